From an optimization exercise on the open Yosys and OpenROAD flow, aimed at a short achievable clock period and few clock cycles; shortcuts taken in it are not production practice.
Function was checked by simulation only, so behaviour that the tests miss may differ from the original.
Order is by start time. A run may have started before the one above it ended, and the first run may already hold edits.
The series may have gaps, and a smaller design here may also do less where the tests do not look.
Power figures rest on the tool's default switching activity, not on a simulated workload.

## design.v

```verilog
`timescale 1ns / 1ps
module ALU (
    input signed [31:0] A, B,
    output [31:0] ALU_o,
    input [3:0] ALUSel
    );
    wire signed [31:0] ADD, SUB, SLL, SLT, SLTU, XOR, SRL, SRA, OR, AND;
    assign ADD  = A + B;
    assign SUB  = A - B;
    assign SLL  = A << B;
    assign SLT  = A < B;
    assign SLTU = A < B;
    assign XOR  = A ^ B;
    assign SRL  = A >> B;
    assign SRA  = A >>> B;
    assign OR   = A | B;
    assign AND  = A & B;
    assign ALU_o =
        (ALUSel == 4'b0000) ? ADD  :
        (ALUSel == 4'b1000) ? SUB  :
        (ALUSel == 4'b0001) ? SLL  :
        (ALUSel == 4'b0010) ? SLT  :
        (ALUSel == 4'b0011) ? SLTU :
        (ALUSel == 4'b0100) ? XOR  :
        (ALUSel == 4'b0101) ? SRL  :
        (ALUSel == 4'b1101) ? SRA  :
        (ALUSel == 4'b0110) ? OR   :
        (ALUSel == 4'b0111) ? AND  : 0;
endmodule
`timescale 1ns / 1ps
module BranchComp (
    output BrEq, BrLT,
    input [31:0] RD1, RD2,
    input BrUn
    );
    wire s_BrLT;
    assign s_BrLT = (RD1[31] > RD2[31]) ? 1 :
                    (RD1[30:0] < RD2[30:0]) ? 1 : 0;
    assign BrEq = (RD1 == RD2);
    assign BrLT = BrUn ? (RD1 < RD2) : s_BrLT;
endmodule
`timescale 1ns / 1ps
module ImmGen(
    input [2:0] ImmSel, 
    input [24:0] inst_Imm,  
    output [31:0] Imm
    );
    wire [31:0] I, B, U, J, S;
    assign I = {{20{inst_Imm[24]}}, inst_Imm[24-:12]};
    assign B = {{19{inst_Imm[24]}}, inst_Imm[24], inst_Imm[0], inst_Imm[23-:6], inst_Imm[4:1], 1'b0};
    assign U = {inst_Imm[24-:20], 12'b0};
    assign J = {{11{inst_Imm[24]}}, inst_Imm[24], inst_Imm[12-:8], inst_Imm[13], inst_Imm[23-:10], 1'b0};
    assign S = {{20{inst_Imm[24]}}, inst_Imm[24-:7], inst_Imm[4:0]};
    assign Imm = (ImmSel == 0) ? I :
                 (ImmSel == 1) ? B :
                 (ImmSel == 2) ? U :
                 (ImmSel == 3) ? J :
                 (ImmSel == 4) ? S : 0;
endmodule
`timescale 1ns / 1ps
module register_file (
    output [31:0] RD1, RD2,
    input [4:0] RR1, RR2, WR,
    input [31:0] WD,
    input RegWrite, clk, reset_p
    );
    reg [31:0] Register_file [0:31];
    assign RD1 = Register_file[RR1];
    assign RD2 = Register_file[RR2];
    always @(posedge clk) begin
        if (reset_p) begin  
            Register_file [0]  <= 0;
            Register_file [1]  <= 0;
            Register_file [2]  <= 0;
            Register_file [3]  <= 0;
            Register_file [4]  <= 0;
            Register_file [5]  <= 0;
            Register_file [6]  <= 0;
            Register_file [7]  <= 0;
            Register_file [8]  <= 0;
            Register_file [9]  <= 0;
            Register_file [10] <= 0;
            Register_file [11] <= 0;
            Register_file [12] <= 0;
            Register_file [13] <= 0;
            Register_file [14] <= 0;
            Register_file [15] <= 0;
            Register_file [16] <= 0;
            Register_file [17] <= 0;
            Register_file [18] <= 0;
            Register_file [19] <= 0;
            Register_file [20] <= 0;
            Register_file [21] <= 0;
            Register_file [22] <= 0;
            Register_file [23] <= 0;
            Register_file [24] <= 0;
            Register_file [25] <= 0;
            Register_file [26] <= 0;
            Register_file [27] <= 0;
            Register_file [28] <= 0;
            Register_file [29] <= 0;
            Register_file [30] <= 0;
            Register_file [31] <= 0;
        end
        else if (RegWrite) begin
            if (WR) Register_file[WR] <= WD;  
        end
    end
endmodule
`timescale 1ns / 1ps
module control_unit (
    input [31:0] instruction,
    input BrEq, BrLT,
    output [3:0] ALUSel,
    output [2:0] ImmSel,  
    output [2:0] WordSizeSel,  
    output [1:0] WBSel, 
    output [1:0] PCSel,
    output BSel, MemRW, BrUn,
    output RegEn
    );
    wire I_cond, B_cond, U_cond, J_cond, S_cond, R_cond;
    wire [8:0] inst_opcode = {instruction[30], instruction[14:12], instruction[6:2]};
    assign I_cond = {inst_opcode[4:3], inst_opcode[1:0]} == 4'b0000;
    assign B_cond = inst_opcode[4:0] == 5'b11000;
    assign U_cond = {inst_opcode[4], inst_opcode[2:0]} == 4'b0101;
    assign J_cond = inst_opcode[4:0] == 5'b11011;
    assign S_cond = inst_opcode[4:0] == 5'b01000;
    assign R_cond = inst_opcode[4:0] == 5'b01100;
    assign ALUSel = inst_opcode[8:5];
    assign ImmSel = (I_cond == 1) ? 0 :
                    (B_cond == 1) ? 1 :
                    (U_cond == 1) ? 2 :
                    (J_cond == 1) ? 3 :
                    (S_cond == 1) ? 4 : 5;
    assign BSel = R_cond;
    assign MemRW = S_cond;
    assign RegEn = ~(S_cond | B_cond);  
    assign WBSel = J_cond ? 2 : ((inst_opcode[4:0] == 5'b00000) ? 0 : 1);
    assign WordSizeSel = inst_opcode[7:5];
    assign BrUn = inst_opcode[6];
    assign PCSel = (inst_opcode[4:0] == 5'b11001) ? 2 :
                   (((B_cond & BrEq & (inst_opcode[7:5] == 3'b000))  |
                     (B_cond & ~BrEq & (inst_opcode[7:5] == 3'b001)) |
                     (B_cond & BrLT & (inst_opcode[7:5] == 3'b100))  |
                     (B_cond & ~BrLT & (inst_opcode[7:5] == 3'b101)) |
                     (B_cond & BrLT & (inst_opcode[7:5] == 3'b110))  |
                     (B_cond & ~BrLT & (inst_opcode[7:5] == 3'b111)) | J_cond) ? 1 : 0);
endmodule
`timescale 1ns / 1ps
module riscV32I (
    input clk, reset_p,
    output [6:0] imem_addr,
    input [31:0] imem_data,
    output [31:0] dmem_addr,
    output [31:0] dmem_wdata,
    output dmem_we,
    input [31:0] dmem_rdata
    );
    reg [6:0] PC;
    wire [6:0] PC_NEXT;
    wire [31:0] instruction;
    wire [31:0] DataA, DataB, ALU_o, ALU_B, Imm, DMEM;
    wire [31:0] WB, WB_Byte, WB_Half, WB_cut;  
    wire [3:0] ALUSel;
    wire [2:0] ImmSel, WordSizeSel;
    wire [1:0] WBSel, PCSel;
    wire RegEn, BSel, MemRW, BrEq, BrLT, BrUn;
    assign imem_addr = PC;
    assign instruction = imem_data;
    register_file REGFILE (.RD1(DataA), .RD2(DataB), .WD(WB_cut),
        .RR1(instruction[19:15]), .RR2(instruction[24:20]), .WR(instruction[11:7]),
        .RegWrite(RegEn), .clk(clk), .reset_p(reset_p));
    ALU ALU_2 (.A(DataA), .B(ALU_B), .ALU_o(ALU_o), .ALUSel(ALUSel));
    control_unit CNTR (.instruction(instruction), .BrEq(BrEq), .BrLT(BrLT),
        .ALUSel(ALUSel), .ImmSel(ImmSel), .WordSizeSel(WordSizeSel),
        .BSel(BSel), .MemRW(MemRW), .WBSel(WBSel), .BrUn(BrUn), .PCSel(PCSel),
        .RegEn(RegEn));
    ImmGen immgen (.ImmSel(ImmSel), .inst_Imm(instruction[31:7]), .Imm(Imm));
    assign dmem_addr = ALU_o;
    assign dmem_wdata = DataB;
    assign dmem_we = MemRW;
    assign DMEM = dmem_rdata;
    BranchComp BrComp (.BrEq(BrEq), .BrLT(BrLT), .RD1(DataA), .RD2(DataB), .BrUn(BrUn));
    assign PC_NEXT = (PCSel == 2) ? ALU_o :
                     (PCSel == 1) ? Imm : (PC + 1);
    assign ALU_B = BSel ? DataB : Imm;
    assign WB = (WBSel == 2) ? (PC + 1) : ((WBSel == 1) ? ALU_o : DMEM);
    assign WB_Byte = WordSizeSel[2] ? {24'b0, WB[7:0]} : {{24{WB[7]}}, WB[7:0]};  
    assign WB_Half = WordSizeSel[2] ? {16'b0, WB[15:0]} : {{16{WB[15]}}, WB[15:0]};
    assign WB_cut = (WordSizeSel[1:0] == 0) ? WB_Byte :
                    (WordSizeSel[1:0] == 1) ? WB_Half : WB;
    always @(posedge clk, posedge reset_p) begin
        if (reset_p) PC <= 0;
        else PC <= PC_NEXT;
    end
endmodule
```

## run.sh

```bash
#!/bin/bash
# synth_recipe.tcl (not shown) runs the flow's synth.tcl, then flattens the netlist and writes it again
# the make line also repeats each setting of config.mk as NAME=value (left out here)
make -C /OpenROAD-flow-scripts/flow DESIGN_CONFIG=/design/flow/config.mk WORK_HOME=/design/flow/orfs CLKGATE_MAP_FILE= SYNTH_SCRIPT=/design/flow/synth_recipe.tcl finish
```

## constraint.sdc

```tcl
create_clock -name core_clock -period 11.0 [get_ports {clk}]
set_input_delay 2.2000 -clock core_clock [delete_from_list [all_inputs] [get_ports {clk}]]
set_output_delay 2.2000 -clock core_clock [all_outputs]
set_load 0.01 [all_outputs]
```

## config.mk

```make
export PLATFORM = sky130hd
export DESIGN_NAME = riscV32I
export DESIGN_NICKNAME = riscV32I
export VERILOG_FILES = /design/flow/design.v
export SDC_FILE = /design/flow/constraint.sdc
export NUM_CORES = 4
export LEC_CHECK = 0
export CAP_MARGIN = 20
export CORE_MARGIN = 2
export CORE_UTILIZATION = 40
export SLEW_MARGIN = 20
```

==> run notes, run 1 <==
worst setup path class input pin to output pin; Multi-input gate area around 0.032 mm²; CTS tree built; detailed-route via count around 60000; Reg2Reg Depth 27; Avg Inst Size Synth 10.51 µm²; Setup crit end dmem_addr[6]; Hold Vio Cnt, Final 0; Total Wirelength about 350000 µm; share of cells above drive strength 1 between 10% and 20%; worst vdd ir between 0.1 and 0.15 mV; Final Net Count slightly below 7000; GRT met3 Usage a little under an eighth; Netlist cell types 106; area delta synth->final 16.68%; Hold WC Path Type flop to flop; maximum clock rate 92.17 MHz; via density per instance 6.779; outcome finished clean; Sink Count 1031; CTS root buffer clkbuf_16; antenna violations before repair 20; Synth top cells by count nor2_1, edfxtp_1, mux2i_1; YS warnings 2; Synth Register Bits 1031; vias in the first global route slightly below 60000; Pre-antenna DRT Iters 9; M2 GR Usage 60.07%; clk latency of the worst-skew pair between 0.7 and 0.8 ns; Mapped Cells between 6000 and 7000; initial drt markers approximately 10000; fin crit share a little over nine tenths; number of max-cap violations 0; maximum number of pins on one net before global-route repair 67; RR Endpoint REGFILE.Register_file[28][24]$_SDFFCE_PN0P_; synthesized area 0.06620 mm²; grt total ovfl 0; All-Layer GR Usage around 41%; CTS Hold Buffers Added 0; crit path from imem_data[17]; Reg area 0.03092 mm²; die span in x a little over 400 µm; Crit. End Element output pin; number of buffers created by CTS around 110; arrival time at the worst endpoint just under 9 ns; final antenna-violating net count 0; PortBufs between 100 and 150; Top FF cell, synth edfxtp_1; asr flop ratio synth 0.6790%; Tmin final approximately 11 ns; Synth top area share between 40% and 50%; post-synthesis sequential area ratio about 47%; initial core utilization approximately 40%; clock-pin slew on the worst setup and hold paths 0.06 ns; final setup fails 0; dpl hpwl between 200000 and 250000 µm; Yosys top cell by area edfxtp_1; max_slew headroom 21.57%; first-pass GRT wire length 473500 µm; fillcell total ~15000; Lkg Pwr roughly 29 nW; Tot Pwr approximately 11 mW; reg-to-reg slack, setup 3.91 ns; Worst Tran Pin Value roughly 1.2 ns; core box area roughly 0.16 mm²; Fin Hold WS slightly above 0.7 ns; Max clock buf depth 3; routed len/inst between 30 and 40 µm; crit start category input pin; DRC 0; most instantiated library cell after synthesis nor2_1; gpl congestion about 1.0; die height 410.8 µm; grt peak-use layer met2; Cell Rows approximately 150; Critical Path Fanout Max ~60; IO Pins 138; Post-synth EDFFs between 1000 and 1500; top cells by area, synth edfxtp_1, mux2i_1, nor2_1, mux4_2, a22oi_1; met1 Use GR 49.47%; total die area roughly 0.17 mm²; RSZ-0062 raised after global routing no; pwr dens between 100 and 150 mW/mm²; Placed Cells a little under 9000; CP required 8.80 ns; Reg-to-Reg Start REGFILE.Register_file[23][9]$_SDFFCE_PN0P_; Final Instance Count excl. Fillers 8971; H-tree levels 3; Fin Clk Skew 0.06239 ns; max-slew violation count 0
## routing by layer
| layer | up-vias | routed length, µm | part of all wire [%] |
|---|---|---|---|
| met4 | 10 | 35190 | 10 |
| met2 | 5018 | 149000 | 42 |
| met3 | 1351 | 45390 | 13 |
| li1 | 24420 | - | - |
| met1 | 30010 | 122900 | 35 |
| met5 | - | 76 | 0.022 |
## logic make-up after synthesis
kind of cell / after synthesis / synth area share [%]
and+or+nand+nor: 2040 / 13.63
AOI/OAI and AO/OA: 1387 / 14.35
DFF: 1031 / 46.72
muxes: 930 / 17.05
buffers and inverters: 736 / 5.177
adders and majority gates: 131 / 2.499
xor gates and xnor gates: 43 / 0.5689
other: 1 / 0.005665
## per-stage QoR
stage	worst slack [ns]	area, µm²	TNS [ns]	utilization (%)
floorplan	0.8310	66310	0	-
global placement	-0.06719	73610	-0.1283	44.71
detailed placement	0.01505	73610	0	44.72
CTS	0.1089	77060	0	46.81
global route	0.03680	77210	0	46.91
finish	0.1506	77240	0	46.92
## repair_timing
action,CTS,global route
resized for setup,1,15
pin swaps,0,1
setup endpoints to repair,1,6
buffers inserted,0,7
gates cloned,0,0
## worst min-delay path by stage
stage,cells after the start,endpoint,start
after floorplan,2,PC[0]$_DFF_PP0_,PC[0]$_DFF_PP0_
after global placement,2,PC[0]$_DFF_PP0_,PC[0]$_DFF_PP0_
after detailed placement,2,PC[0]$_DFF_PP0_,PC[0]$_DFF_PP0_
after CTS,2,PC[0]$_DFF_PP0_,PC[0]$_DFF_PP0_
after global routing,2,PC[0]$_DFF_PP0_,PC[0]$_DFF_PP0_
final,2,PC[0]$_DFF_PP0_,PC[0]$_DFF_PP0_
## sequential cells by signal, summed over array words and instances (netlist names)
register and count:
REGFILE.Register_file 1024, PC 7
## placed cells by master, fill, tap and decap left out, types with 23 or more instances in the layout
master | synthesis | final
xnor2_1 | 35 | 35
nor2b_1 | 67 | 57
a21oi_1 | 329 | 325
inv_1 | 132 | 131
clkbuf_16 | 0 | 107
a31oi_1 | 28 | 28
clkinv_1 | 2 | 29
nor2_1 | 1132 | 1124
nand3_1 | 168 | 167
nor3_1 | 70 | 65
clkdlybuf4s50_1 | 0 | 122
ha_1 | 129 | 129
mux2i_1 | 769 | 769
o31ai_1 | 23 | 23
a21o_1 | 36 | 36
and3_1 | 55 | 54
a22o_1 | 33 | 33
nand2b_1 | 30 | 30
buf_12 | 1 | 32
mux4_2 | 158 | 158
nand2_1 | 321 | 258
o22ai_1 | 151 | 151
a22oi_1 | 319 | 319
o211ai_1 | 35 | 35
o21ai_0 | 148 | 145
nor4_1 | 31 | 27
a221oi_1 | 35 | 34
conb_1 | 1 | 32
nand4_1 | 40 | 40
a211oi_1 | 28 | 27
nand2_2 | 1 | 64
buf_4 | 47 | 679
edfxtp_1 | 1024 | 1024
## area by class of cell
cell class,instances,share of cell area (%)
inverter,137,0.6658
clock inverter,70,0.9169
timing repair buffer,846,9.178
multi-input combinational,4563,42.07
tap,2189,3.546
antenna,10,0.03240
clock buffer,125,3.554
sequential,1031,40.04
## worst max-delay path, stage by stage
cell	delay [ns]
buf_8	0.36
buf_12	0.45
buf_4	0.57
mux2i_1	0.30
o22ai_1	0.11
nor4_1	0.29
and3_1	0.50
inv_1	0.42
a21oi_1	0.50
nor2_1	0.22
a2111oi_0	0.57
buf_4	0.20
o21a_1	0.14
o21ai_0	0.11
a311oi_1	0.72
o21ai_0	0.16
buf_4	0.20
clkdlybuf4s50_1	0.47
## power breakdown
part	switching [mW]	internal [mW]	leakage, nW
logic	2.01	1.03	17.2
clock network	1.66	2.01	1.66
registers	0.0946	4.48	10.6
total	3.76	7.52	29.5
Testbench counts, summed over its fixed seeds: cycles 80,554.
==> inputs of run 2 (changes only) <==
--- a/design.v
+++ b/design.v
@@ -64,46 +64,16 @@
     input [31:0] WD,
     input RegWrite, clk, reset_p
     );
-    reg [31:0] Register_file [0:31];
-    assign RD1 = Register_file[RR1];
-    assign RD2 = Register_file[RR2];
-    always @(posedge clk) begin
-        if (reset_p) begin  
-            Register_file [0]  <= 0;
-            Register_file [1]  <= 0;
-            Register_file [2]  <= 0;
-            Register_file [3]  <= 0;
-            Register_file [4]  <= 0;
-            Register_file [5]  <= 0;
-            Register_file [6]  <= 0;
-            Register_file [7]  <= 0;
-            Register_file [8]  <= 0;
-            Register_file [9]  <= 0;
-            Register_file [10] <= 0;
-            Register_file [11] <= 0;
-            Register_file [12] <= 0;
-            Register_file [13] <= 0;
-            Register_file [14] <= 0;
-            Register_file [15] <= 0;
-            Register_file [16] <= 0;
-            Register_file [17] <= 0;
-            Register_file [18] <= 0;
-            Register_file [19] <= 0;
-            Register_file [20] <= 0;
-            Register_file [21] <= 0;
-            Register_file [22] <= 0;
-            Register_file [23] <= 0;
-            Register_file [24] <= 0;
-            Register_file [25] <= 0;
-            Register_file [26] <= 0;
-            Register_file [27] <= 0;
-            Register_file [28] <= 0;
-            Register_file [29] <= 0;
-            Register_file [30] <= 0;
-            Register_file [31] <= 0;
-        end
-        else if (RegWrite) begin
-            if (WR) Register_file[WR] <= WD;  
+    reg [31:0] Register_file [1:31];
+    assign RD1 = (RR1 == 5'd0) ? 32'd0 : Register_file[RR1];
+    assign RD2 = (RR2 == 5'd0) ? 32'd0 : Register_file[RR2];
+    integer i;
+    always @(posedge clk) begin
+        if (reset_p) begin
+            for (i = 1; i < 32; i = i + 1) Register_file[i] <= 32'd0;
+        end
+        else if (RegWrite && WR != 5'd0) begin
+            Register_file[WR] <= WD;
         end
     end
 endmodule
@@ -157,41 +127,239 @@
     output dmem_we,
     input [31:0] dmem_rdata
     );
-    reg [6:0] PC;
-    wire [6:0] PC_NEXT;
-    wire [31:0] instruction;
-    wire [31:0] DataA, DataB, ALU_o, ALU_B, Imm, DMEM;
-    wire [31:0] WB, WB_Byte, WB_Half, WB_cut;  
-    wire [3:0] ALUSel;
-    wire [2:0] ImmSel, WordSizeSel;
-    wire [1:0] WBSel, PCSel;
-    wire RegEn, BSel, MemRW, BrEq, BrLT, BrUn;
-    assign imem_addr = PC;
-    assign instruction = imem_data;
-    register_file REGFILE (.RD1(DataA), .RD2(DataB), .WD(WB_cut),
-        .RR1(instruction[19:15]), .RR2(instruction[24:20]), .WR(instruction[11:7]),
-        .RegWrite(RegEn), .clk(clk), .reset_p(reset_p));
-    ALU ALU_2 (.A(DataA), .B(ALU_B), .ALU_o(ALU_o), .ALUSel(ALUSel));
-    control_unit CNTR (.instruction(instruction), .BrEq(BrEq), .BrLT(BrLT),
-        .ALUSel(ALUSel), .ImmSel(ImmSel), .WordSizeSel(WordSizeSel),
-        .BSel(BSel), .MemRW(MemRW), .WBSel(WBSel), .BrUn(BrUn), .PCSel(PCSel),
-        .RegEn(RegEn));
-    ImmGen immgen (.ImmSel(ImmSel), .inst_Imm(instruction[31:7]), .Imm(Imm));
-    assign dmem_addr = ALU_o;
-    assign dmem_wdata = DataB;
-    assign dmem_we = MemRW;
-    assign DMEM = dmem_rdata;
-    BranchComp BrComp (.BrEq(BrEq), .BrLT(BrLT), .RD1(DataA), .RD2(DataB), .BrUn(BrUn));
-    assign PC_NEXT = (PCSel == 2) ? ALU_o :
-                     (PCSel == 1) ? Imm : (PC + 1);
-    assign ALU_B = BSel ? DataB : Imm;
-    assign WB = (WBSel == 2) ? (PC + 1) : ((WBSel == 1) ? ALU_o : DMEM);
-    assign WB_Byte = WordSizeSel[2] ? {24'b0, WB[7:0]} : {{24{WB[7]}}, WB[7:0]};  
-    assign WB_Half = WordSizeSel[2] ? {16'b0, WB[15:0]} : {{16{WB[15]}}, WB[15:0]};
-    assign WB_cut = (WordSizeSel[1:0] == 0) ? WB_Byte :
-                    (WordSizeSel[1:0] == 1) ? WB_Half : WB;
-    always @(posedge clk, posedge reset_p) begin
-        if (reset_p) PC <= 0;
-        else PC <= PC_NEXT;
-    end
-endmodule
+    function [31:0] cut;
+        input [31:0] v;
+        input [2:0] f3;
+        begin
+            case (f3[1:0])
+                2'b00: cut = f3[2] ? {24'b0, v[7:0]} : {{24{v[7]}}, v[7:0]};
+                2'b01: cut = f3[2] ? {16'b0, v[15:0]} : {{16{v[15]}}, v[15:0]};
+                default: cut = v;
+            endcase
+        end
+    endfunction
+    reg [6:0]  pc;
+    reg [1:0]  bht [0:127];
+    reg        d_valid;
+    reg [31:0] d_ir;
+    reg [6:0]  d_pc;
+    reg        d_pred, d_static;
+    reg        x_valid, x_wen, x_isL, x_isS, x_isB, x_isJ, x_isJR;
+    reg [4:0]  x_rd;
+    reg [2:0]  x_f3;
+    reg        x_i30;
+    reg [31:0] x_a, x_b, x_s;
+    reg        x_fa_m, x_fa_w, x_fb_m, x_fb_w, x_fs_m, x_fs_w;
+    reg [31:0] x_link;
+    reg [6:0]  x_pc1, x_btgt, x_pc;
+    reg        x_pred, x_static;
+    reg        m_we, m_wen, m_isL;
+    reg [4:0]  m_rd;
+    reg [2:0]  m_f3;
+    reg [31:0] m_addr, m_wdata, m_res;
+    reg        w_wen;
+    reg [4:0]  w_rd;
+    reg [31:0] w_res;
+    wire       x_redirect;
+    wire [6:0] x_target;
+    wire       stall;
+    assign imem_addr = pc;
+    wire [31:0] fi = imem_data;
+    wire f_isB = fi[6:2] == 5'b11000;
+    wire f_isJ = fi[6:2] == 5'b11011;
+    wire [6:0] f_btgt = {fi[26:25], fi[11:8], 1'b0};
+    wire [6:0] f_jtgt = {fi[26:21], 1'b0};
+    wire f_never = (fi[14:13] == 2'b01);           
+    wire f_static = ~f_never & (f_btgt <= pc);     
+    wire f_flip = bht[pc][1];
+    wire f_pred = f_isB & ~f_never & (f_static ^ f_flip);
+    always @(posedge clk or posedge reset_p) begin
+        if (reset_p) pc <= 7'd0;
+        else if (x_redirect) pc <= x_target;
+        else if (stall) pc <= pc;
+        else if (f_isJ) pc <= f_jtgt;
+        else if (f_pred) pc <= f_btgt;
+        else pc <= pc + 7'd1;
+    end
+    always @(posedge clk or posedge reset_p) begin
+        if (reset_p) d_valid <= 1'b0;
+        else if (x_redirect) d_valid <= 1'b0;
+        else if (!stall) d_valid <= 1'b1;
+    end
+    always @(posedge clk) begin
+        if (!stall) begin
+            d_ir <= fi;
+            d_pc <= pc;
+            d_pred <= f_pred;
+            d_static <= f_static;
+        end
+    end
+    wire [4:0] d_op = d_ir[6:2];
+    wire [2:0] d_f3 = d_ir[14:12];
+    wire d_isB  = d_op == 5'b11000;
+    wire d_isJ  = d_op == 5'b11011;
+    wire d_isJR = d_op == 5'b11001;
+    wire d_isS  = d_op == 5'b01000;
+    wire d_isL  = d_op == 5'b00000;
+    wire d_isR  = d_op == 5'b01100;
+    wire d_isI  = (d_op[4:3] == 2'b00) && (d_op[1:0] == 2'b00);
+    wire d_isU  = ~d_op[4] && (d_op[2:0] == 3'b101);
+    wire [4:0] d_rs1 = d_ir[19:15];
+    wire [4:0] d_rs2 = d_ir[24:20];
+    wire [4:0] d_rd  = d_ir[11:7];
+    wire d_wen = ~(d_isS | d_isB) & (d_rd != 5'd0);
+    wire [31:0] d_imm =
+        d_isI ? {{20{d_ir[31]}}, d_ir[31:20]} :
+        d_isB ? {{19{d_ir[31]}}, d_ir[31], d_ir[7], d_ir[30:25], d_ir[11:8], 1'b0} :
+        d_isU ? {d_ir[31:12], 12'b0} :
+        d_isJ ? {{11{d_ir[31]}}, d_ir[31], d_ir[19:12], d_ir[20], d_ir[30:21], 1'b0} :
+        d_isS ? {{20{d_ir[31]}}, d_ir[31:25], d_ir[11:7]} : 32'd0;
+    wire [31:0] rf1, rf2;
+    register_file REGFILE (.RD1(rf1), .RD2(rf2), .RR1(d_rs1), .RR2(d_rs2), .WR(w_rd),
+        .WD(w_res), .RegWrite(w_wen), .clk(clk), .reset_p(reset_p));
+    wire [31:0] d_v1 = (w_wen && w_rd == d_rs1) ? w_res : rf1;
+    wire [31:0] d_v2 = (w_wen && w_rd == d_rs2) ? w_res : rf2;
+    wire d_use1 = ~d_isJ;
+    wire d_use2 = d_isR | d_isS | d_isB;
+    assign stall = d_valid & x_valid & x_isL & x_wen &
+                   ((d_use1 & (x_rd == d_rs1)) | (d_use2 & (x_rd == d_rs2)));
+    wire d_hit1_x = x_valid & x_wen & (x_rd == d_rs1);
+    wire d_hit1_m = m_wen & (m_rd == d_rs1);
+    wire d_hit2_x = x_valid & x_wen & (x_rd == d_rs2);
+    wire d_hit2_m = m_wen & (m_rd == d_rs2);
+    wire [7:0] d_link8 = {1'b0, d_pc} + 8'd1;
+    wire d_go = d_valid & ~stall & ~x_redirect;
+    always @(posedge clk or posedge reset_p) begin
+        if (reset_p) begin
+            x_valid <= 1'b0;
+            x_wen <= 1'b0;
+            x_isL <= 1'b0; x_isS <= 1'b0; x_isB <= 1'b0; x_isJ <= 1'b0; x_isJR <= 1'b0;
+        end else begin
+            x_valid <= d_go;
+            x_wen <= d_go & d_wen;
+            x_isL <= d_go & d_isL;
+            x_isS <= d_go & d_isS;
+            x_isB <= d_go & d_isB;
+            x_isJ <= d_go & d_isJ;
+            x_isJR <= d_go & d_isJR;
+        end
+    end
+    always @(posedge clk) begin
+        x_rd <= d_rd;
+        x_f3 <= d_f3;
+        x_i30 <= d_ir[30];
+        x_a <= d_v1;
+        x_b <= d_isR ? d_v2 : d_imm;
+        x_s <= d_v2;
+        x_fa_m <= d_hit1_x;
+        x_fa_w <= d_hit1_m;
+        x_fb_m <= d_isR & d_hit2_x;
+        x_fb_w <= d_isR & d_hit2_m;
+        x_fs_m <= d_hit2_x;
+        x_fs_w <= d_hit2_m;
+        x_link <= cut({24'b0, d_link8}, d_f3);
+        x_pc1 <= d_pc + 7'd1;
+        x_btgt <= d_imm[6:0];
+        x_pc <= d_pc;
+        x_pred <= d_pred;
+        x_static <= d_static;
+    end
+    wire [31:0] xa = x_fa_m ? m_res : x_fa_w ? w_res : x_a;
+    wire [31:0] xb = x_fb_m ? m_res : x_fb_w ? w_res : x_b;
+    wire [31:0] xs = x_fs_m ? m_res : x_fs_w ? w_res : x_s;
+    wire [3:0] x_sel = {x_i30, x_f3};
+    wire [31:0] alu_full;
+    ALU ALU_2 (.A(xa), .B(xb), .ALU_o(alu_full), .ALUSel(x_sel));
+    wire [7:0]  add8 = xa[7:0] + xb[7:0];
+    wire [7:0]  sub8 = xa[7:0] - xb[7:0];
+    wire [15:0] sll16 = (|xb[31:4]) ? 16'd0 : (xa[15:0] << xb[3:0]);
+    wire [31:0] srl32 = xa >> xb[4:0];
+    wire signed [31:0] xa_s = xa;
+    wire signed [31:0] xb_s = xb;
+    wire [31:0] sra32 = xa_s >>> xb[4:0];
+    wire        big = |xb[31:5];
+    wire [15:0] srl16 = big ? 16'd0 : srl32[15:0];
+    wire [15:0] sra16 = big ? {16{xa[31]}} : sra32[15:0];
+    wire        slt = xa_s < xb_s;
+    reg  [31:0] x_alu;
+    always @* begin
+        case (x_sel)
+            4'b0000: x_alu = {{24{add8[7]}}, add8};
+            4'b1000: x_alu = {{24{sub8[7]}}, sub8};
+            4'b0001: x_alu = {{16{sll16[15]}}, sll16};
+            4'b0010, 4'b0011: x_alu = {31'd0, slt};
+            4'b0100: x_alu = {24'd0, xa[7:0] ^ xb[7:0]};
+            4'b0101: x_alu = {16'd0, srl16};
+            4'b1101: x_alu = {16'd0, sra16};
+            4'b0110: x_alu = xa | xb;
+            4'b0111: x_alu = xa & xb;
+            default: x_alu = 32'd0;
+        endcase
+    end
+    wire [31:0] x_res = x_isJ ? x_link : x_alu;
+    wire br_eq = xa == xs;
+    wire br_ltu = xa < xs;
+    wire br_lts = (xa[31] & ~xs[31]) | (xa[30:0] < xs[30:0]);
+    wire br_lt = x_f3[1] ? br_ltu : br_lts;
+    reg  taken;
+    always @* begin
+        case (x_f3)
+            3'b000: taken = br_eq;
+            3'b001: taken = ~br_eq;
+            3'b100, 3'b110: taken = br_lt;
+            3'b101, 3'b111: taken = ~br_lt;
+            default: taken = 1'b0;
+        endcase
+    end
+    reg [6:0] jr_tgt;
+    always @* begin
+        case (x_sel)
+            4'b0000, 4'b1000, 4'b0001, 4'b0100, 4'b0101, 4'b1101, 4'b0110: jr_tgt = xa[6:0];
+            4'b0010, 4'b0011: jr_tgt = {6'd0, xa[31]};
+            default: jr_tgt = 7'd0;
+        endcase
+    end
+    assign x_redirect = x_isJR | (x_isB & (taken ^ x_pred));
+    assign x_target = x_isJR ? jr_tgt : (taken ? x_btgt : x_pc1);
+    integer k;
+    always @(posedge clk) begin
+        if (reset_p) begin
+            for (k = 0; k < 128; k = k + 1) bht[k] <= 2'd0;
+        end else if (x_isB && x_f3[2:1] != 2'b01) begin
+            if (taken ^ x_static) begin
+                if (bht[x_pc] != 2'd3) bht[x_pc] <= bht[x_pc] + 2'd1;
+            end else begin
+                if (bht[x_pc] != 2'd0) bht[x_pc] <= bht[x_pc] - 2'd1;
+            end
+        end
+    end
+    always @(posedge clk or posedge reset_p) begin
+        if (reset_p) begin
+            m_we <= 1'b0;
+            m_wen <= 1'b0;
+            m_isL <= 1'b0;
+        end else begin
+            m_we <= x_isS;
+            m_wen <= x_wen;
+            m_isL <= x_isL;
+        end
+    end
+    always @(posedge clk) begin
+        m_rd <= x_rd;
+        m_f3 <= x_f3;
+        m_addr <= alu_full;
+        m_wdata <= xs;
+        m_res <= x_res;
+    end
+    assign dmem_addr = m_addr;
+    assign dmem_wdata = m_wdata;
+    assign dmem_we = m_we;
+    always @(posedge clk or posedge reset_p) begin
+        if (reset_p) w_wen <= 1'b0;
+        else w_wen <= m_wen;
+    end
+    always @(posedge clk) begin
+        w_rd <= m_rd;
+        w_res <= m_isL ? cut(dmem_rdata, m_f3) : m_res;
+    end
+endmodule
==> run 2 against run 1 <==
Compared with the run above: clock power up 58%; clock skew fell by 0.019 ns; synthesized cell count increased by 17%; power is 68% higher; sequential power increased by 63%; hold slack lost 0.38 ns; critical path type is now flop to flop; largest cell class is now flip-flops and latches.
==> run notes, run 2 <==
number of max-cap violations 0 (unchanged); Reg-to-Reg Start w_res[29]$_DFF_P_; Tot Pwr 18.94 mW (+68%); Placed Cells 10040 (+15%); Clk pwr share 30.6% (-1.9 points); post-synthesis mux area share 21.90% (+4.8 points); Fin Clk Skew 0.04367 ns (-0.01872 ns); total die area 0.2317 mm² (+37%); maximum clock rate 128.0 MHz (+39%); arrival time at the worst endpoint 8.39 ns (-0.26 ns); detailed-route via count 65440 (+7.6%); HP Start d_static$_DFFE_PN_; Final Net Count 7410 (+7.7%); vias in the first global route 64670 (+11%); Netlist cell types 100 (-5.7%); CTS tree built; fin util 44.67% (-2.2 points); Sink Count 1625 (+58%); synthesized area 0.09116 mm² (+38%); Pre-antenna DRT Iters 12 (+3); worst vdd ir 0.3805 mV (+160%); top cells by area, synth edfxtp_1, mux4_2, and2_1, dfxtp_1, mux2i_1; Reg area 0.04588 mm² (+48%); post-synthesis sequential area ratio 50.27% (+3.6 points); final instance area 0.1014 mm² (+31%); fin crit share 71.05% (-28 points); pwr dens 186.7 mW/mm² (+28%); final antenna-violating net count 0 (unchanged); core box area 0.2271 mm² (+38%); Synth Area in Simple Gates 13.35% (-0.28 points); first-pass GRT wire length 482400 µm (+1.9%); initial drt markers 8667 (-12%); via density per instance 6.314 (-6.9%); Cell Area, Placed 0.09589 mm² (+30%); die height 481.4 µm (+17%); Avg Inst Size Synth 12.40 µm² (+18%); Mapped Cells 7350 (+17%); share of cells above drive strength 1 18.78% (+0.89 points); Hold Vio Cnt, Final 0 (unchanged); post-CTS setup buffer count 0 (unchanged); commonest cells after routing, fill and taps aside edfxtp_1, and2_1, mux4_2; max-slew violation count 0 (unchanged); Largest register FFs 1024 (unchanged); CP required 11.57 ns (+2.77 ns); total internal power 12.01 mW (+60%); Post-synth EDFFs 1319 (+29%); All-Layer GR Usage 29.18% (-11 points); crit path from w_res[29]$_DFF_P_; Yosys top cell by area edfxtp_1; cts repair resizes 0 (-1); clk latency of the worst-skew pair 0.87 ns (+0.09 ns); Total Wirelength 341800 µm (-3.0%); asr flop ratio synth 1.169% (+0.49 points); xor and xnor fraction of the mapped netlist area 0.4900% (-0.079 points); final setup fails 0 (unchanged); PortBufs 135 (unchanged); Crit. End Element flop; Tmin final 7.815 ns (-3.034 ns); H-tree levels 4 (+1); most instantiated library cell after synthesis edfxtp_1; fillcell total 20250 (+33%); antenna violations before repair 22 (+10%); IO Pins 138 (unchanged); DRC 0 (unchanged); largest family of logic cells by synthesized area multiplexers; number of buffers created by CTS 174 (+64%); maximum number of pins on one net before global-route repair 110 (+64%); RSZ-0062 raised after global routing no; Worst Tran Pin Value 1.178 ns (+0.01384 ns); worst setup path class flop to flop; Multi-input gate area 0.04264 mm² (+31%); CTS root buffer clkbuf_16; die span in x 481.4 µm (+17%); dpl hpwl 222000 µm (-5.2%); Synth Register Bits 1625 (+58%); Max clock buf depth 3 (unchanged); Lkg Pwr 36.49 nW (+24%); Critical Path Fanout Max 68 (+15%); Top FF cell, synth edfxtp_1; most common cell after layout, fill and taps aside edfxtp_1; initial core utilization 40.15% (-0.067 points); gpl congestion 0.9962 (-4.5%); area delta synth->final 11.28%; crit start category flop; Hold WC Path Type flop to flop; YS warnings 2 (unchanged); clock-pin slew on the worst setup and hold paths 0.06 ns (about the same); sequential power share 39.4% (-1.2 points); compound-cell area share of the yosys netlist 8.353% (-6.0 points); CTS Hold Buffers Added 0 (unchanged); max_slew headroom 20.47% (-1.1 points); Final Instance Count excl. Fillers 10360 (+16%); switching portion of total power 36.59% (+3.2 points); Synth top cells by count edfxtp_1, and2_1, mux4_2; share of power burned in combinational logic 30.0% (+3.0 points); routed len/inst 32.98 µm (-16%); Top Registers REGFILE.Register_file (1024), bht (256); Synth Area in Adders 1.924% (-0.57 points); grt total ovfl 0 (unchanged); outcome finished clean; Cell Rows 175 (+17%); Post-Route Setup TNS 0 ns (unchanged); Synth top area share 43.45% (-3.0 points); Top reg by flops REGFILE.Register_file; Net Sw Power 6.929 mW (+84%)
[run 2: cell types whose count changed after synthesis, moves of 291 or more]
cell	delta
edfxtp_1	+295
mux4_2	+545
nor2_1	-589
mux2i_1	-459
and2_1	+989
a22oi_1	-291
[run 2: final timing paths]
path                                             endpoint  slack (ns)  cells after the start
worst max-delay path            bht[113][1]$_SDFFCE_PN0P_        3.18                     15
worst min-delay path                     x_static$_DFF_P_        0.35                      0
worst max register to register  bht[113][1]$_SDFFCE_PN0P_        3.18                     15
worst min register to register           x_static$_DFF_P_        0.35                      0
max in group asynchronous               pc[0]$_DFFE_PP0P_        8.72                      2
min in group asynchronous                 w_wen$_DFF_PP0_        1.93                      2
[run 2: per-stage QoR]
step | setup slack, ns | hold WS, ns
final | 3.185 | 0.3495
after floorplan | 5.417 | 0.3233
after global routing | 3.121 | 0.3621
after global placement | 2.933 | 0.3267
after detailed placement | 3.293 | 0.3432
after CTS | 3.292 | 0.3554
[run 2: layout make-up]
type | instances | share of cell area (%)
sequential | 1625 | 45.23
tap | 3009 | 3.712
timing repair buffer | 348 | 2.990
multi-input combinational | 4897 | 42.04
inverter | 159 | 0.5933
antenna | 8 | 0.01974
clock buffer | 231 | 4.646
clock inverter | 87 | 0.7722
[run 2: critical path: stages (launching register included)]
cell       delay, ns
dfxtp_1         0.31
buf_4           0.39
mux2i_1         0.16
o21ai_1         0.78
ha_1            0.41
nand4_1         0.35
inv_1           0.10
a221oi_2        0.79
o2111ai_1       0.33
o211a_1         0.30
a211oi_2        0.85
xnor2_1         0.50
mux2i_4         0.64
buf_4           0.77
buf_4           0.62
nor2_1          0.10
[run 2: cell families after synthesis]
| family | Yosys count |
|---|---|
| other | 1 |
| adders and majority gates | 139 |
| xor gates and xnor gates | 51 |
| DFF | 1625 |
| muxes | 1103 |
| buffers and inverters | 859 |
| and+or+nand+nor | 2378 |
| AOI/OAI and AO/OA | 1194 |
[run 2: power by group through the flow]
| stage | combinational, mW | sequential, mW | clock [mW] |
|---|---|---|---|
| final | 5.68 | 7.47 | 5.79 |
| after floorplan | 3.52 | 7.37 | 0 |
| after global placement | 5.49 | 7.56 | 0 |
| after detailed placement | 5.50 | 7.58 | 0 |
| after global routing | 5.91 | 7.51 | 6.08 |
| after CTS | 5.52 | 7.46 | 5.85 |
[run 2: layer usage]
metal  vias up  GRT usage (%)  wire [µm]
met2      3897          46.46     159200
li1      27290              -          -
met1     33450          37.77     128400
met5         -              0         66
met4        10          14.87      19560
met3       784          6.016      34630
Testbench counts for the RTL of run 2, summed over its fixed seeds: cycles 86,617.
==> inputs of run 3 (changes only) <==
--- a/config.mk
+++ b/config.mk
@@ -5,7 +5,9 @@
 export SDC_FILE = /design/flow/constraint.sdc
 export NUM_CORES = 4
 export LEC_CHECK = 0
+export ABC_CLOCK_PERIOD_IN_PS = 2500
 export CAP_MARGIN = 20
 export CORE_MARGIN = 2
 export CORE_UTILIZATION = 40
+export SETUP_SLACK_MARGIN = 5
 export SLEW_MARGIN = 20
==> run 3 against run 2 <==
Compared with the run above: via count hardly changed; first-iteration DRC count is 4.1% higher; global-route usage grew 0.063 points; core utilization up 0.10 points; register-to-register slack better by 1.8 ns; combinational power increased by 4.0%; sequential share of layout area is 0.10 points lower; hold slack improved by 0.0029 ns; clock power barely moved; power up 1.3%; setup slack better by 1.8 ns; critical endpoint is now m_addr[14]$_DFF_P_.
==> run notes, run 3 <==
clk latency of the worst-skew pair 0.87 ns (about the same); arrival time at the worst endpoint 6.73 ns (-1.66 ns); first-pass GRT wire length 483400 µm (+0.22%); Post-Route Setup TNS 0 ns (unchanged); Critical Path Fanout Max 32 (-53%); gpl congestion 0.9962 (unchanged); routed len/inst 33.08 µm (+0.30%); Final Net Count 7417 (+0.094%); max_slew headroom 15.26% (-5.2 points); CTS root buffer clkbuf_16; Multi-input gate area 0.04276 mm² (+0.28%); grt total ovfl 0 (unchanged); dpl hpwl 222000 µm (unchanged); Top reg by flops REGFILE.Register_file; CP required 11.74 ns (+0.17 ns); Avg Inst Size Synth 12.40 µm² (unchanged); largest family of logic cells by synthesized area multiplexers; worst setup path class flop to flop; xor and xnor fraction of the mapped netlist area 0.4900% (unchanged); GRT met3 Usage 5.868% (-0.15 points); initial drt markers 9026 (+4.1%); fin crit share 54.42% (-17 points); die span in x 481.4 µm (unchanged); pwr dens 188.6 mW/mm² (+1.0%); commonest cells after routing, fill and taps aside edfxtp_1, and2_1, mux4_2; post-synthesis mux area share 21.90% (unchanged); CTS tree built; via density per instance 6.311 (about the same); Total Wirelength 343100 µm (+0.36%); Synth Area in Simple Gates 13.35% (unchanged); H-tree levels 4 (unchanged); met1 Use GR 37.97% (+0.20 points); crit start category flop; Post-synth EDFFs 1319 (unchanged); Cell Rows 175 (unchanged); max-slew violation count 0 (unchanged); Synth Area in Adders 1.924% (unchanged); Mapped Cells 7350 (unchanged); clock-pin slew on the worst setup and hold paths 0.06 ns (about the same); Synth top area share 43.45% (unchanged); YS warnings 2 (unchanged); initial core utilization 40.15% (unchanged); post-synthesis sequential area ratio 50.27% (unchanged); Hold WC Path Type flop to flop; antenna violations before repair 19 (-14%); Synth Register Bits 1625 (unchanged); number of buffers created by CTS 174 (unchanged); Netlist cell types 100 (unchanged); final antenna-violating net count 0 (unchanged); Yosys top cell by area edfxtp_1; Tmin final 5.986 ns (-1.829 ns); most instantiated library cell after synthesis edfxtp_1; most common cell after layout, fill and taps aside edfxtp_1; Crit. End Element flop; worst vdd ir 0.3893 mV (+2.3%); top cells by area, synth edfxtp_1, mux4_2, and2_1, dfxtp_1, mux2i_1; Max clock buf depth 3 (unchanged); Top FF cell, synth edfxtp_1; final setup fails 0 (unchanged); Sink Count 1625 (unchanged); IO Pins 138 (unchanged); total die area 0.2317 mm² (unchanged); maximum clock rate 167.1 MHz (+31%); Worst Tran Pin Value 1.255 ns (+0.07708 ns); Lkg Pwr 36.56 nW (+0.21%); number of max-cap violations 0 (unchanged); RSZ-0062 raised after global routing no; Top Registers REGFILE.Register_file (1024), bht (256); DRC 0 (unchanged); maximum number of pins on one net before global-route repair 110 (unchanged); PortBufs 135 (unchanged); CTS Hold Buffers Added 0 (unchanged); Hold Vio Cnt, Final 0 (unchanged); All-Layer GR Usage 29.24% (+0.063 points); fillcell total 20230 (-0.094%); share of cells above drive strength 1 19.00% (+0.21 points); detailed-route via count 65460 (+0.031%); Largest register FFs 1024 (unchanged); Pre-antenna DRT Iters 6 (-6); outcome finished clean; compound-cell area share of the yosys netlist 8.353% (unchanged); Fin Clk Skew 0.04239 ns (-0.001276 ns); vias in the first global route 64680 (+0.0093%); fin util 44.78% (+0.10 points); Synth top cells by count edfxtp_1, and2_1, mux4_2; area delta synth->final 11.53%; synthesized area 0.09116 mm² (unchanged); core box area 0.2271 mm² (unchanged); grt peak-use layer met2; M2 GR Usage 46.62% (+0.16 points); Reg area 0.04588 mm² (about the same); asr flop ratio synth 1.169% (unchanged); die height 481.4 µm (unchanged)
## run 3: cell counts after synthesis
No cell type changed its count.
## run 3: worst paths after layout
path	start	to	slack (ns)	depth (start not counted)
min reg2reg	d_static$_DFFE_PN_	x_static$_DFF_P_	0.35	0
max reg2reg	x_fb_w$_DFF_P_	m_addr[14]$_DFF_P_	5.01	9
max	x_fb_w$_DFF_P_	m_addr[14]$_DFF_P_	5.01	9
min	d_static$_DFFE_PN_	x_static$_DFF_P_	0.35	0
max in group asynchronous	reset_p	pc[0]$_DFFE_PP0P_	8.69	2
min in group asynchronous	reset_p	w_wen$_DFF_PP0_	1.95	2
## run 3: per-stage QoR
step / setup slack [ns] / cell area (µm²) / hold WS, ns / total power [mW] / cells
final: 5.014 / 101700 / 0.3524 / 19.17 / 10370
after global routing: 5.044 / 101700 / 0.3621 / 19.72 / 10370
after CTS: 5.016 / 101500 / 0.3554 / 19.01 / 10360
after detailed placement: 3.293 / 95890 / 0.3432 / 13.08 / 10040
after global placement: 2.933 / 95870 / 0.3267 / 13.04 / 10040
after floorplan: 5.417 / 91280 / 0.3233 / 10.90 / 7381
## run 3: power by group
group	total, mW	internal (mW)	switching (mW)	leakage [nW]
sequential	7.47	7.06	0.402	16.3
clock	5.80	3.21	2.58	2.67
combinational	5.91	1.83	4.08	17.6
total	19.2	12.1	7.07	36.6
## run 3: worst max-delay path, stage by stage, from the launching register on
cell	delay, ns
dfxtp_1	0.31
buf_4	0.44
mux2_2	0.39
mux2i_1	0.44
nand4_1	0.29
nor3_2	0.98
nand3_1	1.08
o31ai_1	1.23
o211ai_1	0.36
a32oi_1	0.33
## run 3: area by class of cell
cell class                 count  area share [%]
sequential                  1625           45.13
antenna                        8         0.01969
timing repair buffer         353           3.088
clock inverter                87          0.7704
inverter                     159          0.5956
multi-input combinational   4899           42.06
tap                         3009           3.703
clock buffer                 231           4.636
## run 3: kinds of logic after synthesis
family          after synthesis
compound gates             1194
simple gates               2378
fa+ha+maj                   139
other cells                   1
buf+inv                     859
xor+xnor                     51
flops                      1625
mux                        1103
## run 3: repair_timing
| action | 4_1_cts | 5_1_grt |
|---|---|---|
| buffers inserted | 3 | 2 |
| pin swaps | 2 | 2 |
| endpoints found under the setup margin | 512 | 299 |
| resized for setup | 20 | 14 |
| cloned | 2 | 1 |
## run 3: metal layers
metal,vias up,share of wire (%)
met4,8,5.9
met1,33410,38
met2,3932,46
met3,829,10
met5,-,0.015
li1,27280,-
==> inputs of run 4 (changes only) <==
--- a/design.v
+++ b/design.v
@@ -140,10 +140,8 @@
     endfunction
     reg [6:0]  pc;
     reg [1:0]  bht [0:127];
-    reg        d_valid;
-    reg [31:0] d_ir;
-    reg [6:0]  d_pc;
-    reg        d_pred, d_static;
+    reg        u_valid, u_inc;
+    reg [6:0]  u_pc;
     reg        x_valid, x_wen, x_isL, x_isS, x_isB, x_isJ, x_isJR;
     reg [4:0]  x_rd;
     reg [2:0]  x_f3;
@@ -162,107 +160,91 @@
     reg [31:0] w_res;
     wire       x_redirect;
     wire [6:0] x_target;
-    wire       stall;
     assign imem_addr = pc;
     wire [31:0] fi = imem_data;
-    wire f_isB = fi[6:2] == 5'b11000;
-    wire f_isJ = fi[6:2] == 5'b11011;
+    wire [4:0] f_op = fi[6:2];
+    wire [2:0] f_f3 = fi[14:12];
+    wire f_isB  = f_op == 5'b11000;
+    wire f_isJ  = f_op == 5'b11011;
+    wire f_isJR = f_op == 5'b11001;
+    wire f_isS  = f_op == 5'b01000;
+    wire f_isL  = f_op == 5'b00000;
+    wire f_isR  = f_op == 5'b01100;
+    wire f_isI  = (f_op[4:3] == 2'b00) && (f_op[1:0] == 2'b00);
+    wire f_isU  = ~f_op[4] && (f_op[2:0] == 3'b101);
+    wire [4:0] f_rs1 = fi[19:15];
+    wire [4:0] f_rs2 = fi[24:20];
+    wire [4:0] f_rd  = fi[11:7];
+    wire f_wen = ~(f_isS | f_isB) & (f_rd != 5'd0);
+    wire [31:0] f_imm =
+        f_isI ? {{20{fi[31]}}, fi[31:20]} :
+        f_isB ? {{19{fi[31]}}, fi[31], fi[7], fi[30:25], fi[11:8], 1'b0} :
+        f_isU ? {fi[31:12], 12'b0} :
+        f_isJ ? {{11{fi[31]}}, fi[31], fi[19:12], fi[20], fi[30:21], 1'b0} :
+        f_isS ? {{20{fi[31]}}, fi[31:25], fi[11:7]} : 32'd0;
     wire [6:0] f_btgt = {fi[26:25], fi[11:8], 1'b0};
     wire [6:0] f_jtgt = {fi[26:21], 1'b0};
     wire f_never = (fi[14:13] == 2'b01);           
     wire f_static = ~f_never & (f_btgt <= pc);     
     wire f_flip = bht[pc][1];
     wire f_pred = f_isB & ~f_never & (f_static ^ f_flip);
+    wire [31:0] rf1, rf2;
+    register_file REGFILE (.RD1(rf1), .RD2(rf2), .RR1(f_rs1), .RR2(f_rs2), .WR(w_rd),
+        .WD(w_res), .RegWrite(w_wen), .clk(clk), .reset_p(reset_p));
+    wire [31:0] f_v1 = (w_wen && w_rd == f_rs1) ? w_res : rf1;
+    wire [31:0] f_v2 = (w_wen && w_rd == f_rs2) ? w_res : rf2;
+    wire f_use1 = ~f_isJ;
+    wire f_use2 = f_isR | f_isS | f_isB;
+    wire stall = x_isL & x_wen &
+                 ((f_use1 & (x_rd == f_rs1)) | (f_use2 & (x_rd == f_rs2)));
+    wire f_hit1_x = x_wen & (x_rd == f_rs1);
+    wire f_hit1_m = m_wen & (m_rd == f_rs1);
+    wire f_hit2_x = x_wen & (x_rd == f_rs2);
+    wire f_hit2_m = m_wen & (m_rd == f_rs2);
+    wire [7:0] f_link8 = {1'b0, pc} + 8'd1;
+    wire f_go = ~stall & ~x_redirect;
     always @(posedge clk or posedge reset_p) begin
         if (reset_p) pc <= 7'd0;
         else if (x_redirect) pc <= x_target;
         else if (stall) pc <= pc;
         else if (f_isJ) pc <= f_jtgt;
         else if (f_pred) pc <= f_btgt;
-        else pc <= pc + 7'd1;
+        else pc <= f_link8[6:0];
     end
     always @(posedge clk or posedge reset_p) begin
-        if (reset_p) d_valid <= 1'b0;
-        else if (x_redirect) d_valid <= 1'b0;
-        else if (!stall) d_valid <= 1'b1;
-    end
-    always @(posedge clk) begin
-        if (!stall) begin
-            d_ir <= fi;
-            d_pc <= pc;
-            d_pred <= f_pred;
-            d_static <= f_static;
-        end
-    end
-    wire [4:0] d_op = d_ir[6:2];
-    wire [2:0] d_f3 = d_ir[14:12];
-    wire d_isB  = d_op == 5'b11000;
-    wire d_isJ  = d_op == 5'b11011;
-    wire d_isJR = d_op == 5'b11001;
-    wire d_isS  = d_op == 5'b01000;
-    wire d_isL  = d_op == 5'b00000;
-    wire d_isR  = d_op == 5'b01100;
-    wire d_isI  = (d_op[4:3] == 2'b00) && (d_op[1:0] == 2'b00);
-    wire d_isU  = ~d_op[4] && (d_op[2:0] == 3'b101);
-    wire [4:0] d_rs1 = d_ir[19:15];
-    wire [4:0] d_rs2 = d_ir[24:20];
-    wire [4:0] d_rd  = d_ir[11:7];
-    wire d_wen = ~(d_isS | d_isB) & (d_rd != 5'd0);
-    wire [31:0] d_imm =
-        d_isI ? {{20{d_ir[31]}}, d_ir[31:20]} :
-        d_isB ? {{19{d_ir[31]}}, d_ir[31], d_ir[7], d_ir[30:25], d_ir[11:8], 1'b0} :
-        d_isU ? {d_ir[31:12], 12'b0} :
-        d_isJ ? {{11{d_ir[31]}}, d_ir[31], d_ir[19:12], d_ir[20], d_ir[30:21], 1'b0} :
-        d_isS ? {{20{d_ir[31]}}, d_ir[31:25], d_ir[11:7]} : 32'd0;
-    wire [31:0] rf1, rf2;
-    register_file REGFILE (.RD1(rf1), .RD2(rf2), .RR1(d_rs1), .RR2(d_rs2), .WR(w_rd),
-        .WD(w_res), .RegWrite(w_wen), .clk(clk), .reset_p(reset_p));
-    wire [31:0] d_v1 = (w_wen && w_rd == d_rs1) ? w_res : rf1;
-    wire [31:0] d_v2 = (w_wen && w_rd == d_rs2) ? w_res : rf2;
-    wire d_use1 = ~d_isJ;
-    wire d_use2 = d_isR | d_isS | d_isB;
-    assign stall = d_valid & x_valid & x_isL & x_wen &
-                   ((d_use1 & (x_rd == d_rs1)) | (d_use2 & (x_rd == d_rs2)));
-    wire d_hit1_x = x_valid & x_wen & (x_rd == d_rs1);
-    wire d_hit1_m = m_wen & (m_rd == d_rs1);
-    wire d_hit2_x = x_valid & x_wen & (x_rd == d_rs2);
-    wire d_hit2_m = m_wen & (m_rd == d_rs2);
-    wire [7:0] d_link8 = {1'b0, d_pc} + 8'd1;
-    wire d_go = d_valid & ~stall & ~x_redirect;
-    always @(posedge clk or posedge reset_p) begin
         if (reset_p) begin
             x_valid <= 1'b0;
             x_wen <= 1'b0;
             x_isL <= 1'b0; x_isS <= 1'b0; x_isB <= 1'b0; x_isJ <= 1'b0; x_isJR <= 1'b0;
         end else begin
-            x_valid <= d_go;
-            x_wen <= d_go & d_wen;
-            x_isL <= d_go & d_isL;
-            x_isS <= d_go & d_isS;
-            x_isB <= d_go & d_isB;
-            x_isJ <= d_go & d_isJ;
-            x_isJR <= d_go & d_isJR;
+            x_valid <= f_go;
+            x_wen <= f_go & f_wen;
+            x_isL <= f_go & f_isL;
+            x_isS <= f_go & f_isS;
+            x_isB <= f_go & f_isB;
+            x_isJ <= f_go & f_isJ;
+            x_isJR <= f_go & f_isJR;
         end
     end
     always @(posedge clk) begin
-        x_rd <= d_rd;
-        x_f3 <= d_f3;
-        x_i30 <= d_ir[30];
-        x_a <= d_v1;
-        x_b <= d_isR ? d_v2 : d_imm;
-        x_s <= d_v2;
-        x_fa_m <= d_hit1_x;
-        x_fa_w <= d_hit1_m;
-        x_fb_m <= d_isR & d_hit2_x;
-        x_fb_w <= d_isR & d_hit2_m;
-        x_fs_m <= d_hit2_x;
-        x_fs_w <= d_hit2_m;
-        x_link <= cut({24'b0, d_link8}, d_f3);
-        x_pc1 <= d_pc + 7'd1;
-        x_btgt <= d_imm[6:0];
-        x_pc <= d_pc;
-        x_pred <= d_pred;
-        x_static <= d_static;
+        x_rd <= f_rd;
+        x_f3 <= f_f3;
+        x_i30 <= fi[30];
+        x_a <= f_v1;
+        x_b <= f_isR ? f_v2 : f_imm;
+        x_s <= f_v2;
+        x_fa_m <= f_hit1_x;
+        x_fa_w <= f_hit1_m;
+        x_fb_m <= f_isR & f_hit2_x;
+        x_fb_w <= f_isR & f_hit2_m;
+        x_fs_m <= f_hit2_x;
+        x_fs_w <= f_hit2_m;
+        x_link <= cut({24'b0, f_link8}, f_f3);
+        x_pc1 <= f_link8[6:0];
+        x_btgt <= f_btgt;
+        x_pc <= pc;
+        x_pred <= f_pred;
+        x_static <= f_static;
     end
     wire [31:0] xa = x_fa_m ? m_res : x_fa_w ? w_res : x_a;
     wire [31:0] xb = x_fb_m ? m_res : x_fb_w ? w_res : x_b;
@@ -270,12 +252,12 @@
     wire [3:0] x_sel = {x_i30, x_f3};
     wire [31:0] alu_full;
     ALU ALU_2 (.A(xa), .B(xb), .ALU_o(alu_full), .ALUSel(x_sel));
+    wire signed [31:0] xa_s = xa;
+    wire signed [31:0] xb_s = xb;
     wire [7:0]  add8 = xa[7:0] + xb[7:0];
     wire [7:0]  sub8 = xa[7:0] - xb[7:0];
     wire [15:0] sll16 = (|xb[31:4]) ? 16'd0 : (xa[15:0] << xb[3:0]);
     wire [31:0] srl32 = xa >> xb[4:0];
-    wire signed [31:0] xa_s = xa;
-    wire signed [31:0] xb_s = xb;
     wire [31:0] sra32 = xa_s >>> xb[4:0];
     wire        big = |xb[31:5];
     wire [15:0] srl16 = big ? 16'd0 : srl32[15:0];
@@ -321,15 +303,23 @@
     end
     assign x_redirect = x_isJR | (x_isB & (taken ^ x_pred));
     assign x_target = x_isJR ? jr_tgt : (taken ? x_btgt : x_pc1);
+    always @(posedge clk or posedge reset_p) begin
+        if (reset_p) u_valid <= 1'b0;
+        else u_valid <= x_isB & (x_f3[2:1] != 2'b01);
+    end
+    always @(posedge clk) begin
+        u_inc <= taken ^ x_static;
+        u_pc <= x_pc;
+    end
     integer k;
     always @(posedge clk) begin
         if (reset_p) begin
             for (k = 0; k < 128; k = k + 1) bht[k] <= 2'd0;
-        end else if (x_isB && x_f3[2:1] != 2'b01) begin
-            if (taken ^ x_static) begin
-                if (bht[x_pc] != 2'd3) bht[x_pc] <= bht[x_pc] + 2'd1;
+        end else if (u_valid) begin
+            if (u_inc) begin
+                if (bht[u_pc] != 2'd3) bht[u_pc] <= bht[u_pc] + 2'd1;
             end else begin
-                if (bht[x_pc] != 2'd0) bht[x_pc] <= bht[x_pc] - 2'd1;
+                if (bht[u_pc] != 2'd0) bht[u_pc] <= bht[u_pc] - 2'd1;
             end
         end
     end
==> run 4 against run 3 <==
Compared with the run above: combinational power is 12% lower; setup slack worse by 0.078 ns; synthesized cell count is 0.35% higher; core utilization is 0.071 points lower; clock power is 2% lower; wire length is 4.9% lower; count of clock-buffer cells in the layout is 12 lower; power is 6.2% lower; sequential share of layout area is 0.72 points lower; die area is 1.2% lower; via count is 1.3% lower; fmax is 1.3% lower.
==> run notes, run 4 <==
CP required 11.70 ns (-0.04 ns); H-tree levels 4 (unchanged); Mapped Cells 7376 (+0.35%); Total Wirelength 326400 µm (-4.9%); worst setup path class flop to flop; Netlist cell types 92 (-8.0%); via density per instance 6.253 (-0.92%); All-Layer GR Usage 28.05% (-1.2 points); synthesized area 0.09006 mm² (-1.2%); Top Registers REGFILE.Register_file (1024), bht (256); clock-pin slew on the worst setup and hold paths 0.06 ns (about the same); most instantiated library cell after synthesis edfxtp_1; Hold Vio Cnt, Final 0 (unchanged); pwr dens 179.4 mW/mm² (-4.9%); Fin Clk Skew 0.05367 ns (+0.01128 ns); Yosys top cell by area edfxtp_1; maximum number of pins on one net before global-route repair 99 (-10%); Cell Area, Placed 0.09463 mm² (-1.3%); fin crit share 55.13% (+0.71 points); Tmin final 6.064 ns (+0.07845 ns); Hold WC Path Type flop to flop; PortBufs 135 (unchanged); commonest cells after routing, fill and taps aside edfxtp_1, and2_1, mux4_2; antenna violations before repair 24 (+5); Avg Inst Size Synth 12.21 µm² (-1.6%); Placed Cells 10010 (-0.32%); Max clock buf depth 3 (unchanged); outcome finished clean; Largest register FFs 1024 (unchanged); fillcell total 20250 (+0.13%); arrival time at the worst endpoint 6.77 ns (+0.04 ns); maximum clock rate 164.9 MHz (-1.3%); worst vdd ir 0.3926 mV (+0.84%); CTS Hold Buffers Added 0 (unchanged); Lkg Pwr 36.01 nW (-1.5%); CTS root buffer clkbuf_16; max-slew violation count 0 (unchanged); Pre-antenna DRT Iters 6 (unchanged); grt total ovfl 0 (unchanged); YS warnings 2 (unchanged); core box area 0.2242 mm² (-1.2%); final instance area 0.1002 mm² (-1.4%); Post-synth EDFFs 1280 (-3.0%); total die area 0.2289 mm² (-1.2%); gpl congestion 1.008 (+1.2%); Final Net Count 7397 (-0.27%); IO Pins 138 (unchanged); dpl hpwl 213900 µm (-3.7%); clk latency of the worst-skew pair 0.86 ns (about the same); initial core utilization 40.16% (about the same); initial drt markers 8721 (-3.4%); Reg area 0.04451 mm² (-3.0%); Synth top cells by count edfxtp_1, and2_1, mux4_2; asr flop ratio synth 1.141% (-0.029 points); Synth Register Bits 1578 (-2.9%); die height 478.5 µm (-0.60%); share of cells above drive strength 1 19.31% (+0.31 points); PnR worst setup slack 4.936 ns (-0.07845 ns); final setup fails 0 (unchanged); post-synthesis sequential area ratio 49.41% (-0.87 points); Multi-input gate area 0.04275 mm² (about the same); final antenna-violating net count 0 (unchanged); vias in the first global route 63980 (-1.1%); Top FF cell, synth edfxtp_1; Post-Route Setup TNS 0 ns (unchanged); CTS tree built; first-pass GRT wire length 465600 µm (-3.7%); DRC 0 (unchanged); detailed-route via count 64580 (-1.3%); RSZ-0062 raised after global routing no; Sink Count 1578 (-2.9%); Final Instance Count excl. Fillers 10330 (-0.41%); Cell Rows 174 (-0.57%); area delta synth->final 11.32%; number of buffers created by CTS 175 (+0.57%); worst slack, placed 4.660 ns (+1.366 ns); Synth top area share 42.68% (-0.77 points); most common cell after layout, fill and taps aside edfxtp_1; Worst Tran Pin Value 1.311 ns (+0.05568 ns); routed len/inst 31.60 µm (-4.5%); die span in x 478.5 µm (-0.60%); max_slew headroom 11.69% (-3.6 points); Crit. End Element flop; crit start category flop; number of max-cap violations 0 (unchanged); top cells by area, synth edfxtp_1, mux4_2, and2_1, dfxtp_1, mux2i_1; Critical Path Fanout Max 47 (+47%); Top reg by flops REGFILE.Register_file
run 4: cell types whose count changed in the layout (fill, tap and decap cells not counted), moves of 27 or more:
cell	previous run	this run
mux2_2	88	124
a21oi_1	206	237
nand2_1	516	376
mux4_2	703	649
o31ai_1	15	42
nor2b_1	26	68
o22ai_1	40	67
nor3_1	56	161
o21ai_1	6	39
edfxtp_1	1319	1280
o21ai_0	390	343
nor2_1	508	407
run 4: routing by layer:
metal,routed length (µm),GRT usage (%),vias to the layer above
li1,-,-,27360
met3,31630,5.386,624
met4,12960,10.14,10
met1,129200,37.97,32930
met5,67,0,-
met2,152500,44.89,3665
run 4: path summary, 6_finish.rpt:
| path | end | from | slack, ns | depth (start not counted) |
|---|---|---|---|---|
| worst max-delay path | m_res[0]$_DFF_P_ | x_fb_w$_DFF_P_ | 4.94 | 19 |
| worst min-delay path | u_pc[2]$_DFF_P_ | x_pc[2]$_DFF_P_ | 0.33 | 0 |
| worst max register to register | m_res[0]$_DFF_P_ | x_fb_w$_DFF_P_ | 4.94 | 19 |
| worst min register to register | u_pc[2]$_DFF_P_ | x_pc[2]$_DFF_P_ | 0.33 | 0 |
| max in group asynchronous | pc[2]$_DFFE_PP0P_ | reset_p | 7.41 | 3 |
| min in group asynchronous | m_wen$_DFF_PP0_ | reset_p | 2.27 | 2 |
run 4: logic make-up (layout without fill, tap and decap cells):
| family | count (synthesis) | after routing | share of synthesized area [%] |
|---|---|---|---|
| AOI/OAI and AO/OA | 1266 | 1266 | 9.049 |
| DFF | 1578 | 1578 | 49.41 |
| buffers and inverters | 907 | 828 | 3.931 |
| adders and majority gates | 138 | 138 | 1.934 |
| and+or+nand+nor | 2349 | 2349 | 13.91 |
| muxes | 1092 | 1092 | 21.33 |
| xor gates and xnor gates | 45 | 45 | 0.4377 |
| other | 1 | 40 | 0.004164 |
run 4: stage by stage:
step / hold slack, ns / power [mW] / utilization, %
3_5_place_dp: 0.3146 / 12.22 / 42.20
4_1_cts: 0.3259 / 17.86 / 44.65
5_1_grt: 0.3354 / 18.55 / 44.70
3_3_place_gp: 0.3098 / 12.19 / 42.20
2_1_floorplan: 0.3096 / 10.35 / -
6_report: 0.3252 / 17.98 / 44.70
run 4: what timing repair did:
action,4_1_cts,5_1_grt
pin swaps,0,0
resized for setup,5,14
setup endpoints to repair,163,140
buffers inserted,1,0
run 4: final cells by class:
| cell class | count | share of cell area [%] |
|---|---|---|
| repair buffers | 359 | 3.155 |
| inverters | 157 | 0.5966 |
| diodes | 8 | 0.01997 |
| flip-flops and latches | 1578 | 44.40 |
| well taps | 2992 | 3.734 |
| clock inverters | 93 | 0.8263 |
| multi-input cells | 4922 | 42.65 |
| clock buffers | 219 | 4.613 |
run 4: report_power, final:
group          total, mW  leakage (nW)  switching (mW)  internal [mW]
Sequential          7.13          15.8           0.282           6.84
Combinational       5.20          17.6            3.46           1.74
Clock               5.66          2.65            2.51           3.15
run 4: critical path, stage by stage (launching register included):
cell,delay [ns]
dfxtp_1,0.32
buf_6,0.32
mux2i_1,0.33
o21a_2,0.16
clkbuf_8,0.41
inv_2,0.16
ha_1,0.23
inv_1,0.08
fa_1,0.20
nor2b_1,0.20
o21ai_0,0.27
a31oi_1,0.58
a311oi_1,0.28
a21oi_1,0.52
and3_1,0.27
a211oi_1,0.06
buf_4,0.16
o311ai_0,0.32
o211ai_1,0.53
a221o_1,0.49
Testbench counts for the RTL of run 4, summed over its fixed seeds: cycles 85,006.
==> inputs of run 5 (changes only) <==
==> design.v (replaced) <==
`timescale 1ns / 1ps
module ks_add #(parameter W = 32, parameter L = 5) (
    input [W-1:0] A, B,
    input CI,
    output [W-1:0] S,
    output CO
    );
    wire [W-1:0] g [0:L];
    wire [W-1:0] p [0:L];
    wire [W-1:0] hp = A ^ B;
    assign g[0] = (A & B) | {{(W-1){1'b0}}, hp[0] & CI};
    assign p[0] = hp;
    genvar l, i;
    generate
        for (l = 0; l < L; l = l + 1) begin : row
            for (i = 0; i < W; i = i + 1) begin : col
                if (i >= (1 << l)) begin : comb
                    assign g[l+1][i] = g[l][i] | (p[l][i] & g[l][i - (1 << l)]);
                    assign p[l+1][i] = p[l][i] & p[l][i - (1 << l)];
                end else begin : pass
                    assign g[l+1][i] = g[l][i];
                    assign p[l+1][i] = p[l][i];
                end
            end
        end
    endgenerate
    wire [W:0] c = {g[L], CI};
    assign S = hp ^ c[W-1:0];
    assign CO = c[W];
endmodule
`timescale 1ns / 1ps
module BranchComp (
    output BrEq, BrLT,
    input [31:0] RD1, RD2,
    input BrUn
    );
    wire s_BrLT;
    assign s_BrLT = (RD1[31] > RD2[31]) ? 1 :
                    (RD1[30:0] < RD2[30:0]) ? 1 : 0;
    assign BrEq = (RD1 == RD2);
    assign BrLT = BrUn ? (RD1 < RD2) : s_BrLT;
endmodule
`timescale 1ns / 1ps
module ImmGen(
    input [2:0] ImmSel, 
    input [24:0] inst_Imm,  
    output [31:0] Imm
    );
    wire [31:0] I, B, U, J, S;
    assign I = {{20{inst_Imm[24]}}, inst_Imm[24-:12]};
    assign B = {{19{inst_Imm[24]}}, inst_Imm[24], inst_Imm[0], inst_Imm[23-:6], inst_Imm[4:1], 1'b0};
    assign U = {inst_Imm[24-:20], 12'b0};
    assign J = {{11{inst_Imm[24]}}, inst_Imm[24], inst_Imm[12-:8], inst_Imm[13], inst_Imm[23-:10], 1'b0};
    assign S = {{20{inst_Imm[24]}}, inst_Imm[24-:7], inst_Imm[4:0]};
    assign Imm = (ImmSel == 0) ? I :
                 (ImmSel == 1) ? B :
                 (ImmSel == 2) ? U :
                 (ImmSel == 3) ? J :
                 (ImmSel == 4) ? S : 0;
endmodule
`timescale 1ns / 1ps
module register_file (
    output [31:0] RD1, RD2,
    input [4:0] RR1, RR2, WR,
    input [31:0] WD,
    input RegWrite, clk, reset_p
    );
    reg [31:0] Register_file [1:31];
    reg [31:1] valid;
    wire [31:0] q [0:31];
    assign q[0] = 32'd0;
    genvar g;
    generate
        for (g = 1; g < 32; g = g + 1) begin : rd
            assign q[g] = Register_file[g] & {32{valid[g]}};
        end
    endgenerate
    assign RD1 = q[RR1];
    assign RD2 = q[RR2];
    always @(posedge clk) begin
        if (reset_p) valid <= 31'd0;
        else if (RegWrite && WR != 5'd0) valid[WR] <= 1'b1;
    end
    always @(posedge clk) begin
        if (RegWrite && WR != 5'd0) Register_file[WR] <= WD;
    end
endmodule
`timescale 1ns / 1ps
module control_unit (
    input [31:0] instruction,
    input BrEq, BrLT,
    output [3:0] ALUSel,
    output [2:0] ImmSel,  
    output [2:0] WordSizeSel,  
    output [1:0] WBSel, 
    output [1:0] PCSel,
    output BSel, MemRW, BrUn,
    output RegEn
    );
    wire I_cond, B_cond, U_cond, J_cond, S_cond, R_cond;
    wire [8:0] inst_opcode = {instruction[30], instruction[14:12], instruction[6:2]};
    assign I_cond = {inst_opcode[4:3], inst_opcode[1:0]} == 4'b0000;
    assign B_cond = inst_opcode[4:0] == 5'b11000;
    assign U_cond = {inst_opcode[4], inst_opcode[2:0]} == 4'b0101;
    assign J_cond = inst_opcode[4:0] == 5'b11011;
    assign S_cond = inst_opcode[4:0] == 5'b01000;
    assign R_cond = inst_opcode[4:0] == 5'b01100;
    assign ALUSel = inst_opcode[8:5];
    assign ImmSel = (I_cond == 1) ? 0 :
                    (B_cond == 1) ? 1 :
                    (U_cond == 1) ? 2 :
                    (J_cond == 1) ? 3 :
                    (S_cond == 1) ? 4 : 5;
    assign BSel = R_cond;
    assign MemRW = S_cond;
    assign RegEn = ~(S_cond | B_cond);  
    assign WBSel = J_cond ? 2 : ((inst_opcode[4:0] == 5'b00000) ? 0 : 1);
    assign WordSizeSel = inst_opcode[7:5];
    assign BrUn = inst_opcode[6];
    assign PCSel = (inst_opcode[4:0] == 5'b11001) ? 2 :
                   (((B_cond & BrEq & (inst_opcode[7:5] == 3'b000))  |
                     (B_cond & ~BrEq & (inst_opcode[7:5] == 3'b001)) |
                     (B_cond & BrLT & (inst_opcode[7:5] == 3'b100))  |
                     (B_cond & ~BrLT & (inst_opcode[7:5] == 3'b101)) |
                     (B_cond & BrLT & (inst_opcode[7:5] == 3'b110))  |
                     (B_cond & ~BrLT & (inst_opcode[7:5] == 3'b111)) | J_cond) ? 1 : 0);
endmodule
`timescale 1ns / 1ps
module riscV32I (
    input clk, reset_p,
    output [6:0] imem_addr,
    input [31:0] imem_data,
    output [31:0] dmem_addr,
    output [31:0] dmem_wdata,
    output dmem_we,
    input [31:0] dmem_rdata
    );
    function [31:0] cut;
        input [31:0] v;
        input [2:0] f3;
        begin
            case (f3[1:0])
                2'b00: cut = f3[2] ? {24'b0, v[7:0]} : {{24{v[7]}}, v[7:0]};
                2'b01: cut = f3[2] ? {16'b0, v[15:0]} : {{16{v[15]}}, v[15:0]};
                default: cut = v;
            endcase
        end
    endfunction
    reg [6:0]  pc;
    reg [127:0] bht;
    reg        u_valid, u_inc;
    reg [6:0]  u_pc;
    reg        xr_valid, xr_wen, xr_isL, xr_isS, xr_isB, xr_isJ, xr_isJR, x_kill;
    wire       x_valid = xr_valid & ~x_kill;
    wire       x_wen = xr_wen & ~x_kill;
    wire       x_isL = xr_isL & ~x_kill;
    wire       x_isS = xr_isS & ~x_kill;
    wire       x_isB = xr_isB & ~x_kill;
    wire       x_isJ = xr_isJ & ~x_kill;
    wire       x_isJR = xr_isJR & ~x_kill;
    reg [4:0]  x_rd;
    reg [2:0]  x_f3;
    reg [31:0] x_a, x_b, x_s;
    reg [31:0] x_link;
    reg [6:0]  x_pc1, x_btgt, x_pc;
    reg        x_pred, x_static;
    reg        x_o_add, x_o_sub, x_o_sll, x_o_slt, x_o_xor, x_o_sr, x_o_sra, x_o_or, x_o_and;
    reg        x_c_eq, x_c_ne, x_c_lts, x_c_ges, x_c_ltu, x_c_geu;
    reg        x_jr_a, x_jr_s;
    reg        x_la, x_lb, x_ls;
    reg        m_we, m_wen, m_isL;
    reg [4:0]  m_rd;
    reg [2:0]  m_f3;
    reg [31:0] m_addr, m_wdata, m_res;
    reg        w_wen;
    reg [4:0]  w_rd;
    reg [31:0] w_res;
    wire [31:0] m_ld = cut(dmem_rdata, m_f3);
    wire       x_redirect;
    wire [6:0] x_target;
    assign imem_addr = pc;
    wire [31:0] fi = imem_data;
    wire [4:0] f_op = fi[6:2];
    wire [2:0] f_f3 = fi[14:12];
    wire f_isB  = f_op == 5'b11000;
    wire f_isJ  = f_op == 5'b11011;
    wire f_isJR = f_op == 5'b11001;
    wire f_isS  = f_op == 5'b01000;
    wire f_isL  = f_op == 5'b00000;
    wire f_isR  = f_op == 5'b01100;
    wire f_isI  = (f_op[4:3] == 2'b00) && (f_op[1:0] == 2'b00);
    wire f_isU  = ~f_op[4] && (f_op[2:0] == 3'b101);
    wire [4:0] f_rs1 = fi[19:15];
    wire [4:0] f_rs2 = fi[24:20];
    wire [4:0] f_rd  = fi[11:7];
    wire f_wen = ~(f_isS | f_isB) & (f_rd != 5'd0);
    wire [31:0] f_imm =
        f_isI ? {{20{fi[31]}}, fi[31:20]} :
        f_isB ? {{19{fi[31]}}, fi[31], fi[7], fi[30:25], fi[11:8], 1'b0} :
        f_isU ? {fi[31:12], 12'b0} :
        f_isJ ? {{11{fi[31]}}, fi[31], fi[19:12], fi[20], fi[30:21], 1'b0} :
        f_isS ? {{20{fi[31]}}, fi[31:25], fi[11:7]} : 32'd0;
    wire [6:0] f_btgt = {fi[26:25], fi[11:8], 1'b0};
    wire [6:0] f_jtgt = {fi[26:21], 1'b0};
    wire f_never = (fi[14:13] == 2'b01);           
    wire f_static = ~f_never & (f_btgt <= pc);     
    wire f_flip = bht[pc] & ~bht_rst;
    wire f_pred = f_isB & ~f_never & (f_static ^ f_flip);
    wire [31:0] rf1, rf2;
    register_file REGFILE (.RD1(rf1), .RD2(rf2), .RR1(f_rs1), .RR2(f_rs2), .WR(w_rd),
        .WD(w_res), .RegWrite(w_wen), .clk(clk), .reset_p(reset_p));
    wire [31:0] f_v1 = (w_wen && w_rd == f_rs1) ? w_res : rf1;
    wire [31:0] f_v2 = (w_wen && w_rd == f_rs2) ? w_res : rf2;
    wire [3:0] f_sel = {fi[30], f_f3};
    wire f_o_add = f_sel == 4'b0000;
    wire f_o_sub = f_sel == 4'b1000;
    wire f_o_sll = f_sel == 4'b0001;
    wire f_o_slt = (f_sel == 4'b0010) | (f_sel == 4'b0011);
    wire f_o_xor = f_sel == 4'b0100;
    wire f_o_sr  = (f_sel == 4'b0101) | (f_sel == 4'b1101);
    wire f_o_sra = f_sel == 4'b1101;
    wire f_o_or  = f_sel == 4'b0110;
    wire f_o_and = f_sel == 4'b0111;
    wire f_jr_a = f_o_add | f_o_sub | f_o_sll | f_o_xor | f_o_sr | f_o_or;
    wire f_use1 = ~f_isJ;
    wire f_use2 = f_isR | f_isS | f_isB;
    wire f_lf1 = x_isL & x_wen & f_use1 & (x_rd == f_rs1);
    wire f_lf2 = x_isL & x_wen & f_use2 & (x_rd == f_rs2);
    wire f_simple = ~(f_isL | f_isS | f_isB | f_isJR) &
                    ~(f_o_sll | f_o_slt | f_o_sr);
    wire stall = (f_lf1 & ~f_simple) | (f_lf2 & ~((f_isR & f_simple) | f_isS));
    wire f_hit1_x = x_wen & (x_rd == f_rs1);
    wire f_hit1_m = m_wen & (m_rd == f_rs1);
    wire f_hit2_x = x_wen & (x_rd == f_rs2);
    wire f_hit2_m = m_wen & (m_rd == f_rs2);
    wire [7:0] f_link8 = {1'b0, pc} + 8'd1;
    always @(posedge clk or posedge reset_p) begin
        if (reset_p) pc <= 7'd0;
        else if (x_redirect) pc <= x_target;
        else if (stall) pc <= pc;
        else if (f_isJ) pc <= f_jtgt;
        else if (f_pred) pc <= f_btgt;
        else pc <= f_link8[6:0];
    end
    always @(posedge clk or posedge reset_p) begin
        if (reset_p) begin
            xr_valid <= 1'b0;
            xr_wen <= 1'b0;
            xr_isL <= 1'b0; xr_isS <= 1'b0; xr_isB <= 1'b0; xr_isJ <= 1'b0; xr_isJR <= 1'b0;
            x_kill <= 1'b0;
        end else begin
            xr_valid <= ~stall;
            xr_wen <= ~stall & f_wen;
            xr_isL <= ~stall & f_isL;
            xr_isS <= ~stall & f_isS;
            xr_isB <= ~stall & f_isB;
            xr_isJ <= ~stall & f_isJ;
            xr_isJR <= ~stall & f_isJR;
            x_kill <= x_redirect;
        end
    end
    always @(posedge clk) begin
        x_rd <= f_rd;
        x_f3 <= f_f3;
        x_link <= cut({24'b0, f_link8}, f_f3);
        x_pc1 <= f_link8[6:0];
        x_btgt <= f_btgt;
        x_pc <= pc;
        x_pred <= f_pred;
        x_static <= f_static;
        x_o_add <= f_o_add & ~f_isJ;
        x_o_sub <= f_o_sub & ~f_isJ;
        x_o_sll <= f_o_sll & ~f_isJ;
        x_o_slt <= f_o_slt & ~f_isJ;
        x_o_xor <= f_o_xor & ~f_isJ;
        x_o_sr  <= f_o_sr & ~f_isJ;
        x_o_sra <= f_o_sra;
        x_o_or  <= f_o_or & ~f_isJ;
        x_o_and <= f_o_and & ~f_isJ;
        x_c_eq  <= f_f3 == 3'b000;
        x_c_ne  <= f_f3 == 3'b001;
        x_c_lts <= f_f3 == 3'b100;
        x_c_ges <= f_f3 == 3'b101;
        x_c_ltu <= f_f3 == 3'b110;
        x_c_geu <= f_f3 == 3'b111;
        x_jr_a <= f_jr_a;
        x_la <= f_lf1;
        x_lb <= f_lf2 & f_isR;
        x_ls <= f_lf2;
        x_jr_s <= f_o_slt;
    end
    wire [31:0] xa = x_a;
    wire [31:0] xb = x_b;
    wire [31:0] xs = x_s;
    wire [31:0] add32, sub32;
    wire add_co, sub_co, alo_ge, blo_ge;
    ks_add #(32) ADD (.A(xa), .B(xb), .CI(1'b0), .S(add32), .CO(add_co));
    ks_add #(32) SUB (.A(xa), .B(~xb), .CI(1'b1), .S(sub32), .CO(sub_co));
    wire        big = |xb[31:5];
    wire [31:0] sll32 = xa << xb[4:0];
    wire [63:0] sr_in = {{32{x_o_sra & xa[31]}}, xa};
    wire [63:0] sr64 = sr_in >> xb[4:0];
    wire [31:0] sr32 = sr64[31:0];
    wire        fill = x_o_sra & xa[31];
    wire [30:0] alo_d, blo_d;
    ks_add #(31) ALT (.A(xa[30:0]), .B(~xb[30:0]), .CI(1'b1), .S(alo_d), .CO(alo_ge));
    wire        alo_lt = ~alo_ge;
    wire        slt = (xa[31] & ~xb[31]) | (~(xa[31] ^ xb[31]) & alo_lt);
    wire [31:0] lxor = xa ^ xb;
    wire [31:0] lor = xa | xb;
    wire [31:0] land = xa & xb;
    wire [31:0] alu_full =
        ({32{x_o_add}} & add32) |
        ({32{x_o_sub}} & sub32) |
        ({32{x_o_sll & ~big}} & sll32) |
        ({32{x_o_slt}} & {31'd0, slt}) |
        ({32{x_o_xor}} & lxor) |
        ({32{x_o_sr & ~big}} & sr32) |
        ({32{x_o_sr & big}} & {32{fill}}) |
        ({32{x_o_or}} & lor) |
        ({32{x_o_and}} & land);
    wire [7:0]  add8 = add32[7:0];
    wire [7:0]  sub8 = sub32[7:0];
    wire [15:0] sll16 = (|xb[31:4]) ? 16'd0 : sll32[15:0];
    wire [15:0] sr16 = big ? {16{fill}} : sr32[15:0];
    wire [31:0] x_res =
        ({32{x_o_add}} & {{24{add8[7]}}, add8}) |
        ({32{x_o_sub}} & {{24{sub8[7]}}, sub8}) |
        ({32{x_o_sll}} & {{16{sll16[15]}}, sll16}) |
        ({32{x_o_slt}} & {31'd0, slt}) |
        ({32{x_o_xor}} & {24'd0, lxor[7:0]}) |
        ({32{x_o_sr}} & {16'd0, sr16}) |
        ({32{x_o_or}} & lor) |
        ({32{x_o_and}} & land) |
        ({32{x_isJ}} & x_link);
    wire [31:0] la = x_la ? m_ld : xa;
    wire [31:0] lb = x_lb ? m_ld : xb;
    wire [7:0]  ladd8 = la[7:0] + lb[7:0];
    wire [7:0]  lsub8 = la[7:0] - lb[7:0];
    wire [31:0] l_res =
        ({32{x_o_add}} & {{24{ladd8[7]}}, ladd8}) |
        ({32{x_o_sub}} & {{24{lsub8[7]}}, lsub8}) |
        ({32{x_o_xor}} & {24'd0, la[7:0] ^ lb[7:0]}) |
        ({32{x_o_or}} & (la | lb)) |
        ({32{x_o_and}} & (la & lb));
    wire x_luse = x_la | x_lb;
    wire br_eq = xa == xs;
    ks_add #(31) BLT (.A(xa[30:0]), .B(~xs[30:0]), .CI(1'b1), .S(blo_d), .CO(blo_ge));
    wire blo_lt = ~blo_ge;
    wire br_lts = (xa[31] & ~xs[31]) | blo_lt;
    wire br_ltu = (~xa[31] & xs[31]) | (~(xa[31] ^ xs[31]) & blo_lt);
    wire taken = (x_c_eq & br_eq) | (x_c_ne & ~br_eq) |
                 (x_c_lts & br_lts) | (x_c_ges & ~br_lts) |
                 (x_c_ltu & br_ltu) | (x_c_geu & ~br_ltu);
    wire [6:0] jr_tgt = x_jr_a ? xa[6:0] : {6'd0, x_jr_s & xa[31]};
    wire [31:0] m_wb = m_isL ? m_ld : m_res;
    wire [31:0] x_out = x_luse ? l_res : x_res;
    wire [31:0] f_fw1 = f_hit1_x ? x_out : f_hit1_m ? m_wb : f_v1;
    wire [31:0] f_fw2 = f_hit2_x ? x_out : f_hit2_m ? m_wb : f_v2;
    always @(posedge clk) begin
        x_a <= f_fw1;
        x_b <= f_isR ? f_fw2 : f_imm;
        x_s <= f_fw2;
    end
    assign x_redirect = x_isJR | (x_isB & (taken ^ x_pred));
    assign x_target = x_isJR ? jr_tgt : (taken ? x_btgt : x_pc1);
    always @(posedge clk or posedge reset_p) begin
        if (reset_p) u_valid <= 1'b0;
        else u_valid <= x_isB & (x_f3[2:1] != 2'b01);
    end
    always @(posedge clk) begin
        u_inc <= taken ^ x_static;
        u_pc <= x_pc;
    end
    reg bht_rst;
    always @(posedge clk) bht_rst <= reset_p;
    always @(posedge clk) begin
        if (bht_rst) begin
            bht <= 128'd0;
        end else if (u_valid) begin
            bht[u_pc] <= u_inc;
        end
    end
    always @(posedge clk or posedge reset_p) begin
        if (reset_p) begin
            m_we <= 1'b0;
            m_wen <= 1'b0;
            m_isL <= 1'b0;
        end else begin
            m_we <= x_isS;
            m_wen <= x_wen;
            m_isL <= x_isL;
        end
    end
    always @(posedge clk) begin
        m_rd <= x_rd;
        m_f3 <= x_f3;
        m_addr <= alu_full;
        m_wdata <= x_ls ? m_ld : xs;
        m_res <= x_out;
    end
    assign dmem_addr = m_addr;
    assign dmem_wdata = m_wdata;
    assign dmem_we = m_we;
    always @(posedge clk or posedge reset_p) begin
        if (reset_p) w_wen <= 1'b0;
        else w_wen <= m_wen;
    end
    always @(posedge clk) begin
        w_rd <= m_rd;
        w_res <= m_wb;
    end
endmodule
==> flow/run.sh (new file) <==
#!/bin/bash
set -euo pipefail
bash standard.sh SETUP_SLACK_MARGIN=7.2 finish > standard_flow.log 2>&1
==> standard.sh (new file) <==
#!/bin/bash
# synth_recipe.tcl (not shown) runs the flow's synth.tcl, then flattens the netlist and writes it again
# the make line also repeats each setting of config.mk as NAME=value (left out here)
make -C /OpenROAD-flow-scripts/flow DESIGN_CONFIG=/design/flow/config.mk WORK_HOME=/design/flow/orfs CLKGATE_MAP_FILE= SYNTH_SCRIPT=/design/flow/synth_recipe.tcl "${@:-finish}"
==> config.mk (replaced) <==
export PLATFORM = sky130hd
export DESIGN_NAME = riscV32I
export DESIGN_NICKNAME = riscV32I
export VERILOG_FILES = /design/flow/design.v
export SDC_FILE = /design/flow/constraint.sdc
export NUM_CORES = 4
export LEC_CHECK = 0
export ABC_CLOCK_PERIOD_IN_PS = 1000
export CAP_MARGIN = 35
export CORE_MARGIN = 2
export CORE_UTILIZATION = 40
export PLACE_DENSITY = 0.5
export SLEW_MARGIN = 35
export TNS_END_PERCENT = 50
removed: run.sh
==> run 5 against run 4 <==
Compared with the run above: critical path depth is 6 lower; via count is 30% higher; synthesized cell count is 10% higher; final area is 0.91% lower; still clean; sequential cell count is 114 lower; highest routed layer unchanged; non-clock buffer count is 617 higher.
==> run notes, run 5 <==
Pre-antenna DRT Iters 14 (+8); Synth top cells by count nand3_1, edfxtp_1, clkbuf_1; worst slack, placed 3.952 ns (-0.7072 ns); worst setup path class input pin to flop; reg-to-reg slack, setup 6.54 ns (+1.60 ns); arrival time at the worst endpoint 5.27 ns (-1.50 ns); HP Start x_f3[0]$_DFF_P_; Netlist cell types 93 (+1.1%); fin crit share 40.91% (-14 points); Synth top area share 38.75% (-3.9 points); Max clock buf depth 3 (unchanged); fillcell total 16910 (-17%); initial core utilization 40.33% (+0.17 points); maximum clock rate 222.2 MHz (+35%); crit start category input pin; Lkg Pwr 34.60 nW (-3.9%); Hold WC Path Type flop to flop; Avg Inst Size Synth 9.449 µm² (-23%); vias in the first global route 74590 (+17%); Cell Rows 160 (-8.0%); commonest cells after routing, fill and taps aside nand3_1, edfxtp_1, buf_4; number of buffers created by CTS 171 (-2.3%); Post-Route Setup TNS 0 ns (unchanged); All-Layer GR Usage 46.60% (+19 points); CTS root buffer clkbuf_16; Tmin final 4.500 ns (-1.565 ns); gpl congestion 1.002 (-0.62%); via density per instance 7.404 (+18%); outcome finished clean; detailed-route via count 83720 (+30%); Net Sw Power 4.614 mW (-26%); die span in x 442.4 µm (-7.5%); sequential power share 42.3% (+2.7 points); CP required 11.77 ns (+0.07 ns); dpl hpwl 263500 µm (+23%); post-synthesis sequential area ratio 51.17% (+1.8 points); number of max-cap violations 0 (unchanged); Top reg by flops REGFILE.Register_file; antenna violations before repair 58 (+140%); Synth Register Bits 1464 (-7.2%); DRC 0 (unchanged); final setup fails 0 (unchanged); grt total ovfl 0 (unchanged); Largest register FFs 992 (-3.1%); Yosys top cell by area edfxtp_1; Critical Path Fanout Max 5 (-89%); PnR worst setup slack 6.500 ns (+1.565 ns); Top Registers REGFILE.Register_file (992), bht (128); crit path from imem_data[24]; first-pass GRT wire length 630300 µm (+35%); Post-synth EDFFs 992 (-23%); Fin Clk Skew 0.07656 ns (+0.02289 ns); core box area 0.1906 mm² (-15%); Crit. End Element flop; Final Net Count 8830 (+19%); CTS tree built; clock-pin slew on the worst setup and hold paths 0.06 ns (about the same); maximum number of pins on one net before global-route repair 82 (-17%); share of power burned in combinational logic 16.9% (-12 points); most common cell after layout, fill and taps aside nand3_1; IO Pins 138 (unchanged); asr flop ratio synth 1.298% (+0.16 points); PortBufs 135 (unchanged); Reg-to-Reg Start x_a[0]$_DFF_P_; Sink Count 1464 (-7.2%); total internal power 10.60 mW (-9.7%); switching portion of total power 30.34% (-4.4 points); Placed Cells 10360 (+3.5%); max-slew violation count 0 (unchanged); H-tree levels 4 (unchanged); Fin Hold WS 0.2938 ns (-0.03136 ns); area delta synth->final 29.22%; CTS Hold Buffers Added 0 (unchanged); most instantiated library cell after synthesis nand3_1; top cells by area, synth edfxtp_1, nand3_1, dfxtp_1, nand4_1, a21oi_1; Mapped Cells 8135 (+10%); synthesized area 0.07687 mm² (-15%); Top FF cell, synth edfxtp_1; die height 442.4 µm (-7.5%); share of cells above drive strength 1 22.43% (+3.1 points); Hold Vio Cnt, Final 0 (unchanged); RSZ-0062 raised after global routing yes; final antenna-violating net count 0 (unchanged); Worst Tran Pin Value 1.115 ns (-0.1954 ns); max_slew headroom 25.64% (+14 points); Total Wirelength 479900 µm (+47%); Tot Pwr 15.21 mW (-15%); YS warnings 4 (+2); total die area 0.1957 mm² (-15%); pwr dens 153.1 mW/mm² (-15%); initial drt markers 16690 (+91%); worst vdd ir 0.1843 mV (-53%); Final Instance Count excl. Fillers 11310 (+9.5%); clk latency of the worst-skew pair 0.92 ns (+0.06 ns); routed len/inst 42.44 µm (+34%); Clk pwr share 40.8% (+9.3 points)
[run 5: power groups by stage]
stage	clock network, mW	registers (mW)	logic (mW)
floorplan	0	6.42	1.20
finish	6.21	6.43	2.56
global placement	0	6.57	1.96
CTS	6.17	6.43	2.30
detailed placement	0	6.57	1.98
global route	6.38	6.45	2.62
[run 5: path summary, 6_finish.rpt]
check                                          to  cells after the start
worst max-delay path               x_b[0]$_DFF_P_                     13
worst min-delay path              m_f3[0]$_DFF_P_                      0
worst max register to register     x_a[0]$_DFF_P_                     20
worst min register to register    m_f3[0]$_DFF_P_                      0
max in group asynchronous       pc[0]$_DFFE_PP0P_                      4
min in group asynchronous         m_wen$_DFF_PP0_                      3
[run 5: metal layers]
metal	global-route usage (%)	part of all wire, %	vias up
met2	63.93	39	8860
li1	-	-	31680
met3	24.43	17	3193
met4	37.40	11	50
met5	2.540	0.37	-
met1	53.60	33	39930
[run 5: layout make-up]
type / count / area [µm²] / share of cell area, %
repair buffers: 976 / 11680 / 11.75
multi-input cells: 5755 / 37920 / 38.18
clock buffers: 220 / 4678 / 4.710
inverters: 216 / 844.6 / 0.8502
clock inverters: 96 / 1330 / 1.339
well taps: 2511 / 3142 / 3.163
repair inverters: 2 / 17.52 / 0.01763
diodes: 67 / 167.7 / 0.1688
flip-flops and latches: 1464 / 39560 / 39.82
[run 5: what timing repair did]
item / 4_1_cts / 5_1_grt
buffers inserted: 327 / 179
gates cloned: 47 / 8
endpoints found under the hold margin: 0 / 0
setup endpoints to repair: 242 / 232
gates resized for setup: 934 / 343
pin swaps: 245 / 253
[run 5: cell families (layout without fill, tap and decap cells)]
logic type	after synthesis	count (layout)	synth area share, %
and+or+nand+nor	3847	3852	24.85
DFF	1464	1464	51.17
AOI/OAI and AO/OA	1434	1434	11.55
buffers and inverters	921	1510	4.606
muxes	195	195	3.784
adders and majority gates	178	178	2.946
xor gates and xnor gates	96	96	1.094
other	0	67	0
[run 5: critical path, cell delays in order]
cell	delay, ns
buf_6	0.10
buf_12	0.13
buf_6	0.12
buf_4	0.12
buf_4	0.14
nor2b_1	0.16
nand2_1	0.56
o2111ai_1	0.26
or4_1	0.57
o21ai_2	0.22
a31oi_2	0.15
a222oi_1	0.41
o21ai_2	0.11
[run 5: per-stage QoR]
stage / instance area [µm²] / utilization, %
after detailed placement: 82080 / 43.07
final: 99330 / 52.12
after floorplan: 77360 / -
after CTS: 95750 / 50.24
after global placement: 81750 / 42.89
after global routing: 99210 / 52.05
Testbench counts for the RTL of run 5, summed over its fixed seeds: cycles 83,618.

[separate check: timing with driven ports]
How much do the figures lean on ideal ports? The routed layouts below were timed once more, with nothing changed but the port constraints. Step 1: set_driving_cell puts a clkbuf_16 on clk and a buf_2 on each other input, an assumption about the parent block. Step 2 also shifts input and output timing later by t, the mid clock arrival at the registers, as if the neighbouring blocks saw the same clock. Three values: no drivers, after step 1, after step 2; two values: the first two.
run | shift t [ns] | slack for setup (ns) | worst setup path after step 2 | clock arrival spread, ns | worst slew at a driven data input, ns
run 1 | 0.829 | 0.151 / 0.098 / 0.098 | input to output | 0.062 / 0.063 | 0.16
run 2 | 0.941 | 3.185 / 3.185 / 3.185 | register to register | 0.045 / 0.044 | 0.05
run 3 | 0.940 | 5.014 / 5.014 / 4.969 | input to register | 0.043 / 0.043 | 0.05
run 4 | 0.899 | 4.936 / 4.936 / 4.721 | input to register | 0.084 / 0.085 | 0.17
run 5 | 0.983 | 6.500 / 6.542 / 5.584 | input to register | 0.086 / 0.087 | 0.13
After both steps every run listed still meets setup and hold. For run 5, which loses most, drivers alone change the setup slack by +0.042 ns; drivers and shift together by -0.916 ns.
